From an optimization exercise on the open Yosys and OpenROAD flow, aimed at small area; shortcuts taken in it are not production practice.
Only simulation tests tie the RTL to the original design; equivalence was not proved.
Order is by start time. A run may have started before the one above it ended, and the first run may already hold edits.
The series may have gaps, and a smaller design here may also do less where the tests do not look.
No activity file was given, so power comes from the tool's default toggle rates.

File: flow/run.sh
#!/bin/bash
# synth_recipe.tcl (not shown) runs the flow's synth.tcl, then flattens the netlist and writes it again
# the make line also repeats each setting of config.mk as NAME=value (left out here)
make -C /OpenROAD-flow-scripts/flow DESIGN_CONFIG=/design/flow/config.mk WORK_HOME=/design/flow/orfs CLKGATE_MAP_FILE= SYNTH_SCRIPT=/design/flow/synth_recipe.tcl finish
File: flow/constraint.sdc
create_clock -name core_clock -period 15.0 [get_ports {clk}]
set_input_delay 3.0000 -clock core_clock [delete_from_list [all_inputs] [get_ports {clk}]]
set_output_delay 3.0000 -clock core_clock [all_outputs]
set_load 0.01 [all_outputs]
File: flow/config.mk
export PLATFORM = sky130hd
export DESIGN_NAME = CPU
export DESIGN_NICKNAME = CPU
export VERILOG_FILES = /design/flow/design.v
export SDC_FILE = /design/flow/constraint.sdc
export NUM_CORES = 4
export LEC_CHECK = 0
export CAP_MARGIN = 20
export CORE_MARGIN = 2
export CORE_UTILIZATION = 40
export SETUP_SLACK_MARGIN = 0.2
export SLEW_MARGIN = 20
File: flow/design.v
module CPU (clk,reset,pc,inst,Addr,Data_I,Data_O,WE,ACK,STB,debug_next_pc);  
    input  clk, reset;                                   
    input  [31:0] inst;                                  
    input  [31:0] Data_I;                                
    input  ACK;
    output [31:0] pc;                                    
    output [31:0] Addr;                                  
    output [31:0] Data_O;                                
    output WE;                                           
    output STB;
    output [31: 0] debug_next_pc;
    reg           wreg;                                  
    reg           wmem,rmem;                             
    reg    [31:0] alu_out;                               
    reg     [4:0] dest_rn;                               
    reg    [31:0] next_pc;                               
    wire   [31:0] pc_plus_4 = pc + 4;                    
    wire  [05:00] opcode = inst[31:26];
    wire  [04:00] rs     = inst[25:21];
    wire  [04:00] rt     = inst[20:16];
    wire  [04:00] rd     = inst[15:11];
    wire  [04:00] sa     = inst[10:06];
    wire  [05:00] func   = inst[05:00];
    wire  [15:00] imm    = inst[15:00];
    wire  [25:00] addr   = inst[25:00];
    wire          sign   = inst[15];
    wire  [31:00] offset = {{14{sign}},imm,2'b00};
    wire  [31:00] j_addr = {pc_plus_4[31:28],addr,2'b00};
    wire i_add  = (opcode == 6'h00) & (func == 6'h20);   
    wire i_sub  = (opcode == 6'h00) & (func == 6'h22);   
    wire i_and  = (opcode == 6'h00) & (func == 6'h24);   
    wire i_or   = (opcode == 6'h00) & (func == 6'h25);   
    wire i_xor  = (opcode == 6'h00) & (func == 6'h26);   
    wire i_sll  = (opcode == 6'h00) & (func == 6'h00);   
    wire i_srl  = (opcode == 6'h00) & (func == 6'h02);   
    wire i_sra  = (opcode == 6'h00) & (func == 6'h03);   
    wire i_jr   = (opcode == 6'h00) & (func == 6'h08);   
    wire i_addi = (opcode == 6'h08);                     
    wire i_andi = (opcode == 6'h0c);                     
    wire i_ori  = (opcode == 6'h0d);                     
    wire i_xori = (opcode == 6'h0e);                     
    wire i_lw   = (opcode == 6'h23);                     
    wire i_sw   = (opcode == 6'h2b);                     
    wire i_beq  = (opcode == 6'h04);                     
    wire i_bne  = (opcode == 6'h05);                     
    wire i_lui  = (opcode == 6'h0f);                     
    wire i_j    = (opcode == 6'h02);                     
    wire i_jal  = (opcode == 6'h03);                     
    reg [31:0] pc;
    always @ (posedge clk or posedge reset) begin
        if (reset) pc <= 0;
        else begin
            if (STB)
                pc <= ACK ? next_pc : pc;
            else
                pc <= next_pc;
        end
    end
    wire   [31:0] data_2_rf = i_lw ? Data_I : alu_out;
    reg    [31:0] regfile [1:31];                        
    wire   [31:0] a = (rs==0) ? 0 : regfile[rs];         
    wire   [31:0] b = (rt==0) ? 0 : regfile[rt];         
    always @ (posedge clk) begin
        if (wreg && (dest_rn != 0)) begin
            regfile[dest_rn] <= data_2_rf;               
        end
    end
    assign WE = wmem;     
    assign Data_O = b;                                
    assign Addr = alu_out;                          
    assign STB = rmem | wmem;
    always @(*) begin
        alu_out = 0;                                     
        dest_rn = rd;                                    
        wreg    = 0;                                     
        wmem    = 0;                                     
        rmem    = 0;                                     
        next_pc = pc_plus_4;
        case (1'b1)
            i_add: begin                                 
                alu_out = a + b;
                wreg    = 1; end
            i_sub: begin                                 
                alu_out = a - b;
                wreg    = 1; end
            i_and: begin                                 
                alu_out = a & b;
                wreg    = 1; end
            i_or: begin                                  
                alu_out = a | b;
                wreg    = 1; end
            i_xor: begin                                 
                alu_out = a ^ b;
                wreg    = 1; end
            i_sll: begin                                 
                alu_out = b << sa;
                wreg    = 1; end
            i_srl: begin                                 
                alu_out = b >> sa;
                wreg    = 1; end
            i_sra: begin                                 
                alu_out = $signed(b) >>> sa;
                wreg    = 1; end
            i_jr: begin                                  
                next_pc = a; end
            i_addi: begin                                
                alu_out = a + {{16{sign}},imm};
                dest_rn = rt;
                wreg    = 1; end
            i_andi: begin                                
                alu_out = a & {16'h0,imm};
                dest_rn = rt;
                wreg    = 1; end
            i_ori: begin                                 
                alu_out = a | {16'h0,imm};
                dest_rn = rt;
                wreg    = 1; end
            i_xori: begin                                
                alu_out = a ^ {16'h0,imm};
                dest_rn = rt;
                wreg    = 1; end
            i_lw: begin                                  
                alu_out = a + {{16{sign}},imm};
                dest_rn = rt;
                rmem    = 1;
                wreg    = 1; end
            i_sw: begin                                  
                alu_out = a + {{16{sign}},imm};
                wmem    = 1; end
            i_beq: begin                                 
                if (a == b) 
                  next_pc = pc_plus_4 + offset; end
            i_bne: begin                                 
                if (a != b) 
                  next_pc = pc_plus_4 + offset; end
            i_lui: begin                                 
                alu_out = {imm,16'h0};
                dest_rn = rt;
                wreg    = 1; end
            i_j: begin                                   
                next_pc = j_addr; end
            i_jal: begin                                 
                alu_out = pc_plus_4;
                wreg    = 1;
                dest_rn = 5'd31;
                next_pc = j_addr; end
            default: ;
        endcase
        wreg = STB ? wreg & ACK : wreg;
    end
    assign debug_next_pc = next_pc;
endmodule
==> implementation parameters, run 1 <==
Parameter                              Value

Routing
  First-pass DRT Iterations ... 8
  Number of antenna-violating nets in the routed design ... 0
  DRC marker count from the first detailed-route iteration ... 7,635
  Post-Route WL ... 288 mm
  Wire length per cell after detailed routing ... 38.2 um
  DRC viols ... 0
  DR vias/cell ... 6.93
  Via count of the routed design ... 52,324

Logic synthesis
  Nets in the synthesized netlist ... 5,489
  Gate count of the mapped netlist ... 5,240
  Flip-flop cell with the highest count after synthesis ... sky130_fd_sc_hd__edfxtp_1
  Yosys warns ... 1
  Syn Area/Cell ... 12.1 um2
  Post-synthesis sequential element count ... 1,024
  Top-area cell type share of the netlist area ... between 40% and 50%
  Share of synthesized registers carrying an async set or reset ... 3.13%
  Synth Cell Area ... 0.0635 mm2
  Post-synthesis cell type with the largest combined area ... sky130_fd_sc_hd__edfxtp_1
  EDFF count, synth ... 992
  Unique masters post-synth ... 107
  Most area-consuming cells after synthesis ... sky130_fd_sc_hd__edfxtp_1 47%, sky130_fd_sc_hd__mux4_2 9.7%, sky130_fd_sc_hd__mux2i_1 7.8%
  Part of the Yosys area used for sequential elements ... about half

Floorplan
  Total die area ... 0.162 mm2
  Number of primary I/O pins ... 197
  Die outline width ... 402 um
  Std-Cell Core Area ... 0.158 mm2
  Std-Cell Rows ... ~150
  Initial Util ... approximately 40%
  Die Span Y ... 402 um

Critical path
  Kind of launch point of the worst setup path ... input pin
  Crit path capture type ... output port
  Required time at the endpoint of the critical path ... 12,000 ps
  Kind of cell with the highest combined delay on the critical path ... compound AO/OA/AOI/OAI gates
  Delay contributed by the slowest stage of the critical path ... between 1000 and 1500 ps
  Number of buffers and inverters on the critical path ... 4
  Crit path max-delay cell type ... sky130_fd_sc_hd__clkdlybuf4s50_1
  Arr. time, crit path ... 11,500 ps
  Worst Path Max Fanout ... 21
  Cell-by-cell listing of the critical path ... clkdlybuf4s50_1, buf_4, or3b_2, o22ai_1, a2111oi_0, a21oi_1, nand2_1, ha_1, and2_1, a221o_1, a31o_2, a2111oi_0, buf_4, o21a_1, a21oi_1, or2_2, a41oi_1, o21ai_0, xor2_1, a221oi_1, nand2_1, clkdlybuf4s50_1
  Type of the setup path with the least slack ... input pin to output port

STA
  Minimum hold slack ... 551 ps
  Fmax ... 0.0689 GHz
  Setup-violating endpoint count in the final report ... 0
  Fin. Hold Viols ... 0
  Max Transition Viols Final ... 0
  Least-Margin Pin Slew ... 1300 ps
  RSZ-0062 raised after global routing ... no
  Fin Setup TNS ... 0 ps
  Setup skew after layout ... around 68 ps
  Remaining max-slew budget at the tightest pin ... between 10% and 20%
  Final critical-path required period ... around 15,000 ps
  Fin crit share ... 96.7%

Clock network
  Max clock buf depth ... 3
  TritonCTS buffer count ... approximately 110
  TritonCTS clock tree ... yes
  Clock Sink Count ... around 1,000
  Clock transition at the register clock pins on the worst setup and hold paths after CTS ... 60 ps
  Setup repair bufs after CTS ... 0
  CTS root buf ... sky130_fd_sc_hd__clkbuf_16
  Number of buffers inserted for hold repair after clock tree synthesis ... 0
  Post-cts repair resize count ... 0
  H-tree depth ... 3
  Clock latency on the worst-skew pair ... 760 ps

Layout
  Nets ... 5,631
  Final cell area excluding filler cells ... 0.0722 mm2
  Most frequent cells in the layout ... 992 x sky130_fd_sc_hd__edfxtp_1, 497 x sky130_fd_sc_hd__mux2i_1, 319 x sky130_fd_sc_hd__nor2_1, 297 x sky130_fd_sc_hd__nand2_1, 296 x sky130_fd_sc_hd__a21oi_1
  Layout Utilization ... 45.7%
  Most common library cell in the layout ignoring fill and taps ... sky130_fd_sc_hd__edfxtp_1
  Count of placed standard cells in the final layout, fillers left out ... 7,550
  P&R area growth vs syn ... 13.6%
  Fraction of final layout cells with drive strength greater than 1 ... 16.0%

Pwr
  Sequential share of power ... 38.8%
  PD cells ... 119 mW/mm2
  Combinational fraction of design power ... 28.5%
  Static leakage ... approximately 26 nW
  Part of the total power dissipated in the clock network ... between 30% and 40%
  Switching power ... 2.83 mW
  Maximum vdd drop ... approximately 0.10 mV
  Cell-internal power ... ~5.7 mW
  Proportion of total power due to net switching ... 33.1%

Placed design
  Placed Cells incl. Taps ... 7,342
  Total half-perimeter wirelength after legalization and detailed placement ... 197 mm
  Count of port buffers added during placement ... between 150 and 200
  Final GP Congestion ... around 1.0
  Placed standard-cell area ... 0.0684 mm2

Global route
  Pin count of the biggest net entering global routing ... 91
  GR Util All Layers ... 34.7%
  Number of global-route vias before repair ... 49,895
  First-pass GRT wire length ... 396 mm
  Global route total overflow ... 0
  Initial antenna violation count ... 20

Job
  Max-cap violations ... 0

Worst hold path
  Type of the worst min-delay path ... flip-flop to flip-flop

Outcome
  Outcome ... complete, no violations
## worst register-to-register path, stage by stage, from the launching register on
cell and delay, ps:
sky130_fd_sc_hd__edfxtp_1 390, sky130_fd_sc_hd__mux4_2 500, sky130_fd_sc_hd__o22ai_1 180, sky130_fd_sc_hd__nor3_1 110, sky130_fd_sc_hd__o21ai_0 550, sky130_fd_sc_hd__inv_1 350
sky130_fd_sc_hd__ha_1 340, sky130_fd_sc_hd__a21o_1 180, sky130_fd_sc_hd__a21oi_1 440, sky130_fd_sc_hd__o21ai_0 340, sky130_fd_sc_hd__a311oi_1 770, sky130_fd_sc_hd__o21ai_0 190
sky130_fd_sc_hd__a32o_1 300, sky130_fd_sc_hd__o211ai_1 590, sky130_fd_sc_hd__o22ai_1 160, sky130_fd_sc_hd__a211oi_1 570, sky130_fd_sc_hd__o32a_1 390, sky130_fd_sc_hd__buf_4 260
sky130_fd_sc_hd__mux2_2 590
## cells in the mapped netlist, types with 17 or more instances
library cell	count
sky130_fd_sc_hd__mux2_2	65
sky130_fd_sc_hd__o221ai_1	143
sky130_fd_sc_hd__o22a_1	30
sky130_fd_sc_hd__a21o_1	68
sky130_fd_sc_hd__and3_1	26
sky130_fd_sc_hd__nor4_1	33
sky130_fd_sc_hd__a211oi_1	102
sky130_fd_sc_hd__a22oi_1	55
sky130_fd_sc_hd__nand3_1	70
sky130_fd_sc_hd__buf_1	30
sky130_fd_sc_hd__buf_4	24
sky130_fd_sc_hd__or2_2	17
sky130_fd_sc_hd__a21oi_1	297
sky130_fd_sc_hd__nand2b_1	37
sky130_fd_sc_hd__buf_6	22
sky130_fd_sc_hd__a221oi_1	59
sky130_fd_sc_hd__inv_1	142
sky130_fd_sc_hd__xnor2_1	60
sky130_fd_sc_hd__nor3_1	98
sky130_fd_sc_hd__nor2b_1	33
sky130_fd_sc_hd__o21bai_1	25
sky130_fd_sc_hd__nand4_1	27
sky130_fd_sc_hd__mux4_2	273
sky130_fd_sc_hd__edfxtp_1	992
sky130_fd_sc_hd__dfrtp_1	32
sky130_fd_sc_hd__nor2_1	354
sky130_fd_sc_hd__o21a_1	30
sky130_fd_sc_hd__nand2_1	298
sky130_fd_sc_hd__a31oi_1	34
sky130_fd_sc_hd__o21ai_1	17
sky130_fd_sc_hd__or3_1	18
sky130_fd_sc_hd__clkbuf_1	245
sky130_fd_sc_hd__a2111oi_0	19
sky130_fd_sc_hd__a221o_1	28
sky130_fd_sc_hd__a22o_1	25
sky130_fd_sc_hd__ha_1	178
sky130_fd_sc_hd__xor2_1	27
sky130_fd_sc_hd__buf_2	64
sky130_fd_sc_hd__o22ai_1	126
sky130_fd_sc_hd__o211ai_1	37
sky130_fd_sc_hd__mux2i_1	497
sky130_fd_sc_hd__o21ai_0	230
## power groups by stage
stage / clock [mW] / sequential, mW / combinational (mW)
finish: 2.80 / 3.32 / 2.44
global route: 2.93 / 3.33 / 2.55
CTS: 2.83 / 3.32 / 2.37
detailed placement: 0 / 3.38 / 2.36
global placement: 0 / 3.38 / 2.36
floorplan: 0 / 3.37 / 1.34
## cells by family (layout without fill, tap and decap cells)
family,Yosys count,after routing,synth area share (%)
flops,1024,1024,48.2
xor+xnor,87,87,1.20
mux,838,838,18.7
compound gates,1502,1502,16.7
simple gates,1068,1068,7.77
buf+inv,539,773,3.84
fa+ha+maj,182,182,3.63
other cells,0,4,0
## flip-flops by register name, summed over array words and instances, names as in the netlist
name,count
regfile,992
pc,32
## layer usage
| metal | vias up | global-route usage [%] | routed length [um] |
|---|---|---|---|
| met3 | 801 | 7.47 | 31300 |
| met2 | 3639 | 52.9 | 127000 |
| li1 | 21315 | - | - |
| met5 | - | 0 | 61 |
| met4 | 10 | 20.7 | 20500 |
| met1 | 26559 | 45.4 | 109000 |
## cell type report
class                           instances  area [um2]
Multi-Input combinational cell       3677       30900
Antenna cell                            4        10.0
Clock buffer                          123        2780
Clock inverter                         79         892
Sequential cell                      1024       30600
Timing Repair Buffer                  423        3820
Inverter                              148         556
Tap cell                             2072        2590
Fill cell                           14183       85900
## per-stage QoR
| stage | setup slack [ps] | total power [mW] |
|---|---|---|
| finish | 497 | 8.56 |
| global route | 406 | 8.81 |
| CTS | 798 | 8.52 |
| detailed placement | 831 | 5.74 |
| global placement | 924 | 5.74 |
| floorplan | 2500 | 4.71 |
## worst paths after layout
kind,from,to,cells after the start,slack [ps]
setup reg to reg,regfile[23][2],regfile[27][10],18,7480
max in group asynchronous,reset,pc[29],3,12010
hold reg to reg,pc[30],pc[30],1,550
hold / removal,pc[30],pc[30],1,550
setup / recovery,inst[19],Addr[31],22,500
min in group asynchronous,reset,pc[11],3,2650
==> run 2, diff against run 1 <==
==> flow/design.v (replaced) <==
module rf_o22ai (input A1, input A2, input B1, input B2, output Y);
    assign Y = ~((A1 | A2) & (B1 | B2));
endmodule
module rf_nor2 (input A, input B, output Y);
    assign Y = ~(A | B);
endmodule
module rf_or16 (input [15:0] t, output y);
    assign y = |t;
endmodule
module rf_nand4 (input A, input B, input C, input D, output Y);
    assign Y = ~(A & B & C & D);
endmodule
module rf_xor2 (input A, input B, output X);
    assign X = A ^ B;
endmodule
module rf_rdbit (input [31:1] seln, input [31:1] q, output y);
    wire [15:0] t;
    genvar k;
    generate for (k = 0; k < 15; k = k + 1) begin : g_t
        rf_o22ai c (.A1(seln[2*k+1]), .A2(q[2*k+1]), .B1(seln[2*k+2]), .B2(q[2*k+2]), .Y(t[k]));
    end endgenerate
    rf_nor2 c15 (.A(seln[31]), .B(q[31]), .Y(t[15]));
    rf_or16 o (.t(t), .y(y));
endmodule
module CPU (clk,reset,pc,inst,Addr,Data_I,Data_O,WE,ACK,STB,debug_next_pc);
    input  clk, reset;
    input  [31:0] inst;
    input  [31:0] Data_I;
    input  ACK;
    output [31:0] pc;
    output [31:0] Addr;
    output [31:0] Data_O;
    output WE;
    output STB;
    output [31:0] debug_next_pc;
    wire [5:0]  op  = inst[31:26];
    wire [5:0]  fn  = inst[5:0];
    wire [4:0]  rs  = inst[25:21];
    wire [4:0]  rt  = inst[20:16];
    wire [4:0]  rd  = inst[15:11];
    wire [4:0]  sa  = inst[10:6];
    wire [15:0] imm = inst[15:0];
    wire rtype  = (op == 6'h00);
    wire i_add  = rtype & (fn == 6'h20);
    wire i_sub  = rtype & (fn == 6'h22);
    wire i_and  = rtype & (fn == 6'h24);
    wire i_or   = rtype & (fn == 6'h25);
    wire i_xor  = rtype & (fn == 6'h26);
    wire i_sll  = rtype & (fn == 6'h00);
    wire i_srl  = rtype & (fn == 6'h02);
    wire i_sra  = rtype & (fn == 6'h03);
    wire i_jr   = rtype & (fn == 6'h08);
    wire i_addi = (op == 6'h08);
    wire i_andi = (op == 6'h0c);
    wire i_ori  = (op == 6'h0d);
    wire i_xori = (op == 6'h0e);
    wire i_lui  = (op == 6'h0f);
    wire i_lw   = (op == 6'h23);
    wire i_sw   = (op == 6'h2b);
    wire i_beq  = (op == 6'h04);
    wire i_bne  = (op == 6'h05);
    wire i_j    = (op == 6'h02);
    wire i_jal  = (op == 6'h03);
    wire is_arith = i_add | i_sub | i_addi;
    wire is_logic = i_and | i_or | i_xor | i_andi | i_ori | i_xori | i_lui;
    wire is_shift = i_sll | i_srl | i_sra;
    assign STB = i_lw | i_sw;
    assign WE  = op[3];                  
    wire   stall = STB & ~ACK;
    wire [31:0] a, b;
    wire [31:0] wd;
    wire        wreg = (is_arith | is_logic | is_shift | i_lw | i_jal) & ~stall;
    wire [4:0]  dest = i_jal ? 5'd31 : (rtype ? rd : rt);
    wire [31:0] wdn = ~wd;
    reg  [31:0] rf [1:31];
    reg  [31:1] pol;
    wire [31:1] en, enn, sna, snb;
    wire [31:0] qb [0:31];           
    wire [31:1] pa, pb;
    genvar r, i;
    generate for (r = 1; r < 32; r = r + 1) begin : g_rf
        assign en[r]  = wreg & (dest == r);
        assign enn[r] = ~en[r];
        assign sna[r] = ~(rs == r);
        assign snb[r] = ~(rt == r);
        wire [31:0] d;
        wire        dp;
        for (i = 0; i < 32; i = i + 1) begin : g_bit
            rf_o22ai c (.A1(en[r]), .A2(rf[r][i]), .B1(enn[r]), .B2(wdn[i]), .Y(d[i]));
            assign qb[i][r] = rf[r][i];
        end
        rf_nor2 cp (.A(en[r]), .B(pol[r]), .Y(dp));
        always @(posedge clk) begin
            rf[r]  <= d;
            pol[r] <= dp;
        end
    end endgenerate
    wire pna, pnb;
    rf_rdbit rpa (.seln(sna), .q(pol), .y(pna));
    rf_rdbit rpb (.seln(snb), .q(pol), .y(pnb));
    generate for (i = 0; i < 32; i = i + 1) begin : g_rd
        wire na, nb;
        rf_rdbit ra (.seln(sna), .q(qb[i][31:1]), .y(na));
        rf_rdbit rb (.seln(snb), .q(qb[i][31:1]), .y(nb));
        rf_xor2 xa (.A(na), .B(pna), .X(a[i]));
        rf_xor2 xb (.A(nb), .B(pnb), .X(b[i]));
    end endgenerate
    wire        sub  = rtype & fn[1] & ~fn[2];
    wire        hi   = ~op[2] & imm[15];             
    wire [31:0] y    = rtype ? (b ^ {32{sub}}) : {{16{hi}}, imm};
    wire [31:0] p    = a ^ y;
    wire [31:0] g    = a & y;
    wire [31:0] sum  = a + y + {31'd0, sub};
    wire [1:0]  lsel = rtype ? fn[1:0] : op[1:0];
    wire [31:0] lres = ({32{lsel[1]}} & p) | ({32{~lsel[1]}} & g) | ({32{lsel[0]}} & p);
    wire        sll  = ~fn[1];
    wire        fill = fn[0] & b[31];
    wire [31:0] brev, srev;
    genvar k;
    generate for (k = 0; k < 32; k = k + 1) begin : g_rev
        assign brev[k] = b[31-k];
    end endgenerate
    wire [31:0] sx   = sll ? brev : b;
    wire [31:0] s0   = sa[0] ? {fill, sx[31:1]} : sx;
    wire [31:0] s1   = sa[1] ? {{2{fill}}, s0[31:2]} : s0;
    wire [31:0] s2   = sa[2] ? {{4{fill}}, s1[31:4]} : s1;
    wire [31:0] s3   = sa[3] ? {{8{fill}}, s2[31:8]} : s2;
    wire [31:0] s4   = sa[4] ? {{16{fill}}, s3[31:16]} : s3;
    generate for (k = 0; k < 32; k = k + 1) begin : g_srev
        assign srev[k] = s4[31-k];
    end endgenerate
    wire [29:0] pc4h = pc[31:2] + 30'd1;
    wire [31:0] pc4  = {pc4h, pc[1:0]};
    wire [31:0] brt  = {pc4h + {{14{imm[15]}}, imm}, pc[1:0]};
    wire        eq   = (a == b);
    wire        taken = (i_beq & eq) | (i_bne & ~eq);
    wire [31:0] next_pc = i_jr ? a :
                          (i_j | i_jal) ? {pc4[31:28], inst[25:0], 2'b00} :
                          taken ? brt : pc4;
    wire is_lgc = i_and | i_or | i_xor | i_andi | i_ori | i_xori;
    assign wd = ({32{i_lw}} & Data_I) |
                ({32{i_jal}} & pc4) |
                ({32{is_shift & sll}} & srev) |
                ({32{is_shift & ~sll}} & s4) |
                ({32{is_lgc}} & lres) |
                ({32{i_lui}} & {imm, 16'd0}) |
                ({32{is_arith}} & sum);
    reg [31:0] pc_r;
    always @(posedge clk or posedge reset)
        if (reset) pc_r <= 32'd0;
        else if (!stall) pc_r <= next_pc;
    assign pc = pc_r;
    assign Addr = sum;
    assign Data_O = b;
    assign debug_next_pc = next_pc;
endmodule
--- a/flow/config.mk
+++ b/flow/config.mk
@@ -7,6 +7,11 @@
 export LEC_CHECK = 0
 export CAP_MARGIN = 20
 export CORE_MARGIN = 2
-export CORE_UTILIZATION = 40
-export SETUP_SLACK_MARGIN = 0.2
+export CORE_UTILIZATION = 55
+export CTS_BUF_LIST = sky130_fd_sc_hd__clkbuf_8
+export CTS_CLUSTER_DIAMETER = 40
+export CTS_CLUSTER_SIZE = 12
+export SETUP_SLACK_MARGIN = 0.0
 export SLEW_MARGIN = 20
+export SYNTH_HIERARCHICAL = 1
+export SYNTH_MINIMUM_KEEP_SIZE = 0
==> implementation parameters, run 2 <==
Parameter                              Value

Routing
  Number of antenna-violating nets in the routed design ... 0 (unchanged)
  Wire length per cell after detailed routing ... 36.6 um (-4.1%)
  DRC viols ... 0 (unchanged)
  DR vias/cell ... 8.05 (+16%)
  DRC marker count from the first detailed-route iteration ... 10,280 (+35%)
  Post-Route WL ... 252 mm (-12%)
  First-pass DRT Iterations ... 11 (+3)
  Via count of the routed design ... 55,516 (+6.1%)

STA
  Fin crit share ... 97.7% (+0.99 points)
  Fmax ... 0.0683 GHz (-1.0%)
  RSZ-0062 raised after global routing ... no
  Fin Setup TNS ... 0 ps (unchanged)
  PnR worst setup slack ... 348 ps (-148 ps)
  Fin. Hold Viols ... 0 (unchanged)
  Final critical-path required period ... 14,650 ps (+148 ps)
  Max Transition Viols Final ... 0 (unchanged)
  Setup skew after layout ... 81.5 ps (+13.3 ps)
  Least-Margin Pin Slew ... 1360 ps (+62.9 ps)
  Remaining max-slew budget at the tightest pin ... 8.67% (-4.4 points)
  Setup-violating endpoint count in the final report ... 0 (unchanged)

Job
  Max-cap violations ... 0 (unchanged)

Logic synthesis
  Post-synthesis cell type with the largest combined area ... sky130_fd_sc_hd__dfxtp_1
  Unique masters post-synth ... 87 (-19%)
  Syn Area/Cell ... 9.18 um2 (-24%)
  EDFF count, synth ... 0 (-100%)
  Most used standard cell by instance count after synthesis ... sky130_fd_sc_hd__o22ai_1
  Part of the Yosys area used for sequential elements ... 45.0% (-3.2 points)
  Top-area cell type share of the netlist area ... 43.3% (-3.6 points)
  Synth top cells by count ... 1,990 x sky130_fd_sc_hd__o22ai_1, 1,023 x sky130_fd_sc_hd__dfxtp_1, 303 x sky130_fd_sc_hd__nor2_1
  Nets in the synthesized netlist ... 5,285 (-3.7%)
  Share of synthesized registers carrying an async set or reset ... 3.03% (-0.092 points)
  Synth Cell Area ... 0.0473 mm2 (-26%)
  Gate count of the mapped netlist ... 5,153 (-1.7%)
  Flip-flop cell with the highest count after synthesis ... sky130_fd_sc_hd__dfxtp_1
  Yosys warns ... 9 (+8)
  Post-synthesis sequential element count ... 1,055 (+3.0%)
  Most area-consuming cells after synthesis ... sky130_fd_sc_hd__dfxtp_1 43%, sky130_fd_sc_hd__o22ai_1 26%, sky130_fd_sc_hd__nor4_1 3.6%

Critical path
  Required time at the endpoint of the critical path ... 12,000 ps (about the same)
  Crit path capture type ... output port
  Kind of launch point of the worst setup path ... input pin
  Worst Path Max Fanout ... 18 (-14%)
  Type of the setup path with the least slack ... input pin to output port
  Arr. time, crit path ... 11,650 ps (+150 ps)

Global route
  First-pass GRT wire length ... 356 mm (-10%)
  Global route total overflow ... 0 (unchanged)
  GR Util All Layers ... 54.2% (+20 points)
  Pin count of the biggest net entering global routing ... 53 (-42%)
  Initial antenna violation count ... 23 (+15%)
  Number of global-route vias before repair ... 49,695 (-0.40%)

Clock network
  Max clock buf depth ... 3 (unchanged)
  CTS root buf ... sky130_fd_sc_hd__clkbuf_8
  TritonCTS clock tree ... yes
  H-tree depth ... 4 (+1)
  Clock Sink Count ... 1,055 (+3.0%)
  Setup repair bufs after CTS ... 0 (unchanged)
  Clock latency on the worst-skew pair ... 910 ps (+150 ps)
  TritonCTS buffer count ... 138 (+28%)
  Post-cts repair resize count ... 0 (unchanged)
  Number of buffers inserted for hold repair after clock tree synthesis ... 0 (unchanged)
  Clock transition at the register clock pins on the worst setup and hold paths after CTS ... 80 ps (+20 ps)

Layout
  Most frequent cells in the layout ... 1,990 x sky130_fd_sc_hd__o22ai_1, 1,023 x sky130_fd_sc_hd__dfxtp_1, 276 x sky130_fd_sc_hd__nor2_1, 271 x sky130_fd_sc_hd__buf_4, 203 x sky130_fd_sc_hd__nor4_1
  Sequential cell area ... 0.0213 mm2 (-30%)
  Biggest registers after layout ... rf: 992 flops, pc_r: 32 flops, pol: 31 flops
  Fraction of final layout cells with drive strength greater than 1 ... 12.8% (-3.3 points)
  Nets ... 5,771 (+2.5%)
  Top register by number of flip-flops ... rf
  P&R area growth vs syn ... 19.4%
  Largest register FFs ... 992 (unchanged)
  Number of fill cells in the layout ... 7,113 (-50%)
  Most common library cell in the layout ignoring fill and taps ... sky130_fd_sc_hd__o22ai_1
  Area used by multi-input combinational logic ... 0.0263 mm2 (-15%)

Worst hold path
  Type of the worst min-delay path ... flip-flop to flip-flop

Floorplan
  Std-Cell Rows ... 107 (-27%)
  Die outline width ... 297 um (-26%)
  Number of primary I/O pins ... 197 (unchanged)
  Initial Util ... 55.6% (+15 points)
  Std-Cell Core Area ... 0.0851 mm2 (-46%)
  Total die area ... 0.0884 mm2 (-45%)
  Die Span Y ... 297 um (-26%)

Placed design
  Count of port buffers added during placement ... 196 (unchanged)
  Total half-perimeter wirelength after legalization and detailed placement ... 169 mm (-14%)
  Final GP Congestion ... 1.13 (+8.1%)
  Setup slack after placement ... 1240 ps (+405 ps)

Pwr
  Maximum vdd drop ... 0.143 mV (+39%)
  Static leakage ... 20.9 nW (-19%)
  PD cells ... 165 mW/mm2 (+39%)

Outcome
  Outcome ... complete, no violations
-- run 2: worst max-delay path, cell delays in order --
cell	delay (ps)
sky130_fd_sc_hd__clkdlybuf4s50_1	820
sky130_fd_sc_hd__and3_1	450
sky130_fd_sc_hd__nand2_1	320
sky130_fd_sc_hd__buf_4	280
sky130_fd_sc_hd__buf_4	330
sky130_fd_sc_hd__o22ai_1	150
sky130_fd_sc_hd__nor4_2	1010
sky130_fd_sc_hd__nand4_1	640
sky130_fd_sc_hd__xor2_1	870
sky130_fd_sc_hd__xnor2_1	270
sky130_fd_sc_hd__o21ai_0	140
sky130_fd_sc_hd__ha_1	400
sky130_fd_sc_hd__nand4b_1	140
sky130_fd_sc_hd__a21oi_1	460
sky130_fd_sc_hd__o21ai_0	320
sky130_fd_sc_hd__a211oi_1	570
sky130_fd_sc_hd__o31ai_4	170
sky130_fd_sc_hd__xnor2_1	550
sky130_fd_sc_hd__clkdlybuf4s50_1	700
-- run 2: where the power goes --
group / switching [mW] / leakage (nW) / internal (mW)
sequential: 0.291 / 9.59 / 3.12
combinational: 2.10 / 9.70 / 1.35
clock: 1.22 / 1.59 / 1.25
-- run 2: metrics by stage --
step | hold WS (ps) | total power [mW] | area, um2 | std cells | util [%]
after floorplan | 413 | 5.18 | 47300 | 5153 | -
after global placement | 424 | 6.67 | 53000 | 6628 | 62.2
after detailed placement | 429 | 6.70 | 53100 | 6636 | 62.4
after CTS | 442 | 9.10 | 56200 | 6874 | 66.0
after global routing | 466 | 9.53 | 56500 | 6886 | 66.3
final | 444 | 9.33 | 56500 | 6896 | 66.4
-- run 2: worst paths after layout --
check                           cells past startpoint  slack (ps)          to  startpoint
max in group asynchronous                           3       12040    pc_r[26]       reset
min in group asynchronous                           3        2590    pc_r[11]       reset
worst max-delay path                               19         350    Addr[27]    inst[20]
worst min register to register                      1         440     pol[13]     pol[13]
worst max register to register                     18        7890  rf[31][24]   rf[23][4]
worst min-delay path                                1         440     pol[13]     pol[13]
-- run 2: Yosys stat by module, one instance, submodules excluded, a selection --
| module | times used | cell area (um2) | flip-flops and latches | cells |
|---|---|---|---|---|
| rf_xor2 | 64 | 8.76 | 0 | 1 |
| rf_or16 | 66 | 31.3 | 0 | 5 |
| rf_o22ai | 1982 | 6.26 | 0 | 1 |
| rf_nor2 | 97 | 3.75 | 0 | 1 |
| CPU | 1 | 31900 | 1055 | 2680 |
-- run 2: logic make-up after synthesis --
| group | after synthesis | share of synthesized area (%) |
|---|---|---|
| AO/OA/AOI/OAI | 2512 | 33.7 |
| flip-flops | 1055 | 45.0 |
| AND/OR/NAND/NOR | 1045 | 11.1 |
| XOR/XNOR | 208 | 3.85 |
| buffers and inverters | 173 | 1.57 |
| multiplexers | 95 | 3.05 |
| adder cells (fa/ha/maj) | 65 | 1.77 |
-- run 2: layer usage --
metal	up-vias	routed length [um]	track usage [%]
li1	22539	-	-
met4	34	22200	34.1
met3	1385	47200	27.7
met1	26089	85400	66.3
met5	-	893	4.71
met2	5469	96700	74.5
-- run 2: cell type report --
class | instances | area share, %
clock buffer | 149 | 3.63
antenna | 15 | 0.0664
multi-input combinational | 3925 | 46.5
tap | 1144 | 2.53
clock inverter | 89 | 1.84
timing repair buffer | 482 | 7.51
sequential | 1055 | 37.7
inverter | 37 | 0.246
==> run 3, diff against run 2 <==
==> flow/flow/run.sh (new file) <==
#!/bin/bash
# Layout flow: the standard ORFS flow (standard.sh, unchanged synthesis) with two changes:
#  - ports are buffered with the smallest buffer cell (buf_1);
#  - the clock tree uses clkbuf_8 with small sink clusters and no dummy loads.
# The whole make output goes to flow_standard.log in the work folder.
set -euo pipefail
bash standard.sh \
  "BUFFER_PORTS_ARGS=-buffer_cell sky130_fd_sc_hd__buf_1" \
  "CTS_ARGS=-sink_clustering_enable -repair_clock_nets -buf_list sky130_fd_sc_hd__clkbuf_8 -sink_clustering_size 12 -sink_clustering_max_diameter 40 -dont_use_dummy_load" \
  "${@:-finish}" > flow_standard.log 2>&1
==> flow/standard.sh (new file) <==
#!/bin/bash
# synth_recipe.tcl (not shown) runs the flow's synth.tcl, then flattens the netlist and writes it again
# the make line also repeats each setting of config.mk as NAME=value (left out here)
make -C /OpenROAD-flow-scripts/flow DESIGN_CONFIG=/design/flow/config.mk WORK_HOME=/design/flow/orfs CLKGATE_MAP_FILE= SYNTH_SCRIPT=/design/flow/synth_recipe.tcl "${@:-finish}"
--- a/flow/config.mk
+++ b/flow/config.mk
@@ -8,9 +8,6 @@
 export CAP_MARGIN = 20
 export CORE_MARGIN = 2
 export CORE_UTILIZATION = 55
-export CTS_BUF_LIST = sky130_fd_sc_hd__clkbuf_8
-export CTS_CLUSTER_DIAMETER = 40
-export CTS_CLUSTER_SIZE = 12
 export SETUP_SLACK_MARGIN = 0.0
 export SLEW_MARGIN = 20
 export SYNTH_HIERARCHICAL = 1
removed: flow/run.sh
==> implementation parameters, run 3 <==
Parameter                              Value

Clock network
  H-tree depth ... 4 (unchanged)
  CTS root buf ... sky130_fd_sc_hd__clkbuf_8
  TritonCTS clock tree ... yes
  TritonCTS buffer count ... 136 (-1.4%)
  Setup repair bufs after CTS ... 0 (unchanged)
  Clock Sink Count ... 1,055 (unchanged)
  Post-cts repair resize count ... 0 (unchanged)
  Max clock buf depth ... 3 (unchanged)
  Clock latency on the worst-skew pair ... 880 ps (-30 ps)
  Number of buffers inserted for hold repair after clock tree synthesis ... 0 (unchanged)
  Clock transition at the register clock pins on the worst setup and hold paths after CTS ... 40 ps (-40 ps)

Routing
  DRC marker count from the first detailed-route iteration ... 10,307 (+0.26%)
  DR vias/cell ... 8.15 (+1.2%)
  Number of antenna-violating nets in the routed design ... 0 (unchanged)
  Wire length per cell after detailed routing ... 37.3 um (+2.0%)
  Via count of the routed design ... 55,181 (-0.60%)
  Post-Route WL ... 253 mm (+0.20%)
  First-pass DRT Iterations ... 10 (-1)
  DRC viols ... 0 (unchanged)

Placed design
  Count of port buffers added during placement ... 196 (unchanged)
  Total half-perimeter wirelength after legalization and detailed placement ... 170 mm (+0.47%)
  Placed standard-cell area ... 0.0517 mm2 (-2.8%)
  Final GP Congestion ... 1.12 (-0.62%)

Critical path
  Crit path max-delay cell type ... sky130_fd_sc_hd__nand2_1
  Type of the setup path with the least slack ... input pin to output port
  Kind of launch point of the worst setup path ... input pin
  Worst Path Max Fanout ... 19 (+1)
  Crit path capture type ... output port
  Number of buffers and inverters on the critical path ... 3 (-1)
  Cell-by-cell listing of the critical path ... buf_1, nor2b_1, nand2_1, buf_4, o22ai_1, nor4_1, nand4_1, xor2_1, mux2_2, o21ai_0, ha_1, a211oi_2, nor2_1, o41ai_2, o22ai_1, a311o_1, o31a_1, a31oi_4, o21ai_0, xor2_1, buf_1
  Kind of cell with the highest combined delay on the critical path ... compound AO/OA/AOI/OAI gates
  Delay contributed by the slowest stage of the critical path ... 780 ps (-230 ps)
  Required time at the endpoint of the critical path ... 12,000 ps (about the same)
  Arr. time, crit path ... 10,800 ps (-850 ps)

Logic synthesis
  Unique masters post-synth ... 87 (unchanged)
  EDFF count, synth ... 0 (unchanged)
  Gate count of the mapped netlist ... 5,153 (unchanged)
  Yosys warns ... 9 (unchanged)
  Top-area cell type share of the netlist area ... 43.3% (unchanged)
  Synth top cells by count ... 1,990 x sky130_fd_sc_hd__o22ai_1, 1,023 x sky130_fd_sc_hd__dfxtp_1, 303 x sky130_fd_sc_hd__nor2_1
  Part of the Yosys area used for sequential elements ... 45.0% (unchanged)
  Post-synthesis cell type with the largest combined area ... sky130_fd_sc_hd__dfxtp_1
  Most used standard cell by instance count after synthesis ... sky130_fd_sc_hd__o22ai_1
  Syn Area/Cell ... 9.18 um2 (unchanged)
  Flip-flop cell with the highest count after synthesis ... sky130_fd_sc_hd__dfxtp_1
  Nets in the synthesized netlist ... 5,285 (unchanged)
  Most area-consuming cells after synthesis ... sky130_fd_sc_hd__dfxtp_1 43%, sky130_fd_sc_hd__o22ai_1 26%, sky130_fd_sc_hd__nor4_1 3.6%
  Share of synthesized registers carrying an async set or reset ... 3.03% (unchanged)
  Post-synthesis sequential element count ... 1,055 (unchanged)
  Synth Cell Area ... 0.0473 mm2 (unchanged)

Floorplan
  Number of primary I/O pins ... 197 (unchanged)
  Initial Util ... 55.6% (unchanged)
  Die outline width ... 297 um (unchanged)
  Total die area ... 0.0884 mm2 (unchanged)
  Die Span Y ... 297 um (unchanged)
  Std-Cell Rows ... 107 (unchanged)
  Std-Cell Core Area ... 0.0851 mm2 (unchanged)

Pwr
  Static leakage ... 19.6 nW (-6.1%)
  Maximum vdd drop ... 0.118 mV (-17%)
  PD cells ... 156 mW/mm2 (-5.6%)

Global route
  First-pass GRT wire length ... 357 mm (+0.34%)
  GR Util All Layers ... 54.9% (+0.61 points)
  Initial antenna violation count ... 26 (+13%)
  Global route total overflow ... 0 (unchanged)
  Pin count of the biggest net entering global routing ... 53 (unchanged)
  Number of global-route vias before repair ... 49,259 (-0.88%)

STA
  Final critical-path required period ... 13,800 ps (-849 ps)
  Fin. Hold Viols ... 0 (unchanged)
  Fin Setup TNS ... 0 ps (unchanged)
  Setup-violating endpoint count in the final report ... 0 (unchanged)
  Fmax ... 0.0724 GHz (+6.1%)
  Setup skew after layout ... 107 ps (+25.3 ps)
  Least-Margin Pin Slew ... 1370 ps (+11.6 ps)
  Max Transition Viols Final ... 0 (unchanged)
  RSZ-0062 raised after global routing ... no
  Remaining max-slew budget at the tightest pin ... 7.81% (-0.86 points)
  Fin crit share ... 92.0% (-5.7 points)

Layout
  Largest register FFs ... 992 (unchanged)
  P&R area growth vs syn ... 13.8%
  Top register by number of flip-flops ... rf
  Most frequent cells in the layout ... 1,990 x sky130_fd_sc_hd__o22ai_1, 1,023 x sky130_fd_sc_hd__dfxtp_1, 276 x sky130_fd_sc_hd__nor2_1, 254 x sky130_fd_sc_hd__buf_4, 206 x sky130_fd_sc_hd__nor4_1
  Final cell area excluding filler cells ... 0.0538 mm2 (-4.7%)
  Layout Utilization ... 63.2% (-3.1 points)
  Most common library cell in the layout ignoring fill and taps ... sky130_fd_sc_hd__o22ai_1
  Nets ... 5,747 (-0.42%)
  Fraction of final layout cells with drive strength greater than 1 ... 11.2% (-1.6 points)
  Biggest registers after layout ... rf: 992 flops, pc_r: 32 flops, pol: 31 flops

Worst hold path
  Type of the worst min-delay path ... flip-flop to flip-flop

Job
  Max-cap violations ... 0 (unchanged)

Outcome
  Outcome ... complete, no violations
[run 3: cell types whose count changed in the layout (fill, tap and decap cells not counted), moves of 15 or more]
cell	before	now
sky130_fd_sc_hd__buf_4	271	254
sky130_fd_sc_hd__inv_1	50	35
sky130_fd_sc_hd__clkdlybuf4s50_1	192	0
sky130_fd_sc_hd__clkinv_2	15	0
sky130_fd_sc_hd__bufinv_16	17	0
sky130_fd_sc_hd__buf_1	0	191
sky130_fd_sc_hd__clkinvlp_4	16	0
[run 3: stage by stage]
stage                     hold slack, ps  std cells  worst slack [ps]  total power [mW]
final                                439       6771              1200              8.40
after global routing                 450       6758              1260              8.59
after CTS                            436       6745              1660              8.16
after detailed placement             430       6609              1680              6.41
after global placement               423       6607              1790              6.39
after floorplan                      413       5153              2080              5.18
[run 3: metal layers]
metal	global-route usage, %	vias up	wire [um]
met3	25.8	1453	45300
met4	37.9	16	23600
li1	-	22405	-
met5	1.73	-	99
met2	74.3	5430	97300
met1	68.3	25877	86600
[run 3: worst paths after layout]
| check | start | end | slack (ps) | cells after the start |
|---|---|---|---|---|
| worst max-delay path | inst[17] | Addr[28] | 1200 | 21 |
| worst min-delay path | pol[3] | pol[3] | 440 | 1 |
| worst min register to register | pol[3] | pol[3] | 440 | 1 |
| worst max register to register | rf[26][31] | rf[2][5] | 8010 | 16 |
| max in group asynchronous | reset | pc_r[3] | 12350 | 3 |
| min in group asynchronous | reset | pc_r[8] | 2270 | 3 |
[run 3: cells by family (layout without fill, tap and decap cells)]
kind of cell    count (synthesis)  count (layout)  synth area share, %
xor+xnor                      208             208                 3.85
mux                            95              95                 3.05
simple gates                 1045            1045                 11.1
other cells                     0              14                    0
buf+inv                       173             633                 1.57
flops                        1055            1055                 45.0
compound gates               2512            2512                 33.7
fa+ha+maj                      65              65                 1.77
[run 3: area by class of cell]
| class | instances | area, um2 |
|---|---|---|
| diodes | 14 | 35.0 |
| clock buffers | 136 | 1870 |
| fillers | 7423 | 31300 |
| inverters | 37 | 139 |
| multi-input cells | 3925 | 26300 |
| flip-flops and latches | 1055 | 21300 |
| well taps | 1144 | 1430 |
| repair buffers | 460 | 2790 |
[run 3: modules after synthesis, one instance, submodules excluded, a selection]
module    cell area [um2]  times used
rf_xor2              8.76          64
rf_or16              31.3          66
rf_o22ai             6.26        1982
CPU                 31900           1
rf_nor2              3.75          97
[run 3: power breakdown]
part | internal [mW] | total, mW | switching [mW]
Sequential | 3.13 | 3.40 | 0.279
Combinational | 1.08 | 3.18 | 2.10
Clock | 0.800 | 1.82 | 1.02
==> run 4, diff against run 3 <==
--- a/flow/design.v
+++ b/flow/design.v
@@ -121,11 +121,8 @@
         assign brev[k] = b[31-k];
     end endgenerate
     wire [31:0] sx   = sll ? brev : b;
-    wire [31:0] s0   = sa[0] ? {fill, sx[31:1]} : sx;
-    wire [31:0] s1   = sa[1] ? {{2{fill}}, s0[31:2]} : s0;
-    wire [31:0] s2   = sa[2] ? {{4{fill}}, s1[31:4]} : s1;
-    wire [31:0] s3   = sa[3] ? {{8{fill}}, s2[31:8]} : s2;
-    wire [31:0] s4   = sa[4] ? {{16{fill}}, s3[31:16]} : s3;
+    wire [32:0] sxs  = $signed({fill, sx}) >>> sa;
+    wire [31:0] s4   = sxs[31:0];
     generate for (k = 0; k < 32; k = k + 1) begin : g_srev
         assign srev[k] = s4[31-k];
     end endgenerate
--- a/flow/flow/run.sh
+++ b/flow/flow/run.sh
@@ -6,5 +6,5 @@
 set -euo pipefail
 bash standard.sh \
   "BUFFER_PORTS_ARGS=-buffer_cell sky130_fd_sc_hd__buf_1" \
-  "CTS_ARGS=-sink_clustering_enable -repair_clock_nets -buf_list sky130_fd_sc_hd__clkbuf_8 -sink_clustering_size 12 -sink_clustering_max_diameter 40 -dont_use_dummy_load" \
+  "CTS_ARGS=-sink_clustering_enable -repair_clock_nets -buf_list sky130_fd_sc_hd__clkbuf_8 -sink_clustering_size 16 -sink_clustering_max_diameter 50 -dont_use_dummy_load" \
   "${@:-finish}" > flow_standard.log 2>&1
==> flow/config.mk (replaced) <==
export PLATFORM = sky130hd
export DESIGN_NAME = CPU
export DESIGN_NICKNAME = CPU
export VERILOG_FILES = /design/flow/design.v
export SDC_FILE = /design/flow/constraint.sdc
export NUM_CORES = 4
export LEC_CHECK = 0
export CAP_MARGIN = 0
export CORE_MARGIN = 2
export CORE_UTILIZATION = 62
export SETUP_SLACK_MARGIN = 0.0
export SLEW_MARGIN = 0
export SYNTH_HIERARCHICAL = 1
export SYNTH_MINIMUM_KEEP_SIZE = 0
==> implementation parameters, run 4 <==
Parameter                              Value

Global route
  Initial antenna violation count ... 21 (-19%)
  First-pass GRT wire length ... 348 mm (-2.7%)
  GR Util All Layers ... 60.4% (+5.6 points)
  Global route total overflow ... 0 (unchanged)
  Pin count of the biggest net entering global routing ... 56 (+5.7%)
  Number of global-route vias before repair ... 49,773 (+1.0%)

Logic synthesis
  Nets in the synthesized netlist ... 5,261 (-0.45%)
  EDFF count, synth ... 0 (unchanged)
  Share of synthesized registers carrying an async set or reset ... 3.03% (unchanged)
  Synth Cell Area ... 0.0471 mm2 (-0.47%)
  Post-synthesis cell type with the largest combined area ... sky130_fd_sc_hd__dfxtp_1
  Synth top cells by count ... 1,989 x sky130_fd_sc_hd__o22ai_1, 1,023 x sky130_fd_sc_hd__dfxtp_1, 269 x sky130_fd_sc_hd__nor4_1
  Gate count of the mapped netlist ... 5,129 (-0.47%)
  Post-synthesis sequential element count ... 1,055 (unchanged)
  Unique masters post-synth ... 85 (-2.3%)
  Part of the Yosys area used for sequential elements ... 45.2% (+0.21 points)
  Syn Area/Cell ... 9.18 um2 (about the same)
  Most used standard cell by instance count after synthesis ... sky130_fd_sc_hd__o22ai_1
  Flip-flop cell with the highest count after synthesis ... sky130_fd_sc_hd__dfxtp_1
  Most area-consuming cells after synthesis ... sky130_fd_sc_hd__dfxtp_1 43%, sky130_fd_sc_hd__o22ai_1 26%, sky130_fd_sc_hd__nor4_1 3.6%
  Top-area cell type share of the netlist area ... 43.5% (+0.20 points)
  Yosys warns ... 9 (unchanged)

Pwr
  Part of the total power dissipated in the clock network ... 18.6% (-3.0 points)
  Switching power ... 3.23 mW (-4.8%)
  Static leakage ... 19.7 nW (+0.40%)
  Sequential share of power ... 42.7% (+2.2 points)
  Combinational fraction of design power ... 38.7% (+0.9 points)
  Power after layout ... 7.93 mW (-5.5%)
  Maximum vdd drop ... 0.108 mV (-8.1%)
  Proportion of total power due to net switching ... 40.7% (+0.31 points)
  Cell-internal power ... 4.70 mW (-6.0%)
  PD cells ... 151 mW/mm2 (-3.3%)

Placed design
  Total half-perimeter wirelength after legalization and detailed placement ... 162 mm (-4.6%)
  Final GP Congestion ... 1.16 (+3.1%)
  Setup slack after placement ... 2030 ps (+351 ps)
  Placed standard-cell area ... 0.0512 mm2 (-0.97%)
  Count of port buffers added during placement ... 196 (unchanged)

Routing
  DR vias/cell ... 8.58 (+5.2%)
  Number of antenna-violating nets in the routed design ... 0 (unchanged)
  Wire length per cell after detailed routing ... 37.8 um (+1.3%)
  Post-Route WL ... 248 mm (-2.0%)
  DRC viols ... 0 (unchanged)
  Via count of the routed design ... 56,169 (+1.8%)
  DRC marker count from the first detailed-route iteration ... 11,972 (+16%)
  First-pass DRT Iterations ... 14 (+4)

Layout
  Nets ... 5,685 (-1.1%)
  P&R area growth vs syn ... 11.7%
  Final cell area excluding filler cells ... 0.0526 mm2 (-2.3%)
  Fraction of final layout cells with drive strength greater than 1 ... 9.57% (-1.6 points)
  Most frequent cells in the layout ... 1,989 x sky130_fd_sc_hd__o22ai_1, 1,023 x sky130_fd_sc_hd__dfxtp_1, 265 x sky130_fd_sc_hd__nor2_1, 257 x sky130_fd_sc_hd__buf_4, 219 x sky130_fd_sc_hd__nor4_1
  Sequential cell area ... 0.0213 mm2 (unchanged)
  Biggest registers after layout ... rf: 992 flops, pc_r: 32 flops, pol: 31 flops
  Largest register FFs ... 992 (unchanged)
  Number of fill cells in the layout ... 6,092 (-18%)
  Top register by number of flip-flops ... rf
  Most common library cell in the layout ignoring fill and taps ... sky130_fd_sc_hd__o22ai_1
  Area used by multi-input combinational logic ... 0.0258 mm2 (-1.8%)

Worst hold path
  Startpoint of the lowest-slack hold path ... pol[16]
  Worst hold path stage count ... 1 (unchanged)
  Type of the worst min-delay path ... flip-flop to flip-flop
  End of the worst hold path ... pol[16]

Critical path
  Number of buffers and inverters on the critical path ... 3 (unchanged)
  Worst Path Max Fanout ... 19 (unchanged)
  Delay contributed by the slowest stage of the critical path ... 1330 ps (+550 ps)
  Kind of cell with the highest combined delay on the critical path ... simple AND/OR/NAND/NOR gates
  R2R depth ... 17 (+1)
  Worst setup slack for register-to-register paths ... 7580 ps (-430 ps)
  Cell-by-cell listing of the critical path ... buf_1, nor3b_1, nand2_1, buf_4, o22ai_1, nor4_1, nand4_1, xor2_1, xnor2_1, nand4_1, nor4_1, a31o_2, nand2_1, nor2_1, a221oi_1, a21oi_1, buf_1
  Kind of launch point of the worst setup path ... input pin
  Worst reg2reg path endpoint ... rf[5][25]
  Type of the setup path with the least slack ... input pin to output port
  Crit path max-delay cell type ... sky130_fd_sc_hd__nor4_1
  Required time at the endpoint of the critical path ... 12,000 ps (about the same)
  Start point of the critical path ... inst[16]
  Arr. time, crit path ... 11,000 ps (+200 ps)
  Crit path capture type ... output port
  Launch point of the worst reg-to-reg path ... rf[25][11]
  Stages on worst setup path ... 17 (-19%)

Floorplan
  Die Span Y ... 280 um (-6.0%)
  Std-Cell Rows ... 101 (-5.6%)
  Initial Util ... 62.3% (+6.7 points)
  Total die area ... 0.0782 mm2 (-12%)
  Std-Cell Core Area ... 0.0756 mm2 (-11%)
  Die outline width ... 280 um (-6.0%)
  Number of primary I/O pins ... 197 (unchanged)

STA
  Least-Margin Pin Slew ... 1760 ps (+392 ps)
  Setup-violating endpoint count in the final report ... 0 (unchanged)
  Fin. Hold Viols ... 0 (unchanged)
  Remaining max-slew budget at the tightest pin ... -18.5% (-26 points)
  Fmax ... 0.0714 GHz (-1.4%)
  Fin crit share ... 93.3% (+1.3 points)
  Setup skew after layout ... 139 ps (+32.6 ps)
  Max Transition Viols Final ... 36 (+36)
  Final critical-path required period ... 14,000 ps (+199 ps)
  RSZ-0062 raised after global routing ... no
  Fin Setup TNS ... 0 ps (unchanged)
  PnR worst setup slack ... 998 ps (-199 ps)

Outcome
  Failed layout checks ..... capacitance limit, slew limit
  Outcome ... finished with violations

Clock network
  TritonCTS clock tree ... yes
  Post-cts repair resize count ... 0 (unchanged)
  TritonCTS buffer count ... 91 (-33%)
  CTS root buf ... sky130_fd_sc_hd__clkbuf_8
  Setup repair bufs after CTS ... 0 (unchanged)
  H-tree depth ... 3 (-1)
  Max clock buf depth ... 3 (unchanged)
  Clock latency on the worst-skew pair ... 820 ps (-60 ps)
  Clock transition at the register clock pins on the worst setup and hold paths after CTS ... 80 ps (+40 ps)
  Number of buffers inserted for hold repair after clock tree synthesis ... 0 (unchanged)
  Clock Sink Count ... 1,055 (unchanged)

Job
  Max-cap violations ... 18 (+18)
-- run 4: changes by cell type after synthesis, sizes merged, moves of 7 or more --
cell   delta
nand4    -10
mux2i     +7
xnor2    -34
o21a      -7
inv      +27
xor2     +31
a22o     +10
nor2     -37
buf      -16
nand2    +11
o21ai    -10
-- run 4: worst max-delay path by stage --
| stage | end | slack (ps) |
|---|---|---|
| floorplan | Addr[18] | 2420 |
| global placement | Addr[31] | 1770 |
| detailed placement | Addr[30] | 2030 |
| CTS | Addr[30] | 2020 |
| global route | debug_next_pc[27] | 1460 |
| finish | debug_next_pc[27] | 1000 |
-- run 4: cells by family (layout without fill, tap and decap cells) --
logic type | count (synthesis) | in the layout | share of synthesized area (%)
other | 0 | 20 | 0
multiplexers | 99 | 99 | 3.10
flip-flops | 1055 | 1055 | 45.2
AO/OA/AOI/OAI | 2514 | 2514 | 33.8
AND/OR/NAND/NOR | 1003 | 1003 | 10.7
XOR/XNOR | 205 | 205 | 3.81
adder cells (fa/ha/maj) | 65 | 65 | 1.78
buffers and inverters | 188 | 610 | 1.54
-- run 4: stage by stage --
| step | utilization, % | hold slack [ps] | std cells |
|---|---|---|---|
| 6_report | 69.6 | 448 | 6549 |
| 5_1_grt | 69.5 | 460 | 6531 |
| 4_1_cts | 69.4 | 442 | 6526 |
| 3_5_place_dp | 67.7 | 432 | 6435 |
| 3_3_place_gp | 67.6 | 425 | 6434 |
| 2_1_floorplan | - | 413 | 5129 |
-- run 4: layout make-up --
class | instances | share of cell area [%]
multi-input combinational | 3886 | 49.1
inverter | 63 | 0.450
timing repair buffer | 456 | 5.16
antenna | 20 | 0.0952
tap | 978 | 2.33
sequential | 1055 | 40.5
clock buffer | 91 | 2.38
-- run 4: power groups by stage --
stage               clock, mW  combinational [mW]  sequential (mW)
global placement            0                2.83             3.42
finish                   1.47                3.07             3.39
CTS                      1.43                2.86             3.37
global route             1.54                3.13             3.42
detailed placement          0                2.85             3.43
floorplan                   0                1.73             3.39
-- run 4: layer usage --
| layer | global-route usage [%] | vias to the layer above | share of wire [%] |
|---|---|---|---|
| li1 | - | 22217 | - |
| met1 | 70.5 | 25845 | 32 |
| met2 | 78.8 | 6096 | 36 |
| met3 | 35.6 | 1979 | 20 |
| met4 | 48.3 | 32 | 12 |
| met5 | 3.38 | - | 0.29 |
-- run 4: modules after synthesis, one instance, submodules excluded, excerpt --
module    area, um2  flops+latches  times used  cells inside
CPU           31700           1055           1          2656
rf_or16        31.3              0          66             5
rf_xor2        8.76              0          64             1
rf_o22ai       6.26              0        1982             1
rf_nor2        3.75              0          97             1
==> run 5, diff against run 4 <==
==> flow/flow/run.sh (replaced) <==
#!/bin/bash
# Layout flow: the standard ORFS flow (standard.sh) with these changes:
#  - synthesis runs synth_recipe.tcl through flow/synth_area.tcl, which only swaps the ABC
#    script for the area-oriented flow/abc_area.script (registers are unchanged);
#  - ports are buffered with the smallest buffer cell (buf_1);
#  - the clock tree uses clkbuf_8 with small sink clusters and no dummy loads.
# The whole make output goes to flow_standard.log in the work folder.
set -euo pipefail
W=$PWD
export FLOW_ABC_SCRIPT=$W/flow/abc_area.script
export FLOW_REF_SYNTH=$W/synth_recipe.tcl
bash standard.sh \
  "SYNTH_SCRIPT=$W/flow/synth_area.tcl" \
  "BUFFER_PORTS_ARGS=-buffer_cell sky130_fd_sc_hd__buf_1" \
  "CTS_ARGS=-sink_clustering_enable -repair_clock_nets -buf_list sky130_fd_sc_hd__clkbuf_8 -sink_clustering_size 16 -sink_clustering_max_diameter 50 -dont_use_dummy_load" \
  "${@:-finish}" > flow_standard.log 2>&1
==> flow/flow/abc_area.script (new file) <==
&get -n
&st
&dch
&nf -R 1000
&st
&syn2
&if -g -K 6
&synch2
&nf -R 1000
&st
&syn2
&if -g -K 6
&synch2
&nf -R 1000
&st
&syn2
&if -g -K 6
&synch2
&nf -R 1000
&st
&syn2
&if -g -K 6
&synch2
&nf -R 1000
&st
&syn2
&if -g -K 6
&synch2
&nf -R 1000
&put
topo
stime -c
dnsize -c
==> flow/flow/synth_area.tcl (new file) <==
# The standard flow's own synthesis (synth_recipe.tcl, which sources ORFS's synth.tcl), with one change:
# Yosys's abc call runs flow/abc_area.script (ORFS's speed script with delay relaxed in
# every &nf mapping and without ABC's buffering and upsizing) in place of ORFS's script.
proc abc {args} {
  set i [lsearch -exact $args -script]
  if {$i >= 0} { lset args [expr {$i + 1}] $::env(FLOW_ABC_SCRIPT) }
  puts "abc: using $::env(FLOW_ABC_SCRIPT)"
  yosys abc {*}$args
}
source $::env(FLOW_REF_SYNTH)
--- a/flow/config.mk
+++ b/flow/config.mk
@@ -5,10 +5,10 @@
 export SDC_FILE = /design/flow/constraint.sdc
 export NUM_CORES = 4
 export LEC_CHECK = 0
-export CAP_MARGIN = 0
+export CAP_MARGIN = 20
 export CORE_MARGIN = 2
 export CORE_UTILIZATION = 62
 export SETUP_SLACK_MARGIN = 0.0
-export SLEW_MARGIN = 0
+export SLEW_MARGIN = 20
 export SYNTH_HIERARCHICAL = 1
 export SYNTH_MINIMUM_KEEP_SIZE = 0
==> implementation parameters, run 5 <==
Parameter                              Value

Outcome
  Outcome ... finished with violations
  Failed layout checks ..... capacitance limit, slew limit

Critical path
  Arr. time, crit path ... 11,290 ps (+290 ps)
  Kind of launch point of the worst setup path ... input pin
  R2R depth ... 24 (+7)
  Crit path capture type ... output port
  Crit path max-delay cell type ... sky130_fd_sc_hd__xor2_1
  Required time at the endpoint of the critical path ... 12,000 ps (about the same)
  Type of the setup path with the least slack ... input pin to output port
  Worst Path Max Fanout ... 39 (+20)
  Worst reg2reg path endpoint ... rf[29][28]
  Delay contributed by the slowest stage of the critical path ... 1080 ps (-250 ps)
  Worst setup slack for register-to-register paths ... 7290 ps (-290 ps)
  Launch point of the worst reg-to-reg path ... rf[3][2]
  Cell-by-cell listing of the critical path ... buf_1, and3b_1, nand2_1, buf_4, o22ai_1, nor4_1, nand4_1, xor2_1, xor2_1, nor4_1, nand4_1, nor2_1, xnor2_1, nand4b_1, buf_4, nand2_1, o221ai_1, o21ai_0, buf_1

Floorplan
  Number of primary I/O pins ... 197 (unchanged)
  Die outline width ... 277 um (-1.0%)
  Die Span Y ... 277 um (-1.0%)
  Initial Util ... 62.9% (+0.56 points)
  Std-Cell Rows ... 99 (-2.0%)
  Total die area ... 0.0765 mm2 (-2.1%)
  Std-Cell Core Area ... 0.0733 mm2 (-3.0%)

STA
  RSZ-0062 raised after global routing ... no
  Fin Setup TNS ... 0 ps (unchanged)
  Fmax ... 0.0700 GHz (-2.0%)
  Minimum hold slack ... 446 ps (-1.87 ps)
  Least-Margin Pin Slew ... 1600 ps (-159 ps)
  Fin. Hold Viols ... 0 (unchanged)
  Setup skew after layout ... 171 ps (+31.1 ps)
  Fin crit share ... 95.3% (+1.9 points)
  Max Transition Viols Final ... 6 (-83%)
  Remaining max-slew budget at the tightest pin ... -7.72% (+11 points)
  PnR worst setup slack ... 711 ps (-287 ps)
  Final critical-path required period ... 14,290 ps (+287 ps)
  Setup-violating endpoint count in the final report ... 0 (unchanged)

Routing
  First-pass DRT Iterations ... 17 (+3)
  DRC viols ... 0 (unchanged)
  Post-Route WL ... 247 mm (-0.12%)
  Wire length per cell after detailed routing ... 37.6 um (-0.55%)
  Via count of the routed design ... 57,279 (+2.0%)
  Number of antenna-violating nets in the routed design ... 0 (unchanged)
  DR vias/cell ... 8.71 (+1.5%)
  DRC marker count from the first detailed-route iteration ... 12,786 (+6.8%)

Clock network
  Number of buffers inserted for hold repair after clock tree synthesis ... 0 (unchanged)
  Post-cts repair resize count ... 0 (unchanged)
  CTS root buf ... sky130_fd_sc_hd__clkbuf_8
  Clock latency on the worst-skew pair ... 830 ps (about the same)
  Clock Sink Count ... 1,055 (unchanged)
  TritonCTS buffer count ... 92 (+1.1%)
  Setup repair bufs after CTS ... 0 (unchanged)
  Clock transition at the register clock pins on the worst setup and hold paths after CTS ... 70 ps (about the same)
  Max clock buf depth ... 3 (unchanged)
  TritonCTS clock tree ... yes
  H-tree depth ... 3 (unchanged)

Global route
  Global route total overflow ... 0 (unchanged)
  Pin count of the biggest net entering global routing ... 58 (+3.6%)
  Initial antenna violation count ... 57 (+170%)
  First-pass GRT wire length ... 348 mm (about the same)
  Number of global-route vias before repair ... 50,582 (+1.6%)
  GR Util All Layers ... 61.1% (+0.65 points)

Logic synthesis
  Unique masters post-synth ... 62 (-27%)
  Synth Cell Area ... 0.0461 mm2 (-2.1%)
  EDFF count, synth ... 0 (unchanged)
  Yosys warns ... 9 (unchanged)
  Gate count of the mapped netlist ... 5,005 (-2.4%)
  Nets in the synthesized netlist ... 5,137 (-2.4%)
  Most used standard cell by instance count after synthesis ... sky130_fd_sc_hd__o22ai_1
  Most area-consuming cells after synthesis ... sky130_fd_sc_hd__dfxtp_1 44%, sky130_fd_sc_hd__o22ai_1 27%, sky130_fd_sc_hd__nor4_1 3.7%
  Syn Area/Cell ... 9.21 um2 (+0.33%)
  Flip-flop cell with the highest count after synthesis ... sky130_fd_sc_hd__dfxtp_1
  Post-synthesis sequential element count ... 1,055 (unchanged)
  Post-synthesis cell type with the largest combined area ... sky130_fd_sc_hd__dfxtp_1
  Share of synthesized registers carrying an async set or reset ... 3.03% (unchanged)
  Part of the Yosys area used for sequential elements ... 46.2% (+0.97 points)
  Top-area cell type share of the netlist area ... 44.4% (+0.93 points)
  Synth top cells by count ... 1,989 x sky130_fd_sc_hd__o22ai_1, 1,023 x sky130_fd_sc_hd__dfxtp_1, 309 x sky130_fd_sc_hd__nor2_1

Layout
  Fraction of final layout cells with drive strength greater than 1 ... 9.08% (-0.48 points)
  Most frequent cells in the layout ... 1,989 x sky130_fd_sc_hd__o22ai_1, 1,023 x sky130_fd_sc_hd__dfxtp_1, 305 x sky130_fd_sc_hd__nor2_1, 264 x sky130_fd_sc_hd__buf_4, 239 x sky130_fd_sc_hd__nand2_1
  Top register by number of flip-flops ... rf
  Most common library cell in the layout ignoring fill and taps ... sky130_fd_sc_hd__o22ai_1
  Count of placed standard cells in the final layout, fillers left out ... 6,577 (+0.43%)
  Layout Utilization ... 71.4% (+1.8 points)
  P&R area growth vs syn ... 13.6%
  Biggest registers after layout ... rf: 992 flops, pc_r: 32 flops, pol: 31 flops
  Number of fill cells in the layout ... 5,610 (-7.9%)
  Largest register FFs ... 992 (unchanged)
  Nets ... 5,704 (+0.33%)

Job
  Max-cap violations ... 4 (-14)

Placed design
  Total half-perimeter wirelength after legalization and detailed placement ... 163 mm (+0.61%)
  Final GP Congestion ... 1.17 (+0.99%)
  Count of port buffers added during placement ... 196 (unchanged)
  Placed Cells incl. Taps ... 6,428 (-0.11%)
  Setup slack after placement ... 1440 ps (-589 ps)

Pwr
  Static leakage ... 19.3 nW (-1.8%)
  Maximum vdd drop ... 0.114 mV (+4.9%)
  PD cells ... 150 mW/mm2 (-0.84%)

Worst hold path
  Worst hold path stage count ... 1 (unchanged)
  Startpoint of the lowest-slack hold path ... pol[30]
  Type of the worst min-delay path ... flip-flop to flip-flop
  End of the worst hold path ... pol[30]
run 5: cell types whose count changed after synthesis, moves of 13 or more:
cell,delta
sky130_fd_sc_hd__nor2_1,+41
sky130_fd_sc_hd__and2_0,+13
sky130_fd_sc_hd__a21o_1,-15
sky130_fd_sc_hd__inv_1,-62
sky130_fd_sc_hd__clkbuf_1,-101
sky130_fd_sc_hd__nand2_1,+33
sky130_fd_sc_hd__o21ai_1,-14
sky130_fd_sc_hd__mux2_2,-26
sky130_fd_sc_hd__o21ai_0,+33
sky130_fd_sc_hd__clkinv_1,+55
run 5: how the worst max path moves through the flow:
| stage | slack, ps | startpoint | endpoint |
|---|---|---|---|
| floorplan | 1770 | inst[19] | rf[10][27] |
| global placement | 1460 | inst[19] | Addr[30] |
| detailed placement | 1440 | inst[19] | Addr[31] |
| CTS | 1400 | inst[18] | Addr[30] |
| global route | 660 | inst[18] | Addr[30] |
| finish | 710 | inst[16] | debug_next_pc[18] |
run 5: critical path, delay by kind of cell:
family | cells | cell delay (ps)
XOR/XNOR | 3 | 1410
buffers and inverters | 4 | 1520
AO/OA/AOI/OAI | 3 | 900
AND/OR/NAND/NOR | 9 | 4440
run 5: cell families (layout without fill, tap and decap cells):
| family | count (synthesis) | in the layout | share of synthesized area (%) |
|---|---|---|---|
| AO/OA/AOI/OAI | 2479 | 2479 | 33.7 |
| multiplexers | 72 | 72 | 2.54 |
| AND/OR/NAND/NOR | 1067 | 1067 | 11.4 |
| buffers and inverters | 57 | 622 | 0.472 |
| flip-flops | 1055 | 1055 | 46.2 |
| adder cells (fa/ha/maj) | 65 | 65 | 1.81 |
| XOR/XNOR | 210 | 210 | 3.99 |
| other | 0 | 48 | 0 |
run 5: where the power goes:
group	leakage, nW	internal, mW	switching [mW]
clock network	0.662	0.545	0.936
logic	9.05	0.991	1.97
registers	9.60	3.11	0.283
run 5: layout make-up:
type	instances	area [um2]	area share, %
Clock buffer	92	1270	2.42
Antenna cell	48	120	0.229
Multi-Input combinational cell	3893	25400	48.4
Tap cell	959	1200	2.29
Sequential cell	1055	21300	40.6
Inverter	56	213	0.406
Timing Repair Buffer	474	2940	5.61
run 5: through the flow:
step	total power [mW]	area (um2)
after global placement	6.10	50500
final	7.83	52400
after CTS	7.54	52000
after global routing	7.96	52300
after floorplan	5.00	46100
after detailed placement	6.16	50800
run 5: modules after synthesis, one instance, submodules excluded, a selection:
module	cells	cell area, um2	flops+latches	times used
rf_xor2	1	8.76	0	64
CPU	2532	30700	1055	1
rf_nor2	1	3.75	0	97
rf_o22ai	1	6.26	0	1982
rf_or16	5	31.3	0	66
run 5: routing by layer:
metal / global-route usage [%] / up-vias / part of all wire [%]
met4: 52.9 / 41 / 13
li1: - / 22158 / -
met3: 33.6 / 2455 / 19
met5: 8.07 / - / 0.32
met1: 67.1 / 26051 / 31
met2: 84.2 / 6574 / 37
==> run 6, diff against run 5 <==
==> flow/flow/run.sh (replaced) <==
#!/bin/bash
# Layout flow: the standard ORFS flow (standard.sh, unchanged synthesis) with two changes:
#  - ports are buffered with the smallest buffer cell (buf_1);
#  - the clock tree uses clkbuf_8 with small sink clusters and no dummy loads.
# The whole make output goes to flow_standard.log in the work folder.
set -euo pipefail
bash standard.sh \
  "BUFFER_PORTS_ARGS=-buffer_cell sky130_fd_sc_hd__buf_1" \
  "CTS_ARGS=-sink_clustering_enable -repair_clock_nets -buf_list sky130_fd_sc_hd__clkbuf_8 -sink_clustering_size 16 -sink_clustering_max_diameter 50 -dont_use_dummy_load" \
  "${@:-finish}" > flow_standard.log 2>&1
removed: flow/flow/abc_area.script
removed: flow/flow/synth_area.tcl
==> implementation parameters, run 6 <==
Parameter                              Value

Outcome
  Outcome ... complete, no violations

Logic synthesis
  Multiplexer area fraction after synthesis ... 3.10% (+0.57 points)
  Simple-gate share of the synthesized area ... 10.7% (-0.62 points)
  Most area-consuming cells after synthesis ... sky130_fd_sc_hd__dfxtp_1 43%, sky130_fd_sc_hd__o22ai_1 26%, sky130_fd_sc_hd__nor4_1 3.6%
  Gate count of the mapped netlist ... 5,129 (+2.5%)
  Post-synthesis cell type with the largest combined area ... sky130_fd_sc_hd__dfxtp_1
  Most used standard cell by instance count after synthesis ... sky130_fd_sc_hd__o22ai_1
  Area share of xor/xnor cells in the synthesized design ... 3.81% (-0.18 points)
  Synthesized-area fraction occupied by adder cells ... 1.78% (-0.038 points)
  Post-synthesis sequential element count ... 1,055 (unchanged)
  Dominant combinational cell family by area after synthesis ... compound AO/OA/AOI/OAI gates
  Area fraction in compound gates after synthesis ... 33.8% (+0.17 points)
  Synth Cell Area ... 0.0471 mm2 (+2.1%)
  Syn Area/Cell ... 9.18 um2 (-0.33%)
  Synth top cells by count ... 1,989 x sky130_fd_sc_hd__o22ai_1, 1,023 x sky130_fd_sc_hd__dfxtp_1, 269 x sky130_fd_sc_hd__nor4_1
  EDFF count, synth ... 0 (unchanged)
  Share of synthesized registers carrying an async set or reset ... 3.03% (unchanged)
  Nets in the synthesized netlist ... 5,261 (+2.4%)
  Part of the Yosys area used for sequential elements ... 45.2% (-0.97 points)
  Flip-flop cell with the highest count after synthesis ... sky130_fd_sc_hd__dfxtp_1
  Yosys warns ... 9 (unchanged)
  Top-area cell type share of the netlist area ... 43.5% (-0.93 points)
  Unique masters post-synth ... 85 (+37%)

Pwr
  Static leakage ... 19.8 nW (+2.7%)
  Maximum vdd drop ... 0.105 mV (-7.5%)
  PD cells ... 151 mW/mm2 (+0.73%)

STA
  Setup-violating endpoint count in the final report ... 0 (unchanged)
  Least-Margin Pin Slew ... 1430 ps (-177 ps)
  Final critical-path required period ... 13,970 ps (-323 ps)
  RSZ-0062 raised after global routing ... no
  Setup skew after layout ... 144 ps (-26.3 ps)
  Fmax ... 0.0716 GHz (+2.3%)
  PnR worst setup slack ... 1030 ps (+323 ps)
  Max Transition Viols Final ... 0 (-6)
  Fin crit share ... 93.1% (-2.2 points)
  Minimum hold slack ... 448 ps (+1.92 ps)
  Fin. Hold Viols ... 0 (unchanged)
  Remaining max-slew budget at the tightest pin ... 4.10% (+12 points)
  Fin Setup TNS ... 0 ps (unchanged)

Floorplan
  Initial Util ... 62.3% (-0.56 points)
  Die Span Y ... 280 um (+1.1%)
  Std-Cell Core Area ... 0.0756 mm2 (+3.1%)
  Die outline width ... 280 um (+1.1%)
  Std-Cell Rows ... 101 (+2.0%)
  Total die area ... 0.0782 mm2 (+2.1%)
  Number of primary I/O pins ... 197 (unchanged)

Layout
  Sequential cell area ... 0.0213 mm2 (unchanged)
  Most common library cell in the layout ignoring fill and taps ... sky130_fd_sc_hd__o22ai_1
  Nets ... 5,703 (-0.018%)
  Largest register FFs ... 992 (unchanged)
  P&R area growth vs syn ... 12.5%
  Area used by multi-input combinational logic ... 0.0260 mm2 (+2.6%)
  Most frequent cells in the layout ... 1,989 x sky130_fd_sc_hd__o22ai_1, 1,023 x sky130_fd_sc_hd__dfxtp_1, 265 x sky130_fd_sc_hd__nor2_1, 262 x sky130_fd_sc_hd__buf_4, 206 x sky130_fd_sc_hd__nand2_1
  Top register by number of flip-flops ... rf
  Number of fill cells in the layout ... 6,046 (+7.8%)
  Fraction of final layout cells with drive strength greater than 1 ... 10.3% (+1.2 points)
  Biggest registers after layout ... rf: 992 flops, pc_r: 32 flops, pol: 31 flops

Job
  Max-cap violations ... 0 (-4)

Routing
  DRC viols ... 0 (unchanged)
  DRC marker count from the first detailed-route iteration ... 11,719 (-8.3%)
  DR vias/cell ... 8.63 (-0.96%)
  Wire length per cell after detailed routing ... 37.9 um (+0.67%)
  Number of antenna-violating nets in the routed design ... 0 (unchanged)
  Via count of the routed design ... 56,617 (-1.2%)
  Post-Route WL ... 249 mm (+0.47%)
  First-pass DRT Iterations ... 20 (+3)

Worst hold path
  Type of the worst min-delay path ... flip-flop to flip-flop
  Worst hold path stage count ... 1 (unchanged)
  End of the worst hold path ... pol[10]
  Startpoint of the lowest-slack hold path ... pol[10]

Global route
  Global route total overflow ... 0 (unchanged)
  First-pass GRT wire length ... 350 mm (+0.43%)
  Initial antenna violation count ... 18 (-68%)
  Number of global-route vias before repair ... 49,836 (-1.5%)
  GR Util All Layers ... 60.7% (-0.37 points)
  Pin count of the biggest net entering global routing ... 56 (-3.4%)

Critical path
  Type of the setup path with the least slack ... input pin to output port
  Kind of launch point of the worst setup path ... input pin
  R2R depth ... 18 (-25%)
  Worst Path Max Fanout ... 20 (-49%)
  Worst setup slack for register-to-register paths ... 7830 ps (+540 ps)
  Required time at the endpoint of the critical path ... 12,000 ps (about the same)
  Crit path capture type ... output port
  Arr. time, crit path ... 10,970 ps (-320 ps)
  Worst reg2reg path endpoint ... rf[5][25]
  Launch point of the worst reg-to-reg path ... rf[21][11]

Placed design
  Count of port buffers added during placement ... 196 (unchanged)
  Total half-perimeter wirelength after legalization and detailed placement ... 162 mm (-0.32%)
  Setup slack after placement ... 1930 ps (+485 ps)
  Final GP Congestion ... 1.16 (-0.98%)

Clock network
  H-tree depth ... 3 (unchanged)
  Number of buffers inserted for hold repair after clock tree synthesis ... 0 (unchanged)
  Setup repair bufs after CTS ... 0 (unchanged)
  TritonCTS buffer count ... 93 (+1.1%)
  Clock transition at the register clock pins on the worst setup and hold paths after CTS ... 80 ps (about the same)
  Clock Sink Count ... 1,055 (unchanged)
  Max clock buf depth ... 3 (unchanged)
  Post-cts repair resize count ... 0 (unchanged)
  TritonCTS clock tree ... yes
  Clock latency on the worst-skew pair ... 800 ps (-30 ps)
  CTS root buf ... sky130_fd_sc_hd__clkbuf_8
-- run 6: where the power goes --
part | internal, mW | switching, mW
logic | 1.06 | 2.03
clock network | 0.551 | 0.943
registers | 3.11 | 0.278
total | 4.72 | 3.25
-- run 6: cell families after synthesis --
| kind of cell | after synthesis |
|---|---|
| adders and majority gates | 65 |
| muxes | 99 |
| xor gates and xnor gates | 205 |
| and+or+nand+nor | 1003 |
| AOI/OAI and AO/OA | 2514 |
| DFF | 1055 |
| buffers and inverters | 188 |
-- run 6: how the worst max path moves through the flow --
stage,startpoint,to,slack [ps],depth (start not counted)
2_1_floorplan,inst[20],Addr[18],2420,19
3_3_place_gp,inst[20],Addr[31],1770,21
3_5_place_dp,inst[16],Addr[25],1930,21
4_1_cts,inst[16],Addr[25],1900,21
5_1_grt,inst[16],Addr[30],1460,22
6_report,inst[16],Addr[25],1030,21
-- run 6: critical path: stages --
cell,delay (ps)
sky130_fd_sc_hd__buf_1,450
sky130_fd_sc_hd__nor3b_1,240
sky130_fd_sc_hd__nand2_1,680
sky130_fd_sc_hd__buf_4,490
sky130_fd_sc_hd__o22ai_1,130
sky130_fd_sc_hd__nor4_1,1080
sky130_fd_sc_hd__nand4_1,430
sky130_fd_sc_hd__xor2_1,1110
sky130_fd_sc_hd__xor2_1,190
sky130_fd_sc_hd__o21ai_0,90
sky130_fd_sc_hd__ha_1,410
sky130_fd_sc_hd__and4_1,290
sky130_fd_sc_hd__and3_1,190
sky130_fd_sc_hd__and3_1,180
sky130_fd_sc_hd__a211o_1,380
sky130_fd_sc_hd__a31oi_1,470
sky130_fd_sc_hd__o21ai_1,230
sky130_fd_sc_hd__a21o_1,240
sky130_fd_sc_hd__a21oi_1,170
sky130_fd_sc_hd__xnor2_1,240
sky130_fd_sc_hd__buf_1,200
-- run 6: cell type report --
type / instances / share of cell area [%]
Antenna cell: 17 / 0.0803
Timing Repair Buffer: 472 / 5.43
Sequential cell: 1055 / 40.2
Multi-Input combinational cell: 3886 / 49.1
Inverter: 63 / 0.447
Tap cell: 978 / 2.31
Clock buffer: 93 / 2.42
-- run 6: metrics by stage --
step	total power [mW]	area, um2	utilization [%]	cells
final	7.98	53000	70.1	6564
after detailed placement	6.29	51300	67.9	6444
after floorplan	5.12	47100	-	5129
after global routing	8.13	52900	70.0	6552
after CTS	7.68	52600	69.6	6537
after global placement	6.25	51100	67.6	6434
-- run 6: metal layers --
metal,wire (um),up-vias,GRT usage (%)
li1,-,22272,-
met3,48700,2027,34.9
met4,28800,28,46.9
met2,90600,6240,79.7
met5,624,-,5.69
met1,79800,26050,71.4
-- run 6: modules after synthesis, one instance, submodules excluded, excerpt --
| module | area (um2) | copies in the design | flops+latches |
|---|---|---|---|
| rf_xor2 | 8.76 | 64 | 0 |
| CPU | 31700 | 1 | 1055 |
| rf_nor2 | 3.75 | 97 | 0 |
| rf_o22ai | 6.26 | 1982 | 0 |
| rf_or16 | 31.3 | 66 | 0 |
==> run 7, diff against run 6 <==
--- a/flow/design.v
+++ b/flow/design.v
@@ -4,8 +4,11 @@
 module rf_nor2 (input A, input B, output Y);
     assign Y = ~(A | B);
 endmodule
-module rf_or16 (input [15:0] t, output y);
-    assign y = |t;
+module rf_or4 (input A, input B, input C, input D, output X);
+    assign X = A | B | C | D;
+endmodule
+module rf_nor4 (input A, input B, input C, input D, output Y);
+    assign Y = ~(A | B | C | D);
 endmodule
 module rf_nand4 (input A, input B, input C, input D, output Y);
     assign Y = ~(A & B & C & D);
@@ -13,14 +16,18 @@
 module rf_xor2 (input A, input B, output X);
     assign X = A ^ B;
 endmodule
-module rf_rdbit (input [31:1] seln, input [31:1] q, output y);
+module rf_rdbit (input [31:1] seln, input [31:1] q, output yn);
     wire [15:0] t;
+    wire [3:0]  u;
     genvar k;
     generate for (k = 0; k < 15; k = k + 1) begin : g_t
         rf_o22ai c (.A1(seln[2*k+1]), .A2(q[2*k+1]), .B1(seln[2*k+2]), .B2(q[2*k+2]), .Y(t[k]));
     end endgenerate
     rf_nor2 c15 (.A(seln[31]), .B(q[31]), .Y(t[15]));
-    rf_or16 o (.t(t), .y(y));
+    generate for (k = 0; k < 4; k = k + 1) begin : g_u
+        rf_or4 o (.A(t[4*k]), .B(t[4*k+1]), .C(t[4*k+2]), .D(t[4*k+3]), .X(u[k]));
+    end endgenerate
+    rf_nor4 n (.A(u[0]), .B(u[1]), .C(u[2]), .D(u[3]), .Y(yn));
 endmodule
 module CPU (clk,reset,pc,inst,Addr,Data_I,Data_O,WE,ACK,STB,debug_next_pc);
     input  clk, reset;
@@ -96,12 +103,12 @@
         end
     end endgenerate
     wire pna, pnb;
-    rf_rdbit rpa (.seln(sna), .q(pol), .y(pna));
-    rf_rdbit rpb (.seln(snb), .q(pol), .y(pnb));
+    rf_rdbit rpa (.seln(sna), .q(pol), .yn(pna));
+    rf_rdbit rpb (.seln(snb), .q(pol), .yn(pnb));
     generate for (i = 0; i < 32; i = i + 1) begin : g_rd
         wire na, nb;
-        rf_rdbit ra (.seln(sna), .q(qb[i][31:1]), .y(na));
-        rf_rdbit rb (.seln(snb), .q(qb[i][31:1]), .y(nb));
+        rf_rdbit ra (.seln(sna), .q(qb[i][31:1]), .yn(na));
+        rf_rdbit rb (.seln(snb), .q(qb[i][31:1]), .yn(nb));
         rf_xor2 xa (.A(na), .B(pna), .X(a[i]));
         rf_xor2 xb (.A(nb), .B(pnb), .X(b[i]));
     end endgenerate
==> flow/flow/run.sh (replaced) <==
#!/bin/bash
# Layout flow: the standard ORFS flow (standard.sh) with these changes:
#  - synthesis runs synth_recipe.tcl through flow/synth_area.tcl, which only swaps the ABC
#    script for the area-oriented flow/abc_area.script (registers are unchanged);
#  - ports are buffered with the smallest buffer cell (buf_1);
#  - the clock tree uses clkbuf_8 with small sink clusters and no dummy loads.
# The whole make output goes to flow_standard.log in the work folder.
set -euo pipefail
W=$PWD
export FLOW_ABC_SCRIPT=$W/flow/abc_area.script
export FLOW_REF_SYNTH=$W/synth_recipe.tcl
bash standard.sh \
  "SYNTH_SCRIPT=$W/flow/synth_area.tcl" \
  "BUFFER_PORTS_ARGS=-buffer_cell sky130_fd_sc_hd__buf_1" \
  "CTS_ARGS=-sink_clustering_enable -repair_clock_nets -buf_list sky130_fd_sc_hd__clkbuf_8 -sink_clustering_size 16 -sink_clustering_max_diameter 50 -dont_use_dummy_load" \
  "${@:-finish}" > flow_standard.log 2>&1
==> flow/flow/abc_area.script (new file) <==
&get -n
&st
&dch
&nf -R 1000
&st
&syn2
&if -g -K 6
&synch2
&nf -R 1000
&st
&syn2
&if -g -K 6
&synch2
&nf -R 1000
&st
&syn2
&if -g -K 6
&synch2
&nf -R 1000
&st
&syn2
&if -g -K 6
&synch2
&nf -R 1000
&st
&syn2
&if -g -K 6
&synch2
&nf -R 1000
&put
topo
stime -c
dnsize -c
==> flow/flow/synth_area.tcl (new file) <==
# The standard flow's own synthesis (synth_recipe.tcl, which sources ORFS's synth.tcl), with one change:
# Yosys's abc call runs flow/abc_area.script (ORFS's speed script with delay relaxed in
# every &nf mapping and without ABC's buffering and upsizing) in place of ORFS's script.
proc abc {args} {
  set i [lsearch -exact $args -script]
  if {$i >= 0} { lset args [expr {$i + 1}] $::env(FLOW_ABC_SCRIPT) }
  puts "abc: using $::env(FLOW_ABC_SCRIPT)"
  yosys abc {*}$args
}
source $::env(FLOW_REF_SYNTH)
--- a/flow/config.mk
+++ b/flow/config.mk
@@ -7,7 +7,7 @@
 export LEC_CHECK = 0
 export CAP_MARGIN = 20
 export CORE_MARGIN = 2
-export CORE_UTILIZATION = 62
+export CORE_UTILIZATION = 55
 export SETUP_SLACK_MARGIN = 0.0
 export SLEW_MARGIN = 20
 export SYNTH_HIERARCHICAL = 1
==> implementation parameters, run 7 <==
Parameter                              Value

Routing
  First-pass DRT Iterations ... 16 (-20%)
  Wire length per cell after detailed routing ... 36.2 um (-4.5%)
  DRC marker count from the first detailed-route iteration ... 9,163 (-22%)
  Via count of the routed design ... 53,593 (-5.3%)
  Post-Route WL ... 240 mm (-3.4%)
  Number of antenna-violating nets in the routed design ... 0 (unchanged)
  DR vias/cell ... 8.07 (-6.4%)
  DRC viols ... 0 (unchanged)

Floorplan
  Std-Cell Core Area ... 0.0836 mm2 (+11%)
  Initial Util ... 55.6% (-6.7 points)
  Die Span Y ... 295 um (+5.3%)
  Number of primary I/O pins ... 197 (unchanged)
  Die outline width ... 295 um (+5.3%)
  Std-Cell Rows ... 106 (+5.0%)
  Total die area ... 0.0867 mm2 (+11%)

STA
  Fin crit share ... 97.2% (+4.1 points)
  Fmax ... 0.0686 GHz (-4.3%)
  Least-Margin Pin Slew ... 1330 ps (-95.7 ps)
  Fin Setup TNS ... 0 ps (unchanged)
  Fin. Hold Viols ... 0 (unchanged)
  Final critical-path required period ... 14,590 ps (+620 ps)
  Remaining max-slew budget at the tightest pin ... 11.1% (+7.0 points)
  Setup skew after layout ... 151 ps (+7.12 ps)
  RSZ-0062 raised after global routing ... no
  PnR worst setup slack ... 414 ps (-620 ps)
  Setup-violating endpoint count in the final report ... 0 (unchanged)
  Max Transition Viols Final ... 0 (unchanged)

Layout
  Nets ... 5,678 (-0.44%)
  Sequential cell area ... 0.0213 mm2 (unchanged)
  Most frequent cells in the layout ... 1,986 x sky130_fd_sc_hd__o22ai_1, 1,023 x sky130_fd_sc_hd__dfxtp_1, 282 x sky130_fd_sc_hd__nor2_1, 265 x sky130_fd_sc_hd__or4_1, 255 x sky130_fd_sc_hd__nand2_1
  Area used by multi-input combinational logic ... 0.0254 mm2 (-2.3%)
  Number of fill cells in the layout ... 7,244 (+20%)
  Most common library cell in the layout ignoring fill and taps ... sky130_fd_sc_hd__o22ai_1
  Largest register FFs ... 992 (unchanged)
  Fraction of final layout cells with drive strength greater than 1 ... 7.58% (-2.7 points)
  P&R area growth vs syn ... 12.6%
  Biggest registers after layout ... rf: 992 flops, pc_r: 32 flops, pol: 31 flops
  Top register by number of flip-flops ... rf

Clock network
  H-tree depth ... 3 (unchanged)
  TritonCTS buffer count ... 96 (+3.2%)
  Post-cts repair resize count ... 0 (unchanged)
  CTS root buf ... sky130_fd_sc_hd__clkbuf_8
  Number of buffers inserted for hold repair after clock tree synthesis ... 0 (unchanged)
  TritonCTS clock tree ... yes
  Clock Sink Count ... 1,055 (unchanged)
  Clock transition at the register clock pins on the worst setup and hold paths after CTS ... 70 ps (about the same)
  Max clock buf depth ... 3 (unchanged)
  Setup repair bufs after CTS ... 0 (unchanged)
  Clock latency on the worst-skew pair ... 870 ps (+70 ps)

Placed design
  Total half-perimeter wirelength after legalization and detailed placement ... 164 mm (+1.1%)
  Setup slack after placement ... 825 ps (-1100 ps)
  Final GP Congestion ... 1.12 (-2.9%)
  Count of port buffers added during placement ... 196 (unchanged)

Logic synthesis
  Part of the Yosys area used for sequential elements ... 45.8% (+0.64 points)
  Dominant combinational cell family by area after synthesis ... compound AO/OA/AOI/OAI gates
  Flip-flop cell with the highest count after synthesis ... sky130_fd_sc_hd__dfxtp_1
  Area share of xor/xnor cells in the synthesized design ... 3.87% (+0.054 points)
  Share of synthesized registers carrying an async set or reset ... 3.03% (unchanged)
  Most area-consuming cells after synthesis ... sky130_fd_sc_hd__dfxtp_1 44%, sky130_fd_sc_hd__o22ai_1 27%, sky130_fd_sc_hd__or4_1 4.3%
  Simple-gate share of the synthesized area ... 12.2% (+1.5 points)
  Post-synthesis sequential element count ... 1,055 (unchanged)
  Post-synthesis cell type with the largest combined area ... sky130_fd_sc_hd__dfxtp_1
  Syn Area/Cell ... 9.27 um2 (+0.94%)
  Top-area cell type share of the netlist area ... 44.1% (+0.62 points)
  Gate count of the mapped netlist ... 5,010 (-2.3%)
  Nets in the synthesized netlist ... 5,142 (-2.3%)
  Yosys warns ... 9 (unchanged)
  Most used standard cell by instance count after synthesis ... sky130_fd_sc_hd__o22ai_1
  Synth Cell Area ... 0.0464 mm2 (-1.4%)
  Unique masters post-synth ... 60 (-29%)
  Multiplexer area fraction after synthesis ... 2.39% (-0.72 points)
  Synth top cells by count ... 1,986 x sky130_fd_sc_hd__o22ai_1, 1,023 x sky130_fd_sc_hd__dfxtp_1, 284 x sky130_fd_sc_hd__nor2_1
  Synthesized-area fraction occupied by adder cells ... 1.80% (+0.025 points)
  Area fraction in compound gates after synthesis ... 33.4% (-0.38 points)
  EDFF count, synth ... 0 (unchanged)

Outcome
  Outcome ... complete, no violations

Pwr
  Static leakage ... 20.3 nW (+2.4%)
  PD cells ... 149 mW/mm2 (-1.3%)
  Maximum vdd drop ... 0.120 mV (+14%)

Critical path
  Worst Path Max Fanout ... 25 (+25%)
  Worst setup slack for register-to-register paths ... 6420 ps (-1410 ps)
  Launch point of the worst reg-to-reg path ... pol[28]
  Start point of the critical path ... inst[19]
  Required time at the endpoint of the critical path ... 12,000 ps (about the same)
  Type of the setup path with the least slack ... input pin to output port
  Arr. time, crit path ... 11,590 ps (+620 ps)
  Delay contributed by the slowest stage of the critical path ... 680 ps (-430 ps)
  Most frequent CP cell ... sky130_fd_sc_hd__a21oi_1
  Crit path max-delay cell type ... sky130_fd_sc_hd__or4_1
  Worst reg2reg path endpoint ... rf[29][31]
  R2R depth ... 31 (+13)
  Kind of launch point of the worst setup path ... input pin
  Crit path capture type ... output port
  Crit path capture ... Addr[31]

Global route
  First-pass GRT wire length ... 337 mm (-3.7%)
  Number of global-route vias before repair ... 47,539 (-4.6%)
  GR Util All Layers ... 52.9% (-7.8 points)
  Pin count of the biggest net entering global routing ... 55 (-1.8%)
  Initial antenna violation count ... 31 (+13)
  Global route total overflow ... 0 (unchanged)

Job
  Max-cap violations ... 0 (unchanged)

Worst hold path
  Type of the worst min-delay path ... flip-flop to flip-flop
==> run 7: changes by cell type after synthesis, sizes merged, moves of 50 or more <==
cell / before / now
nand4: 86 / 12
clkinv: 1 / 52
nand2: 206 / 256
or4: 3 / 265
clkbuf: 101 / 0
nor4: 270 / 77
inv: 62 / 0
==> run 7: power breakdown <==
| part | leakage, nW | internal (mW) | switching, mW | total (mW) |
|---|---|---|---|---|
| Clock | 0.690 | 0.567 | 0.945 | 1.51 |
| Combinational | 10.0 | 0.980 | 1.90 | 2.88 |
| Sequential | 9.60 | 3.11 | 0.272 | 3.38 |
==> run 7: through the flow <==
stage | power (mW) | util (%) | hold WS, ps | instance area [um2] | instances
floorplan | 4.99 | - | 413 | 46400 | 5010
global placement | 6.13 | 60.8 | 426 | 50800 | 6521
detailed placement | 6.16 | 60.9 | 427 | 50900 | 6527
CTS | 7.60 | 62.5 | 443 | 52200 | 6623
global route | 7.99 | 62.6 | 457 | 52300 | 6628
finish | 7.78 | 62.6 | 450 | 52300 | 6637
==> run 7: logic make-up after synthesis <==
logic type	after synthesis
buffers and inverters	53
and+or+nand+nor	1082
muxes	71
AOI/OAI and AO/OA	2479
adders and majority gates	65
DFF	1055
xor gates and xnor gates	205
==> run 7: how the worst min path moves through the flow <==
stage | depth (start not counted) | endpoint | start | slack, ps
6_report | 1 | pol[20] | pol[20] | 450
5_1_grt | 1 | pol[20] | pol[20] | 460
4_1_cts | 1 | pol[13] | pol[13] | 440
3_5_place_dp | 1 | pol[13] | pol[13] | 430
3_3_place_gp | 1 | pol[23] | pol[23] | 430
2_1_floorplan | 1 | pol[11] | pol[11] | 410
==> run 7: cell type report <==
cell class	instances	share of cell area, %
diodes	13	0.0622
clock buffers	96	2.53
inverters	52	0.373
multi-input cells	3902	48.6
flip-flops and latches	1055	40.7
well taps	1080	2.58
repair buffers	439	5.15
==> run 7: metal layers <==
metal / track usage, % / vias to the layer above / wire length (um)
li1: - / 22069 / -
met1: 63.9 / 25230 / 82400
met2: 73.4 / 4884 / 93200
met3: 23.5 / 1378 / 40100
met4: 40.0 / 32 / 24000
met5: 1.02 / - / 349
==> run 7: per-module statistics from Yosys (local to each module, per instance), excerpt <==
module / area (um2) / copies in the design / cells inside / flip-flops and latches
CPU: 30700 / 1 / 2537 / 1055
rf_nor4: 6.26 / 66 / 1 / 0
rf_xor2: 8.76 / 64 / 1 / 0
rf_o22ai: 6.26 / 1982 / 1 / 0
rf_or4: 7.51 / 264 / 1 / 0
rf_nor2: 3.75 / 97 / 1 / 0
==> run 7: critical path, delay by kind of cell <==
family	cells	cell delay (ps)
AOI/OAI and AO/OA	15	3270
adders and majority gates	1	290
and+or+nand+nor	11	3300
xor gates and xnor gates	2	780
buffers and inverters	3	900
==> run 8, diff against run 7 <==
==> flow/flow/run.sh (replaced) <==
#!/bin/bash
# Layout flow: the standard ORFS flow (standard.sh, unchanged synthesis) with two changes:
#  - ports are buffered with the smallest buffer cell (buf_1);
#  - the clock tree uses clkbuf_8 with small sink clusters and no dummy loads.
# The whole make output goes to flow_standard.log in the work folder.
set -euo pipefail
bash standard.sh \
  "BUFFER_PORTS_ARGS=-buffer_cell sky130_fd_sc_hd__buf_1" \
  "CTS_ARGS=-sink_clustering_enable -repair_clock_nets -buf_list sky130_fd_sc_hd__clkbuf_8 -sink_clustering_size 16 -sink_clustering_max_diameter 50 -dont_use_dummy_load" \
  "${@:-finish}" > flow_standard.log 2>&1
removed: flow/flow/abc_area.script
removed: flow/flow/synth_area.tcl
==> implementation parameters, run 8 <==
Parameter                              Value

Outcome
  Outcome ... complete, no violations

Floorplan
  Std-Cell Rows ... 108 (+1.9%)
  Initial Util ... 55.2% (-0.31 points)
  Total die area ... 0.0892 mm2 (+2.9%)
  Die Span Y ... 299 um (+1.4%)
  Std-Cell Core Area ... 0.0865 mm2 (+3.5%)
  Die outline width ... 299 um (+1.4%)
  Number of primary I/O pins ... 197 (unchanged)

Routing
  DRC viols ... 0 (unchanged)
  Via count of the routed design ... 54,005 (+0.77%)
  First-pass DRT Iterations ... 10 (-6)
  Post-Route WL ... 250 mm (+4.3%)
  Number of antenna-violating nets in the routed design ... 0 (unchanged)
  DRC marker count from the first detailed-route iteration ... 9,818 (+7.1%)
  Wire length per cell after detailed routing ... 37.5 um (+3.6%)
  DR vias/cell ... 8.08 (+0.12%)

Global route
  Global route total overflow ... 0 (unchanged)
  GR Util All Layers ... 53.7% (+0.74 points)
  First-pass GRT wire length ... 351 mm (+4.3%)
  Initial antenna violation count ... 14 (-55%)
  Number of global-route vias before repair ... 48,169 (+1.3%)
  Pin count of the biggest net entering global routing ... 50 (-9.1%)

Clock network
  Setup repair bufs after CTS ... 0 (unchanged)
  Clock latency on the worst-skew pair ... 890 ps (+20 ps)
  Max clock buf depth ... 3 (unchanged)
  Clock transition at the register clock pins on the worst setup and hold paths after CTS ... 90 ps (+20 ps)
  TritonCTS buffer count ... 100 (+4.2%)
  Number of buffers inserted for hold repair after clock tree synthesis ... 0 (unchanged)
  TritonCTS clock tree ... yes
  Clock Sink Count ... 1,055 (unchanged)
  H-tree depth ... 3 (unchanged)
  Post-cts repair resize count ... 0 (unchanged)
  CTS root buf ... sky130_fd_sc_hd__clkbuf_8

STA
  RSZ-0062 raised after global routing ... no
  Fmax ... 0.0719 GHz (+4.8%)
  Fin crit share ... 92.7% (-4.5 points)
  Setup skew after layout ... 172 ps (+20.2 ps)
  Setup-violating endpoint count in the final report ... 0 (unchanged)
  Final critical-path required period ... 13,910 ps (-673 ps)
  Fin Setup TNS ... 0 ps (unchanged)
  Fin. Hold Viols ... 0 (unchanged)
  Minimum hold slack ... 446 ps (-4.55 ps)
  PnR worst setup slack ... 1090 ps (+673 ps)
  Remaining max-slew budget at the tightest pin ... 13.7% (+2.6 points)
  Max Transition Viols Final ... 0 (unchanged)
  Least-Margin Pin Slew ... 1290 ps (-38.9 ps)

Pwr
  PD cells ... 151 mW/mm2 (+1.2%)
  Maximum vdd drop ... 0.141 mV (+18%)
  Static leakage ... 20.6 nW (+1.5%)

Logic synthesis
  Top-area cell type share of the netlist area ... 42.9% (-1.3 points)
  Area fraction in compound gates after synthesis ... 33.2% (-0.24 points)
  Simple-gate share of the synthesized area ... 12.4% (+0.13 points)
  Nets in the synthesized netlist ... 5,272 (+2.5%)
  Flip-flop cell with the highest count after synthesis ... sky130_fd_sc_hd__dfxtp_1
  Part of the Yosys area used for sequential elements ... 44.5% (-1.3 points)
  Synth Cell Area ... 0.0478 mm2 (+2.9%)
  Share of synthesized registers carrying an async set or reset ... 3.03% (unchanged)
  Most area-consuming cells after synthesis ... sky130_fd_sc_hd__dfxtp_1 43%, sky130_fd_sc_hd__o22ai_1 26%, sky130_fd_sc_hd__or4_1 4.2%
  Post-synthesis sequential element count ... 1,055 (unchanged)
  Yosys warns ... 9 (unchanged)
  Synth top cells by count ... 1,988 x sky130_fd_sc_hd__o22ai_1, 1,023 x sky130_fd_sc_hd__dfxtp_1, 266 x sky130_fd_sc_hd__or4_1
  Gate count of the mapped netlist ... 5,140 (+2.6%)
  Most used standard cell by instance count after synthesis ... sky130_fd_sc_hd__o22ai_1
  Multiplexer area fraction after synthesis ... 2.97% (+0.58 points)
  EDFF count, synth ... 0 (unchanged)
  Area share of xor/xnor cells in the synthesized design ... 3.65% (-0.22 points)
  Syn Area/Cell ... 9.30 um2 (+0.32%)
  Synthesized-area fraction occupied by adder cells ... 1.75% (-0.051 points)
  Dominant combinational cell family by area after synthesis ... compound AO/OA/AOI/OAI gates
  Post-synthesis cell type with the largest combined area ... sky130_fd_sc_hd__dfxtp_1
  Unique masters post-synth ... 68 (+13%)

Placed design
  Count of port buffers added during placement ... 196 (unchanged)
  Total half-perimeter wirelength after legalization and detailed placement ... 165 mm (+0.80%)
  Setup slack after placement ... 1590 ps (+769 ps)
  Placed Cells incl. Taps ... 6,575 (+0.74%)
  Final GP Congestion ... 1.11 (-0.94%)

Layout
  Biggest registers after layout ... rf: 992 flops, pc_r: 32 flops, pol: 31 flops
  Layout Utilization ... 61.2% (-1.4 points)
  Largest register FFs ... 992 (unchanged)
  Top register by number of flip-flops ... rf
  Most common library cell in the layout ignoring fill and taps ... sky130_fd_sc_hd__o22ai_1
  Nets ... 5,654 (-0.42%)
  Count of placed standard cells in the final layout, fillers left out ... 6,680 (+0.65%)
  Fraction of final layout cells with drive strength greater than 1 ... 8.89% (+1.3 points)
  Most frequent cells in the layout ... 1,988 x sky130_fd_sc_hd__o22ai_1, 1,023 x sky130_fd_sc_hd__dfxtp_1, 266 x sky130_fd_sc_hd__or4_1, 255 x sky130_fd_sc_hd__nor2_1, 214 x sky130_fd_sc_hd__nand2_1
  P&R area growth vs syn ... 10.8%
  Number of fill cells in the layout ... 7,653 (+5.6%)

Critical path
  R2R depth ... 16 (-48%)
  Crit path capture type ... output port
  Launch point of the worst reg-to-reg path ... pol[11]
  Type of the setup path with the least slack ... input pin to output port
  Worst setup slack for register-to-register paths ... 7710 ps (+1290 ps)
  Worst reg2reg path endpoint ... rf[24][4]
  Start point of the critical path ... inst[20]
  Kind of launch point of the worst setup path ... input pin
  Arr. time, crit path ... 10,910 ps (-680 ps)
  Required time at the endpoint of the critical path ... 12,000 ps (about the same)
  Worst Path Max Fanout ... 23 (-8.0%)
  Crit path capture ... Addr[31]

Worst hold path
  Type of the worst min-delay path ... flip-flop to flip-flop
  Worst hold path stage count ... 1 (unchanged)

Job
  Max-cap violations ... 0 (unchanged)
==> run 8: changes by cell type after synthesis, sizes merged, moves of 17 or more <==
cell | previous run | this run
nor2 | 284 | 256
clkinv | 52 | 2
clkbuf | 0 | 93
inv | 0 | 59
mux2 | 8 | 25
nand2 | 256 | 214
buf | 1 | 32
==> run 8: worst min-delay path by stage <==
| stage | startpoint | endpoint |
|---|---|---|
| after floorplan | pol[11] | pol[11] |
| after global placement | pol[17] | pol[17] |
| after detailed placement | pol[17] | pol[17] |
| after CTS | pol[17] | pol[17] |
| after global routing | pol[21] | pol[21] |
| final | pol[16] | pol[16] |
==> run 8: critical path, stage by stage <==
cell and delay (ps):
sky130_fd_sc_hd__buf_1 470, sky130_fd_sc_hd__nor3b_1 390, sky130_fd_sc_hd__nand2_1 680, sky130_fd_sc_hd__buf_4 480, sky130_fd_sc_hd__o22ai_1 130, sky130_fd_sc_hd__or4_1 690, sky130_fd_sc_hd__nor4_2 690, sky130_fd_sc_hd__xor2_1 660
sky130_fd_sc_hd__mux2_2 410, sky130_fd_sc_hd__o21ai_0 180, sky130_fd_sc_hd__ha_1 310, sky130_fd_sc_hd__a21oi_1 320, sky130_fd_sc_hd__o21ai_0 220, sky130_fd_sc_hd__a21oi_1 500, sky130_fd_sc_hd__a211oi_1 180, sky130_fd_sc_hd__o22ai_1 390
sky130_fd_sc_hd__o21ai_0 230, sky130_fd_sc_hd__a21oi_1 280, sky130_fd_sc_hd__a21oi_1 120, sky130_fd_sc_hd__xor2_1 340, sky130_fd_sc_hd__buf_1 190
==> run 8: kinds of logic after synthesis <==
kind of cell / after synthesis
AO/OA/AOI/OAI: 2517
flip-flops: 1055
AND/OR/NAND/NOR: 1023
XOR/XNOR: 199
buffers and inverters: 186
multiplexers: 95
adder cells (fa/ha/maj): 65
==> run 8: through the flow <==
step	total power, mW	instance area (um2)
3_3_place_gp	6.26	51500
4_1_cts	7.75	52900
2_1_floorplan	5.10	47800
3_5_place_dp	6.28	51500
6_report	7.97	52900
5_1_grt	8.15	52900
==> run 8: metal layers <==
metal  up-vias  GRT usage (%)  part of all wire, %
met2      5023           73.2                   38
li1      22186              -                    -
met4        10           37.4                  9.3
met3      1216           22.8                   17
met5         -              0                0.024
met1     25570           68.1                   35
==> run 8: per-module statistics from Yosys (local to each module, per instance), a selection <==
module / area (um2) / flip-flops and latches / cells inside / copies in the design
CPU: 31600 / 1055 / 2667 / 1
rf_xor2: 8.76 / 0 / 1 / 64
rf_nor2: 3.75 / 0 / 1 / 97
rf_o22ai: 6.26 / 0 / 1 / 1982
rf_nor4: 12.5 / 0 / 1 / 66
rf_or4: 7.51 / 0 / 1 / 264
==> run 8: area by class of cell <==
| class | count | area, um2 | area share, % |
|---|---|---|---|
| antenna | 5 | 12.5 | 0.0236 |
| clock buffer | 100 | 1380 | 2.60 |
| inverter | 61 | 229 | 0.433 |
| multi-input combinational | 3899 | 26200 | 49.5 |
| sequential | 1055 | 21300 | 40.2 |
| tap | 1155 | 1450 | 2.73 |
| timing repair buffer | 405 | 2380 | 4.51 |
==> run 8: where the power goes <==
group / internal [mW] / switching, mW / total (mW)
Clock: 0.590 / 0.949 / 1.54
Sequential: 3.11 / 0.263 / 3.37
Combinational: 1.03 / 2.03 / 3.05
==> run 9, diff against run 8 <==
==> flow/flow/run.sh (replaced) <==
#!/bin/bash
# Layout flow: the standard ORFS flow (standard.sh) with these changes:
#  - synthesis runs synth_recipe.tcl through flow/synth_area.tcl, which only swaps the ABC
#    script for the area-oriented flow/abc_area.script (registers are unchanged);
#  - ports are buffered with the smallest buffer cell (buf_1);
#  - the clock tree uses clkbuf_8 with small sink clusters and no dummy loads.
# The whole make output goes to flow_standard.log in the work folder.
set -euo pipefail
W=$PWD
export FLOW_ABC_SCRIPT=$W/flow/abc_area.script
export FLOW_REF_SYNTH=$W/synth_recipe.tcl
bash standard.sh \
  "SYNTH_SCRIPT=$W/flow/synth_area.tcl" \
  "BUFFER_PORTS_ARGS=-buffer_cell sky130_fd_sc_hd__buf_1" \
  "CTS_ARGS=-sink_clustering_enable -repair_clock_nets -buf_list sky130_fd_sc_hd__clkbuf_8 -sink_clustering_size 16 -sink_clustering_max_diameter 50 -dont_use_dummy_load" \
  "${@:-finish}" > flow_standard.log 2>&1
==> flow/flow/abc_area.script (new file) <==
&get -n
&st
&dch -f
&nf -R 1000 -p
&st
&syn2
&if -g -K 6
&synch2
&nf -R 1000 -p
&st
&syn2
&if -g -K 6
&synch2
&nf -R 1000 -p
&put
topo
stime -c
dnsize -c
==> flow/flow/synth_area.tcl (new file) <==
# The standard flow's own synthesis (synth_recipe.tcl, which sources ORFS's synth.tcl), with one change:
# Yosys's abc call runs flow/abc_area.script (ORFS's speed script with delay relaxed in
# every &nf mapping, with pin permutation, and without ABC's buffering and upsizing) in place
# of ORFS's script.
proc abc {args} {
  set i [lsearch -exact $args -script]
  if {$i >= 0} { lset args [expr {$i + 1}] $::env(FLOW_ABC_SCRIPT) }
  puts "abc: using $::env(FLOW_ABC_SCRIPT)"
  yosys abc {*}$args
}
source $::env(FLOW_REF_SYNTH)
==> implementation parameters, run 9 <==
Parameter                              Value

Floorplan
  Std-Cell Core Area ... 0.0836 mm2 (-3.4%)
  Std-Cell Rows ... 106 (-1.9%)
  Initial Util ... 55.5% (+0.30 points)
  Number of primary I/O pins ... 197 (unchanged)
  Die outline width ... 294 um (-1.4%)
  Die Span Y ... 294 um (-1.4%)
  Total die area ... 0.0867 mm2 (-2.8%)

STA
  Minimum hold slack ... 452 ps (+6.19 ps)
  Max Transition Viols Final ... 0 (unchanged)
  Least-Margin Pin Slew ... 1290 ps (-1.35 ps)
  Remaining max-slew budget at the tightest pin ... 13.7% (+0.090 points)
  Final critical-path required period ... 14,590 ps (+682 ps)
  Fmax ... 0.0685 GHz (-4.7%)
  Fin. Hold Viols ... 0 (unchanged)
  Fin Setup TNS ... 0 ps (unchanged)
  Fin crit share ... 97.3% (+4.5 points)
  Setup-violating endpoint count in the final report ... 0 (unchanged)
  RSZ-0062 raised after global routing ... no
  PnR worst setup slack ... 406 ps (-682 ps)
  Setup skew after layout ... 149 ps (-22.8 ps)

Global route
  Global route total overflow ... 0 (unchanged)
  Met2 layer usage reported by global route ... 77.7% (+4.5 points)
  Global routing usage on met1 ... 66.0% (-2.0 points)
  Global routing usage on met3 ... 26.9% (+4.1 points)
  Number of global-route vias before repair ... 48,485 (+0.66%)
  First-pass GRT wire length ... 354 mm (+0.92%)
  Pin count of the biggest net entering global routing ... 51 (+2.0%)
  GR Util All Layers ... 56.3% (+2.7 points)
  Highest-utilization routing layer at the global route stage ... met2
  Initial antenna violation count ... 53 (+39)

Placed design
  Placed standard-cell area ... 0.0506 mm2 (-1.8%)
  Total half-perimeter wirelength after legalization and detailed placement ... 171 mm (+3.2%)
  Setup slack after placement ... 1190 ps (-408 ps)
  Final GP Congestion ... 1.13 (+1.8%)
  Count of port buffers added during placement ... 196 (unchanged)

Logic synthesis
  Yosys warns ... 9 (unchanged)
  Synth top cells by count ... 1,987 x sky130_fd_sc_hd__o22ai_1, 1,023 x sky130_fd_sc_hd__dfxtp_1, 300 x sky130_fd_sc_hd__nor2_1
  Part of the Yosys area used for sequential elements ... 45.8% (+1.3 points)
  Share of synthesized registers carrying an async set or reset ... 3.03% (unchanged)
  Most area-consuming cells after synthesis ... sky130_fd_sc_hd__dfxtp_1 44%, sky130_fd_sc_hd__o22ai_1 27%, sky130_fd_sc_hd__or4_1 4.3%
  Post-synthesis cell type with the largest combined area ... sky130_fd_sc_hd__dfxtp_1
  Unique masters post-synth ... 59 (-13%)
  Syn Area/Cell ... 9.30 um2 (+0.11%)
  Top-area cell type share of the netlist area ... 44.1% (+1.3 points)
  Synth Cell Area ... 0.0464 mm2 (-2.9%)
  Most used standard cell by instance count after synthesis ... sky130_fd_sc_hd__o22ai_1
  Gate count of the mapped netlist ... 4,988 (-3.0%)
  EDFF count, synth ... 0 (unchanged)
  Nets in the synthesized netlist ... 5,120 (-2.9%)
  Post-synthesis sequential element count ... 1,055 (unchanged)
  Flip-flop cell with the highest count after synthesis ... sky130_fd_sc_hd__dfxtp_1

Layout
  Most frequent cells in the layout ... 1,987 x sky130_fd_sc_hd__o22ai_1, 1,023 x sky130_fd_sc_hd__dfxtp_1, 294 x sky130_fd_sc_hd__nor2_1, 265 x sky130_fd_sc_hd__or4_1, 246 x sky130_fd_sc_hd__nand2_1
  Area used by multi-input combinational logic ... 0.0254 mm2 (-3.0%)
  Largest register FFs ... 992 (unchanged)
  Nets ... 5,632 (-0.39%)
  Most common library cell in the layout ignoring fill and taps ... sky130_fd_sc_hd__o22ai_1
  Biggest registers after layout ... rf: 992 flops, pc_r: 32 flops, pol: 31 flops
  Fraction of final layout cells with drive strength greater than 1 ... 7.37% (-1.5 points)
  Top register by number of flip-flops ... rf
  Sequential cell area ... 0.0213 mm2 (unchanged)
  P&R area growth vs syn ... 12.2%
  Number of fill cells in the layout ... 7,223 (-5.6%)
  Final cell area excluding filler cells ... 0.0521 mm2 (-1.6%)

Clock network
  TritonCTS clock tree ... yes
  Clock transition at the register clock pins on the worst setup and hold paths after CTS ... 100 ps (about the same)
  TritonCTS buffer count ... 97 (-3.0%)
  CTS root buf ... sky130_fd_sc_hd__clkbuf_8
  Max clock buf depth ... 3 (unchanged)
  Clock Sink Count ... 1,055 (unchanged)
  Clock latency on the worst-skew pair ... 880 ps (about the same)
  H-tree depth ... 3 (unchanged)
  Post-cts repair resize count ... 0 (unchanged)
  Number of buffers inserted for hold repair after clock tree synthesis ... 0 (unchanged)
  Setup repair bufs after CTS ... 0 (unchanged)

Critical path
  Arr. time, crit path ... 11,590 ps (+680 ps)
  Start point of the critical path ... inst[17]
  Required time at the endpoint of the critical path ... 12,000 ps (about the same)
  Worst setup slack for register-to-register paths ... 7510 ps (-200 ps)
  Kind of launch point of the worst setup path ... input pin
  Crit path capture type ... output port
  Worst Path Max Fanout ... 42 (+83%)
  Type of the setup path with the least slack ... input pin to output port
  Launch point of the worst reg-to-reg path ... pol[4]

Job
  Max-cap violations ... 0 (unchanged)

Routing
  Wire length per cell after detailed routing ... 38.6 um (+2.9%)
  Post-Route WL ... 255 mm (+1.8%)
  Via count of the routed design ... 54,846 (+1.6%)
  DRC marker count from the first detailed-route iteration ... 10,194 (+3.8%)
  DR vias/cell ... 8.30 (+2.7%)
  First-pass DRT Iterations ... 13 (+3)
  Number of antenna-violating nets in the routed design ... 0 (unchanged)
  DRC viols ... 0 (unchanged)

Pwr
  PD cells ... 152 mW/mm2 (+0.83%)
  Power after layout ... 7.90 mW (-0.79%)
  Static leakage ... 20.3 nW (-1.6%)
  Maximum vdd drop ... 0.102 mV (-28%)

Worst hold path
  Type of the worst min-delay path ... flip-flop to flip-flop
  Startpoint of the lowest-slack hold path ... pol[23]

Outcome
  Outcome ... complete, no violations
==> run 9: final timing paths <==
path	end	depth (start not counted)
setup / recovery	debug_next_pc[18]	21
setup reg to reg	rf[9][27]	22
hold reg to reg	pol[23]	1
max in group asynchronous	pc_r[0]	3
min in group asynchronous	pc_r[28]	3
hold / removal	pol[23]	1
==> run 9: layer usage <==
metal	routed length [um]	vias to the layer above
met3	44000	1715
met4	27800	36
met1	83800	25592
met2	98900	5488
li1	-	22015
met5	340	-
==> run 9: power breakdown <==
part | internal [mW] | switching (mW) | total (mW)
clock network | 0.573 | 0.958 | 1.53
registers | 3.11 | 0.268 | 3.38
logic | 0.965 | 2.03 | 2.99
==> run 9: stage by stage <==
stage                     util (%)  instances
after floorplan                  -       4988
after global placement        60.5       6477
after detailed placement      60.5       6477
after CTS                     62.1       6574
after global routing          62.2       6585
final                         62.3       6608
==> run 9: area by class of cell <==
class                   instances  area share (%)
multi-input cells            3880            48.8
inverters                      52           0.375
repair buffers                414            4.67
clock buffers                  97            2.56
diodes                         30           0.144
flip-flops and latches       1055            40.9
well taps                    1080            2.60
==> run 9: cell families (layout without fill, tap and decap cells) <==
kind of cell             Yosys count  in the layout  synth area share (%)
flip-flops                      1055           1055                  45.8
buffers and inverters             53            563                 0.437
multiplexers                      77             77                  2.62
other                              0             30                     0
AND/OR/NAND/NOR                 1060           1060                  11.9
AO/OA/AOI/OAI                   2464           2464                  33.3
XOR/XNOR                         214            214                  4.04
adder cells (fa/ha/maj)           65             65                  1.80
==> run 9: critical path, stage by stage <==
cell	delay, ps
sky130_fd_sc_hd__buf_1	310
sky130_fd_sc_hd__buf_4	290
sky130_fd_sc_hd__and3_1	410
sky130_fd_sc_hd__nand2_1	760
sky130_fd_sc_hd__buf_4	390
sky130_fd_sc_hd__o22ai_1	110
sky130_fd_sc_hd__or4_1	750
sky130_fd_sc_hd__nor4_1	940
sky130_fd_sc_hd__xor2_1	900
sky130_fd_sc_hd__xor2_1	180
sky130_fd_sc_hd__nor4_1	330
sky130_fd_sc_hd__nand4_1	150
sky130_fd_sc_hd__nor2_1	330
sky130_fd_sc_hd__xnor2_1	160
sky130_fd_sc_hd__nand4b_1	120
sky130_fd_sc_hd__buf_4	430
sky130_fd_sc_hd__clkinv_1	420
sky130_fd_sc_hd__nor2_1	830
sky130_fd_sc_hd__a221oi_1	290
sky130_fd_sc_hd__nor2_1	260
sky130_fd_sc_hd__buf_1	180
==> run 9: modules after synthesis, one instance, submodules excluded, excerpt <==
| module | area [um2] | cells | flops+latches |
|---|---|---|---|
| rf_xor2 | 8.76 | 1 | 0 |
| rf_o22ai | 6.26 | 1 | 0 |
| rf_or4 | 7.51 | 1 | 0 |
| CPU | 30700 | 2515 | 1055 |
| rf_nor2 | 3.75 | 1 | 0 |
| rf_nor4 | 6.26 | 1 | 0 |

port drivers added, routing unchanged:
How much do the figures lean on ideal ports? The routed layouts below were timed once more, with nothing changed but the port constraints.
Step 1 sets driving cells, clkbuf_16 on the clock port and buf_2 on the other inputs (assumed; they add their load-dependent delay and slew).
Step 2 also shifts input and output timing later by t, the mid clock arrival at the registers, as if the neighbouring blocks saw the same clock.
Three values: ideal ports, drivers, drivers and shift; two values: the first two.
run | shift t [ns] | setup slack, ns | worst hold slack (ns)
run 1 | 0.819 | 0.497 / 0.475 / 0.475 | 0.551 / 0.551 / 0.551
run 2 | 0.938 | 0.348 / 0.301 / 0.301 | 0.444 / 0.444 / 0.444
run 3 | 0.895 | 1.197 / 1.163 / 1.163 | 0.439 / 0.439 / 0.439
run 4 | 0.816 | 0.998 / 0.974 / 0.974 | 0.448 / 0.448 / 0.448
run 5 | 0.821 | 0.711 / 0.683 / 0.683 | 0.446 / 0.446 / 0.446
run 6 | 0.797 | 1.034 / 1.011 / 1.011 | 0.448 / 0.448 / 0.448
run 7 | 0.865 | 0.414 / 0.348 / 0.348 | 0.450 / 0.450 / 0.450
run 8 | 0.886 | 1.088 / 1.057 / 1.057 | 0.446 / 0.446 / 0.446
run 9 | 0.883 | 0.406 / 0.380 / 0.380 | 0.452 / 0.452 / 0.452
For run 7, which loses most, drivers alone change the setup slack by -0.066 ns; drivers and shift together by -0.066 ns.
